Context: an optimization exercise on an open-source flow, tuned for small area and a short achievable clock period. The choices shown serve that exercise and are no tape-out recipe.
The RTL was checked by simulation tests, not by an equivalence proof against the original design.
Runs are listed by start time; runs that overlapped did not see each other's results, and the first one shown may already differ from the original design.
Not every run is shown, and edits may drop behaviour that the tests do not exercise.

<file path="design/flow/run.sh">
#!/bin/bash
# synth_recipe.tcl (not shown) runs the flow's synth.tcl, then flattens the netlist and writes it again
# the make line also repeats each setting of config.mk as NAME=value (left out here)
make -C /OpenROAD-flow-scripts/flow DESIGN_CONFIG=/design/flow/config.mk WORK_HOME=/design/flow/orfs CLKGATE_MAP_FILE= SYNTH_SCRIPT=/design/flow/synth_recipe.tcl finish
</file>
<file path="design/flow/config.mk">
export PLATFORM = sky130hd
export DESIGN_NAME = hw8Pipelined
export DESIGN_NICKNAME = hw8Pipelined
export VERILOG_FILES = /design/flow/design.v
export SDC_FILE = /design/flow/constraint.sdc
export NUM_CORES = 4
export LEC_CHECK = 0
export CAP_MARGIN = 20
export CORE_MARGIN = 2
export CORE_UTILIZATION = 40
export SLEW_MARGIN = 20
</file>
<file path="design/flow/constraint.sdc">
create_clock -name core_clock -period 5.5 [get_ports {CLK}]
set_input_delay 1.1000 -clock core_clock [delete_from_list [all_inputs] [get_ports {CLK}]]
set_output_delay 1.1000 -clock core_clock [all_outputs]
set_load 0.01 [all_outputs]
</file>
<file path="design/flow/design.v">
module hw8Pipelined        #(parameter WL = 8)
                    (input signed [WL-1:0] in1,
                    input signed [WL-1:0] in2,
						  input signed [WL-1:0] in3,
						  input signed [WL-1:0] c1,
                    input signed [WL-1:0] c2,
						  input signed [WL-1:0] c3,
						  input CLK,
                    output reg [(WL*2)+1:0] q);
		reg signed [(WL*2)-1:0] o1, o2, o3;
		always @(posedge CLK) begin 
		o1 <= in1 * c1;
		o2 <= in2 * c2;
		o3 <= in3 * c3;
		q <= o1 + o2 + o3;
         end
endmodule
</file>
==> flow_metrics.env, run 1 <==
export IMPL_async_flop_share=0
export IMPL_die_w_um=161
export IMPL_grt_ovfl_total=0
export IMPL_rows=57
export IMPL_fin_crit_sh=0.940
export IMPL_min_path_cells=3
export IMPL_area_growth_pct=17.5
export IMPL_finalMaxSlewViolations=0
export IMPL_critical_path_arrival_ps=5370
export IMPL_grt_max_degree=13
export IMPL_clk_pin_slew_worst_paths_ps=50
export IMPL_dieHeight_um=161
export IMPL_yosysUniqueCellTypes=46
export IMPL_ios=67
export IMPL_antenna_found_initial=0
export IMPL_clk_insertion_delay_late_ps=320
export IMPL_fin_nets=1483
export IMPL_rsz0062_at_grt="no"
export IMPL_worstHoldEndpoint="q[0]"
export IMPL_min_path_type="register to register"
export IMPL_ys_seq_elements=66
export IMPL_fillCellCount=2324
export IMPL_hold_buffers=0
export IMPL_cts_buffers=9
export IMPL_max_freq_ghz=0.193
export IMPL_path_buf_inv=5
export IMPL_synth_simple_area_share=0.149
export IMPL_cts_max_level=3
export IMPL_grt_pass1_wl_um=32300
export IMPL_critPathMaxStageDelay_ps=540
export IMPL_routed_wl_um=18100
export IMPL_synthesis_area_um2=9900
export IMPL_crit_type="input pin to register"
export IMPL_hold_viol=0
export IMPL_clock_sinks=66
export IMPL_first_global_vias=6942
export IMPL_crit_fanout=8
export IMPL_cap_violations=0
export IMPL_end_kind="register"
export IMPL_via_per_inst=4.51
export IMPL_core_region_area_um2=24300
export IMPL_avgSynthCellArea_um2=9.66
export IMPL_synth_area_top_cells="fa_1 37%, dfxtp_1 13%, ha_1 13%, inv_1 9.5%, and2_1 8.2%"
export IMPL_timing_rr_end="q[17]"
export IMPL_status="complete, no violations"
export IMPL_regArea_um2=1320
export IMPL_drt_initial_drc_count=260
export IMPL_drive_gt1_frac=0.0659
export IMPL_clock_path_buffers=2
export IMPL_muxShareOfSynthArea=0.00442
export IMPL_dr_pass1_iters=5
export IMPL_start_util=0.407
export IMPL_slew_headroom=0.701
export IMPL_cts_root_buf="clkbuf_16"
export IMPL_cts_tree="yes"
export IMPL_cts_resized=0
export IMPL_dp_hpwl_um=16400
export IMPL_synth_top_area_share=0.368
export IMPL_cts_setup_buffers=0
export IMPL_cp_slowest_cell="fa_1"
export IMPL_synth_area_leader_cell="fa_1"
export IMPL_multi_input_area_um2=7630
export IMPL_min_period_ps=5170
export IMPL_synth_compound_area_frac=0.0657
export IMPL_grt_use_total=0.151
export IMPL_yosysSeqAreaShare=0.133
export IMPL_gp_congestion=0.826
export IMPL_rr_startpoint="o3[0]"
export IMPL_worst_pin_slew_ps=446
export IMPL_final_antenna_net_count=0
export IMPL_die_area_um2=26000
export IMPL_rr_worst_depth=12
export IMPL_yosys_most_used_dff="dfxtp_1"
export IMPL_vias=6669
export IMPL_ys_warn_count=1
export IMPL_setup_viol=0
export IMPL_diodes=0
export IMPL_hold_start="o1[0]"
export IMPL_setup_tns_ps=0
export IMPL_port_buffers=66
export IMPL_drc=0
export IMPL_synth_xor_area_frac=0.0531
export IMPL_synthAdderAreaFrac=0.498
export IMPL_startpoint_type="input pin"
export IMPL_netlist_instances=1025
export IMPL_synth_edf_count=0
export IMPL_finClkSkew_ps=3.83
export IMPL_synth_top_family_by_area="adder cells"
export IMPL_critPathTopFamily="adder cells"
export IMPL_r2r_slack_ps=2720
export IMPL_crit_chain="clkdlybuf4s50_1 -> and2_1 -> fa_1 -> inv_1 -> fa_1 -> inv_1 -> fa_1 -> inv_1 -> fa_1 -> inv_1 -> ha_1 -> a21o_1 -> a31oi_1 -> o21ai_0 -> a31oi_1 -> o21ai_0 -> xnor2_1"
export IMPL_worstPathRequired_ps=5700
export IMPL_wl_per_cell_um=12.2
[worst reg2reg max path, stage by stage (launching register included)]
cell and delay [ps]:
dfxtp_1 410, inv_1 80, fa_1 350, inv_1 70, ha_1 180, inv_1 70
fa_1 500, nor2b_4 140, o21a_4 140, o21ai_4 70, a31oi_4 280, a2111oi_2 110
a211o_1 280
[how the worst max path moves through the flow]
stage	end	start	slack, ps	depth (start not counted)
finish	o1[15]	in1[5]	330	17
CTS	o1[15]	in1[5]	360	17
detailed placement	o1[15]	in1[5]	30	17
floorplan	o3[14]	c3[4]	740	16
global route	o1[15]	in1[4]	30	17
global placement	o3[13]	in3[4]	30	17
[per-stage QoR]
step	area, µm²	worst slack, ps	utilization	std cells	hold WS, ps
after floorplan	9900	744	-	1025	549
after global placement	11300	29.9	0.465	1462	595
after detailed placement	11300	25.8	0.465	1462	593
after CTS	11600	359	0.478	1478	600
after global routing	11600	32.1	0.478	1478	673
final	11600	330	0.478	1478	592
[Yosys cell counts (2+ instances only)]
| library cell | count |
|---|---|
| fa_1 | 182 |
| ha_1 | 103 |
| nor3_1 | 8 |
| nand4_1 | 5 |
| nor4_1 | 5 |
| mux2_2 | 3 |
| nand3_1 | 3 |
| nor2_1 | 18 |
| a21o_1 | 8 |
| a211o_1 | 2 |
| o21ai_1 | 2 |
| o21a_1 | 8 |
| xor2_1 | 6 |
| nand2_1 | 54 |
| a31oi_1 | 8 |
| nand2b_1 | 10 |
| and2_1 | 129 |
| a21oi_1 | 32 |
| o221ai_1 | 2 |
| xnor2_1 | 54 |
| a211oi_1 | 3 |
| nor2b_1 | 25 |
| inv_1 | 250 |
| or4_1 | 2 |
| dfxtp_1 | 66 |
| and3_1 | 2 |
| o21ai_0 | 16 |
[flip-flops by register name (all words and copies together) (netlist names)]
name	flops
o1	16
o2	16
o3	16
q	18
[area by class of cell]
cell class | count | area share
multi-input combinational | 708 | 0.656
sequential | 66 | 0.114
timing repair buffer | 114 | 0.0878
inverter | 250 | 0.0807
tap | 324 | 0.0348
clock buffer | 9 | 0.0194
clock inverter | 7 | 0.00807
[metal layers]
layer,global-route usage,part of all wire
met3,0.0195,0.023
met1,0.218,0.51
met2,0.250,0.47
met4,0.0211,0.0040
met5,0,0
[logic make-up (layout without fill, tap and decap cells)]
group	Yosys count	in the layout
AOI/OAI and AO/OA	95	95
adders and majority gates	285	285
DFF	66	66
buffers and inverters	251	380
and+or+nand+nor	264	264
muxes	4	4
xor gates and xnor gates	60	60
[cells in the final DEF (no fill, tap or decap), types with 2 or more instances in the layout]
master           netlist  routed
a211o_1                2       2
a211oi_1               3       3
a21o_1                 8       8
a21oi_1               32      32
a31oi_1                8       8
and2_1               129     129
and3_1                 2       2
buf_4                  0      48
bufinv_16              0       2
clkbuf_16              0       9
clkdlybuf4s50_1        0      66
clkinv_2               0       2
clkinvlp_4             0       2
dfxtp_1               66      66
fa_1                 182     182
ha_1                 103     103
inv_1                250     250
mux2_2                 3       3
nand2_1               54      54
nand2b_1              10      10
nand3_1                3       3
nand4_1                5       5
nor2_1                18      18
nor2b_1               25      25
nor3_1                 8       8
nor4_1                 5       5
o21a_1                 8       8
o21ai_0               16      16
o21ai_1                2       2
o221ai_1               2       2
or4_1                  2       2
xnor2_1               54      54
xor2_1                 6       6
Power of run 1 is not shown: the default activity estimate is doubtful for this run.
==> inputs of run 2 (changes only) <==
==> design/flow/design.v (replaced) <==
module hw8Pipelined        #(parameter WL = 8)
  (input signed [WL-1:0] in1,
   input signed [WL-1:0] in2,
   input signed [WL-1:0] in3,
   input signed [WL-1:0] c1,
   input signed [WL-1:0] c2,
   input signed [WL-1:0] c3,
   input CLK,
   output reg [(WL*2)+1:0] q);
  reg [51:0] r;
  wire p1_0_0 = ~(in1[0] & c1[0]);
  wire p1_0_1 = ~(in1[0] & c1[1]);
  wire p1_0_2 = ~(in1[0] & c1[2]);
  wire p1_0_3 = ~(in1[0] & c1[3]);
  wire p1_0_4 = ~(in1[0] & c1[4]);
  wire p1_0_5 = ~(in1[0] & c1[5]);
  wire p1_0_6 = ~(in1[0] & c1[6]);
  wire p1_0_7 = in1[0] & c1[7];
  wire p1_1_0 = ~(in1[1] & c1[0]);
  wire p1_1_1 = ~(in1[1] & c1[1]);
  wire p1_1_2 = ~(in1[1] & c1[2]);
  wire p1_1_3 = ~(in1[1] & c1[3]);
  wire p1_1_4 = ~(in1[1] & c1[4]);
  wire p1_1_5 = ~(in1[1] & c1[5]);
  wire p1_1_6 = ~(in1[1] & c1[6]);
  wire p1_1_7 = in1[1] & c1[7];
  wire p1_2_0 = ~(in1[2] & c1[0]);
  wire p1_2_1 = ~(in1[2] & c1[1]);
  wire p1_2_2 = ~(in1[2] & c1[2]);
  wire p1_2_3 = ~(in1[2] & c1[3]);
  wire p1_2_4 = ~(in1[2] & c1[4]);
  wire p1_2_5 = ~(in1[2] & c1[5]);
  wire p1_2_6 = ~(in1[2] & c1[6]);
  wire p1_2_7 = in1[2] & c1[7];
  wire p1_3_0 = ~(in1[3] & c1[0]);
  wire p1_3_1 = ~(in1[3] & c1[1]);
  wire p1_3_2 = ~(in1[3] & c1[2]);
  wire p1_3_3 = ~(in1[3] & c1[3]);
  wire p1_3_4 = ~(in1[3] & c1[4]);
  wire p1_3_5 = ~(in1[3] & c1[5]);
  wire p1_3_6 = ~(in1[3] & c1[6]);
  wire p1_3_7 = in1[3] & c1[7];
  wire p1_4_0 = ~(in1[4] & c1[0]);
  wire p1_4_1 = ~(in1[4] & c1[1]);
  wire p1_4_2 = ~(in1[4] & c1[2]);
  wire p1_4_3 = ~(in1[4] & c1[3]);
  wire p1_4_4 = ~(in1[4] & c1[4]);
  wire p1_4_5 = ~(in1[4] & c1[5]);
  wire p1_4_6 = ~(in1[4] & c1[6]);
  wire p1_4_7 = in1[4] & c1[7];
  wire p1_5_0 = ~(in1[5] & c1[0]);
  wire p1_5_1 = ~(in1[5] & c1[1]);
  wire p1_5_2 = ~(in1[5] & c1[2]);
  wire p1_5_3 = ~(in1[5] & c1[3]);
  wire p1_5_4 = ~(in1[5] & c1[4]);
  wire p1_5_5 = ~(in1[5] & c1[5]);
  wire p1_5_6 = ~(in1[5] & c1[6]);
  wire p1_5_7 = in1[5] & c1[7];
  wire p1_6_0 = ~(in1[6] & c1[0]);
  wire p1_6_1 = ~(in1[6] & c1[1]);
  wire p1_6_2 = ~(in1[6] & c1[2]);
  wire p1_6_3 = ~(in1[6] & c1[3]);
  wire p1_6_4 = ~(in1[6] & c1[4]);
  wire p1_6_5 = ~(in1[6] & c1[5]);
  wire p1_6_6 = ~(in1[6] & c1[6]);
  wire p1_6_7 = in1[6] & c1[7];
  wire p1_7_0 = in1[7] & c1[0];
  wire p1_7_1 = in1[7] & c1[1];
  wire p1_7_2 = in1[7] & c1[2];
  wire p1_7_3 = in1[7] & c1[3];
  wire p1_7_4 = in1[7] & c1[4];
  wire p1_7_5 = in1[7] & c1[5];
  wire p1_7_6 = in1[7] & c1[6];
  wire p1_7_7 = ~(in1[7] & c1[7]);
  wire p2_0_0 = ~(in2[0] & c2[0]);
  wire p2_0_1 = ~(in2[0] & c2[1]);
  wire p2_0_2 = ~(in2[0] & c2[2]);
  wire p2_0_3 = ~(in2[0] & c2[3]);
  wire p2_0_4 = ~(in2[0] & c2[4]);
  wire p2_0_5 = ~(in2[0] & c2[5]);
  wire p2_0_6 = ~(in2[0] & c2[6]);
  wire p2_0_7 = in2[0] & c2[7];
  wire p2_1_0 = ~(in2[1] & c2[0]);
  wire p2_1_1 = ~(in2[1] & c2[1]);
  wire p2_1_2 = ~(in2[1] & c2[2]);
  wire p2_1_3 = ~(in2[1] & c2[3]);
  wire p2_1_4 = ~(in2[1] & c2[4]);
  wire p2_1_5 = ~(in2[1] & c2[5]);
  wire p2_1_6 = ~(in2[1] & c2[6]);
  wire p2_1_7 = in2[1] & c2[7];
  wire p2_2_0 = ~(in2[2] & c2[0]);
  wire p2_2_1 = ~(in2[2] & c2[1]);
  wire p2_2_2 = ~(in2[2] & c2[2]);
  wire p2_2_3 = ~(in2[2] & c2[3]);
  wire p2_2_4 = ~(in2[2] & c2[4]);
  wire p2_2_5 = ~(in2[2] & c2[5]);
  wire p2_2_6 = ~(in2[2] & c2[6]);
  wire p2_2_7 = in2[2] & c2[7];
  wire p2_3_0 = ~(in2[3] & c2[0]);
  wire p2_3_1 = ~(in2[3] & c2[1]);
  wire p2_3_2 = ~(in2[3] & c2[2]);
  wire p2_3_3 = ~(in2[3] & c2[3]);
  wire p2_3_4 = ~(in2[3] & c2[4]);
  wire p2_3_5 = ~(in2[3] & c2[5]);
  wire p2_3_6 = ~(in2[3] & c2[6]);
  wire p2_3_7 = in2[3] & c2[7];
  wire p2_4_0 = ~(in2[4] & c2[0]);
  wire p2_4_1 = ~(in2[4] & c2[1]);
  wire p2_4_2 = ~(in2[4] & c2[2]);
  wire p2_4_3 = ~(in2[4] & c2[3]);
  wire p2_4_4 = ~(in2[4] & c2[4]);
  wire p2_4_5 = ~(in2[4] & c2[5]);
  wire p2_4_6 = ~(in2[4] & c2[6]);
  wire p2_4_7 = in2[4] & c2[7];
  wire p2_5_0 = ~(in2[5] & c2[0]);
  wire p2_5_1 = ~(in2[5] & c2[1]);
  wire p2_5_2 = ~(in2[5] & c2[2]);
  wire p2_5_3 = ~(in2[5] & c2[3]);
  wire p2_5_4 = ~(in2[5] & c2[4]);
  wire p2_5_5 = ~(in2[5] & c2[5]);
  wire p2_5_6 = ~(in2[5] & c2[6]);
  wire p2_5_7 = in2[5] & c2[7];
  wire p2_6_0 = ~(in2[6] & c2[0]);
  wire p2_6_1 = ~(in2[6] & c2[1]);
  wire p2_6_2 = ~(in2[6] & c2[2]);
  wire p2_6_3 = ~(in2[6] & c2[3]);
  wire p2_6_4 = ~(in2[6] & c2[4]);
  wire p2_6_5 = ~(in2[6] & c2[5]);
  wire p2_6_6 = ~(in2[6] & c2[6]);
  wire p2_6_7 = in2[6] & c2[7];
  wire p2_7_0 = in2[7] & c2[0];
  wire p2_7_1 = in2[7] & c2[1];
  wire p2_7_2 = in2[7] & c2[2];
  wire p2_7_3 = in2[7] & c2[3];
  wire p2_7_4 = in2[7] & c2[4];
  wire p2_7_5 = in2[7] & c2[5];
  wire p2_7_6 = in2[7] & c2[6];
  wire p2_7_7 = ~(in2[7] & c2[7]);
  wire p3_0_0 = ~(in3[0] & c3[0]);
  wire p3_0_1 = ~(in3[0] & c3[1]);
  wire p3_0_2 = ~(in3[0] & c3[2]);
  wire p3_0_3 = ~(in3[0] & c3[3]);
  wire p3_0_4 = ~(in3[0] & c3[4]);
  wire p3_0_5 = ~(in3[0] & c3[5]);
  wire p3_0_6 = ~(in3[0] & c3[6]);
  wire p3_0_7 = in3[0] & c3[7];
  wire p3_1_0 = ~(in3[1] & c3[0]);
  wire p3_1_1 = ~(in3[1] & c3[1]);
  wire p3_1_2 = ~(in3[1] & c3[2]);
  wire p3_1_3 = ~(in3[1] & c3[3]);
  wire p3_1_4 = ~(in3[1] & c3[4]);
  wire p3_1_5 = ~(in3[1] & c3[5]);
  wire p3_1_6 = ~(in3[1] & c3[6]);
  wire p3_1_7 = in3[1] & c3[7];
  wire p3_2_0 = ~(in3[2] & c3[0]);
  wire p3_2_1 = ~(in3[2] & c3[1]);
  wire p3_2_2 = ~(in3[2] & c3[2]);
  wire p3_2_3 = ~(in3[2] & c3[3]);
  wire p3_2_4 = ~(in3[2] & c3[4]);
  wire p3_2_5 = ~(in3[2] & c3[5]);
  wire p3_2_6 = ~(in3[2] & c3[6]);
  wire p3_2_7 = in3[2] & c3[7];
  wire p3_3_0 = ~(in3[3] & c3[0]);
  wire p3_3_1 = ~(in3[3] & c3[1]);
  wire p3_3_2 = ~(in3[3] & c3[2]);
  wire p3_3_3 = ~(in3[3] & c3[3]);
  wire p3_3_4 = ~(in3[3] & c3[4]);
  wire p3_3_5 = ~(in3[3] & c3[5]);
  wire p3_3_6 = ~(in3[3] & c3[6]);
  wire p3_3_7 = in3[3] & c3[7];
  wire p3_4_0 = ~(in3[4] & c3[0]);
  wire p3_4_1 = ~(in3[4] & c3[1]);
  wire p3_4_2 = ~(in3[4] & c3[2]);
  wire p3_4_3 = ~(in3[4] & c3[3]);
  wire p3_4_4 = ~(in3[4] & c3[4]);
  wire p3_4_5 = ~(in3[4] & c3[5]);
  wire p3_4_6 = ~(in3[4] & c3[6]);
  wire p3_4_7 = in3[4] & c3[7];
  wire p3_5_0 = ~(in3[5] & c3[0]);
  wire p3_5_1 = ~(in3[5] & c3[1]);
  wire p3_5_2 = ~(in3[5] & c3[2]);
  wire p3_5_3 = ~(in3[5] & c3[3]);
  wire p3_5_4 = ~(in3[5] & c3[4]);
  wire p3_5_5 = ~(in3[5] & c3[5]);
  wire p3_5_6 = ~(in3[5] & c3[6]);
  wire p3_5_7 = in3[5] & c3[7];
  wire p3_6_0 = ~(in3[6] & c3[0]);
  wire p3_6_1 = ~(in3[6] & c3[1]);
  wire p3_6_2 = ~(in3[6] & c3[2]);
  wire p3_6_3 = ~(in3[6] & c3[3]);
  wire p3_6_4 = ~(in3[6] & c3[4]);
  wire p3_6_5 = ~(in3[6] & c3[5]);
  wire p3_6_6 = ~(in3[6] & c3[6]);
  wire p3_6_7 = in3[6] & c3[7];
  wire p3_7_0 = in3[7] & c3[0];
  wire p3_7_1 = in3[7] & c3[1];
  wire p3_7_2 = in3[7] & c3[2];
  wire p3_7_3 = in3[7] & c3[3];
  wire p3_7_4 = in3[7] & c3[4];
  wire p3_7_5 = in3[7] & c3[5];
  wire p3_7_6 = in3[7] & c3[6];
  wire p3_7_7 = ~(in3[7] & c3[7]);
  wire s1, k2;
  fa_cell u2 (.a(p1_0_0), .b(p2_0_0), .c(p3_0_0), .s(s1), .co(k2));
  wire s3, k4;
  fa_cell u4 (.a(p1_0_1), .b(p1_1_0), .c(p2_0_1), .s(s3), .co(k4));
  wire s5, k6;
  fa_cell u6 (.a(p2_1_0), .b(p3_0_1), .c(p3_1_0), .s(s5), .co(k6));
  wire s7, k8;
  fa_cell u8 (.a(k2), .b(s3), .c(s5), .s(s7), .co(k8));
  wire s9, k10;
  fa_cell u10 (.a(p1_0_2), .b(p1_1_1), .c(p1_2_0), .s(s9), .co(k10));
  wire s11, k12;
  fa_cell u12 (.a(p2_0_2), .b(p2_1_1), .c(p2_2_0), .s(s11), .co(k12));
  wire s13, k14;
  fa_cell u14 (.a(p3_0_2), .b(p3_1_1), .c(p3_2_0), .s(s13), .co(k14));
  wire s15, k16;
  fa_cell u16 (.a(k4), .b(k6), .c(s11), .s(s15), .co(k16));
  wire s17, k18;
  fa_cell u18 (.a(s13), .b(s9), .c(k8), .s(s17), .co(k18));
  wire s19, k20;
  fa_cell u20 (.a(p1_0_3), .b(p1_1_2), .c(p1_2_1), .s(s19), .co(k20));
  wire s21, k22;
  fa_cell u22 (.a(p1_3_0), .b(p2_0_3), .c(p2_1_2), .s(s21), .co(k22));
  wire s23, k24;
  fa_cell u24 (.a(p2_2_1), .b(p2_3_0), .c(p3_0_3), .s(s23), .co(k24));
  wire s25, k26;
  fa_cell u26 (.a(p3_1_2), .b(p3_2_1), .c(p3_3_0), .s(s25), .co(k26));
  wire s27, k28;
  fa_cell u28 (.a(k10), .b(k12), .c(k14), .s(s27), .co(k28));
  wire s29, k30;
  fa_cell u30 (.a(s19), .b(s21), .c(s23), .s(s29), .co(k30));
  wire s31, k32;
  fa_cell u32 (.a(s25), .b(k16), .c(s27), .s(s31), .co(k32));
  wire s33, k34;
  fa_cell u34 (.a(s29), .b(k18), .c(s31), .s(s33), .co(k34));
  wire s35, k36;
  fa_cell u36 (.a(p1_0_4), .b(p1_1_3), .c(p1_2_2), .s(s35), .co(k36));
  wire s37, k38;
  fa_cell u38 (.a(p1_3_1), .b(p1_4_0), .c(p2_0_4), .s(s37), .co(k38));
  wire s39, k40;
  fa_cell u40 (.a(p2_1_3), .b(p2_2_2), .c(p2_3_1), .s(s39), .co(k40));
  wire s41, k42;
  fa_cell u42 (.a(p2_4_0), .b(p3_0_4), .c(p3_1_3), .s(s41), .co(k42));
  wire s43, k44;
  fa_cell u44 (.a(p3_2_2), .b(p3_3_1), .c(p3_4_0), .s(s43), .co(k44));
  wire s45, k46;
  fa_cell u46 (.a(k20), .b(k22), .c(k24), .s(s45), .co(k46));
  wire s47, k48;
  fa_cell u48 (.a(k26), .b(s35), .c(s37), .s(s47), .co(k48));
  wire s49, k50;
  fa_cell u50 (.a(s39), .b(s41), .c(s43), .s(s49), .co(k50));
  wire s51, k52;
  fa_cell u52 (.a(k28), .b(k30), .c(s45), .s(s51), .co(k52));
  wire s53, k54;
  fa_cell u54 (.a(s47), .b(s49), .c(k32), .s(s53), .co(k54));
  wire s55, k56;
  fa_cell u56 (.a(p1_0_5), .b(p1_1_4), .c(p1_2_3), .s(s55), .co(k56));
  wire s57, k58;
  fa_cell u58 (.a(p1_3_2), .b(p1_4_1), .c(p1_5_0), .s(s57), .co(k58));
  wire s59, k60;
  fa_cell u60 (.a(p2_0_5), .b(p2_1_4), .c(p2_2_3), .s(s59), .co(k60));
  wire s61, k62;
  fa_cell u62 (.a(p2_3_2), .b(p2_4_1), .c(p2_5_0), .s(s61), .co(k62));
  wire s63, k64;
  fa_cell u64 (.a(p3_0_5), .b(p3_1_4), .c(p3_2_3), .s(s63), .co(k64));
  wire s65, k66;
  fa_cell u66 (.a(p3_3_2), .b(p3_4_1), .c(p3_5_0), .s(s65), .co(k66));
  wire s67, k68;
  fa_cell u68 (.a(k36), .b(k38), .c(k40), .s(s67), .co(k68));
  wire s69, k70;
  fa_cell u70 (.a(k42), .b(k44), .c(s55), .s(s69), .co(k70));
  wire s71, k72;
  fa_cell u72 (.a(s57), .b(s59), .c(s61), .s(s71), .co(k72));
  wire s73, k74;
  fa_cell u74 (.a(s63), .b(s65), .c(k46), .s(s73), .co(k74));
  wire s75, k76;
  fa_cell u76 (.a(k48), .b(k50), .c(s67), .s(s75), .co(k76));
  wire s77, k78;
  fa_cell u78 (.a(s69), .b(s71), .c(k52), .s(s77), .co(k78));
  wire s79, k80;
  fa_cell u80 (.a(p1_0_6), .b(p1_1_5), .c(p1_2_4), .s(s79), .co(k80));
  wire s81, k82;
  fa_cell u82 (.a(p1_3_3), .b(p1_4_2), .c(p1_5_1), .s(s81), .co(k82));
  wire s83, k84;
  fa_cell u84 (.a(p1_6_0), .b(p2_0_6), .c(p2_1_5), .s(s83), .co(k84));
  wire s85, k86;
  fa_cell u86 (.a(p2_2_4), .b(p2_3_3), .c(p2_4_2), .s(s85), .co(k86));
  wire s87, k88;
  fa_cell u88 (.a(p2_5_1), .b(p2_6_0), .c(p3_0_6), .s(s87), .co(k88));
  wire s89, k90;
  fa_cell u90 (.a(p3_1_5), .b(p3_2_4), .c(p3_3_3), .s(s89), .co(k90));
  wire s91, k92;
  fa_cell u92 (.a(p3_4_2), .b(p3_5_1), .c(p3_6_0), .s(s91), .co(k92));
  wire s93, k94;
  fa_cell u94 (.a(k56), .b(k58), .c(k60), .s(s93), .co(k94));
  wire s95, k96;
  fa_cell u96 (.a(k62), .b(k64), .c(k66), .s(s95), .co(k96));
  wire s97, k98;
  fa_cell u98 (.a(s79), .b(s81), .c(s83), .s(s97), .co(k98));
  wire s99, k100;
  fa_cell u100 (.a(s85), .b(s87), .c(s89), .s(s99), .co(k100));
  wire s101, k102;
  fa_cell u102 (.a(s91), .b(k68), .c(k70), .s(s101), .co(k102));
  wire s103, k104;
  fa_cell u104 (.a(k72), .b(s93), .c(s95), .s(s103), .co(k104));
  wire s105, k106;
  fa_cell u106 (.a(s97), .b(s99), .c(k74), .s(s105), .co(k106));
  wire s107, k108;
  fa_cell u108 (.a(k76), .b(s101), .c(s103), .s(s107), .co(k108));
  wire s109, k110;
  fa_cell u110 (.a(p1_0_7), .b(p1_1_6), .c(p1_2_5), .s(s109), .co(k110));
  wire s111, k112;
  fa_cell u112 (.a(p1_3_4), .b(p1_4_3), .c(p1_5_2), .s(s111), .co(k112));
  wire s113, k114;
  fa_cell u114 (.a(p1_6_1), .b(p1_7_0), .c(p2_0_7), .s(s113), .co(k114));
  wire s115, k116;
  fa_cell u116 (.a(p2_1_6), .b(p2_2_5), .c(p2_3_4), .s(s115), .co(k116));
  wire s117, k118;
  fa_cell u118 (.a(p2_4_3), .b(p2_5_2), .c(p2_6_1), .s(s117), .co(k118));
  wire s119, k120;
  fa_cell u120 (.a(p2_7_0), .b(p3_0_7), .c(p3_1_6), .s(s119), .co(k120));
  wire s121, k122;
  fa_cell u122 (.a(p3_2_5), .b(p3_3_4), .c(p3_4_3), .s(s121), .co(k122));
  wire s123, k124;
  fa_cell u124 (.a(p3_5_2), .b(p3_6_1), .c(p3_7_0), .s(s123), .co(k124));
  wire s125, k126;
  fa_cell u126 (.a(k80), .b(k82), .c(k84), .s(s125), .co(k126));
  wire s127, k128;
  fa_cell u128 (.a(k86), .b(k88), .c(k90), .s(s127), .co(k128));
  wire s129, k130;
  fa_cell u130 (.a(k92), .b(s109), .c(s111), .s(s129), .co(k130));
  wire s131, k132;
  fa_cell u132 (.a(s113), .b(s115), .c(s117), .s(s131), .co(k132));
  wire s133, k134;
  fa_cell u134 (.a(s119), .b(s121), .c(s123), .s(s133), .co(k134));
  wire s135, k136;
  fa_cell u136 (.a(k100), .b(k94), .c(k96), .s(s135), .co(k136));
  wire s137, k138;
  fa_cell u138 (.a(k98), .b(s125), .c(s127), .s(s137), .co(k138));
  wire s139, k140;
  fa_cell u140 (.a(s129), .b(s131), .c(s133), .s(s139), .co(k140));
  wire s141, k142;
  fa_cell u142 (.a(k102), .b(k104), .c(s135), .s(s141), .co(k142));
  wire s143, k144;
  fa_cell u144 (.a(1'b0), .b(p1_1_7), .c(p1_2_6), .s(s143), .co(k144));
  wire s145, k146;
  fa_cell u146 (.a(p1_3_5), .b(p1_4_4), .c(p1_5_3), .s(s145), .co(k146));
  wire s147, k148;
  fa_cell u148 (.a(p1_6_2), .b(p1_7_1), .c(p2_1_7), .s(s147), .co(k148));
  wire s149, k150;
  fa_cell u150 (.a(p2_2_6), .b(p2_3_5), .c(p2_4_4), .s(s149), .co(k150));
  wire s151, k152;
  fa_cell u152 (.a(p2_5_3), .b(p2_6_2), .c(p2_7_1), .s(s151), .co(k152));
  wire s153, k154;
  fa_cell u154 (.a(p3_1_7), .b(p3_2_6), .c(p3_3_5), .s(s153), .co(k154));
  wire s155, k156;
  fa_cell u156 (.a(p3_4_4), .b(p3_5_3), .c(p3_6_2), .s(s155), .co(k156));
  wire s157, k158;
  fa_cell u158 (.a(p3_7_1), .b(k110), .c(k112), .s(s157), .co(k158));
  wire s159, k160;
  fa_cell u160 (.a(k114), .b(k116), .c(k118), .s(s159), .co(k160));
  wire s161, k162;
  fa_cell u162 (.a(k120), .b(k122), .c(k124), .s(s161), .co(k162));
  wire s163, k164;
  fa_cell u164 (.a(s143), .b(s145), .c(s147), .s(s163), .co(k164));
  wire s165, k166;
  fa_cell u166 (.a(s149), .b(s151), .c(s153), .s(s165), .co(k166));
  wire s167, k168;
  fa_cell u168 (.a(s155), .b(k126), .c(k128), .s(s167), .co(k168));
  wire s169, k170;
  fa_cell u170 (.a(k130), .b(k132), .c(k134), .s(s169), .co(k170));
  wire s171, k172;
  fa_cell u172 (.a(s157), .b(s159), .c(s161), .s(s171), .co(k172));
  wire s173, k174;
  fa_cell u174 (.a(s163), .b(s165), .c(k136), .s(s173), .co(k174));
  wire s175, k176;
  fa_cell u176 (.a(k138), .b(k140), .c(s167), .s(s175), .co(k176));
  wire s177, k178;
  fa_cell u178 (.a(1'b0), .b(p1_2_7), .c(p1_3_6), .s(s177), .co(k178));
  wire s179, k180;
  fa_cell u180 (.a(p1_4_5), .b(p1_5_4), .c(p1_6_3), .s(s179), .co(k180));
  wire s181, k182;
  fa_cell u182 (.a(p1_7_2), .b(p2_2_7), .c(p2_3_6), .s(s181), .co(k182));
  wire s183, k184;
  fa_cell u184 (.a(p2_4_5), .b(p2_5_4), .c(p2_6_3), .s(s183), .co(k184));
  wire s185, k186;
  fa_cell u186 (.a(p2_7_2), .b(p3_2_7), .c(p3_3_6), .s(s185), .co(k186));
  wire s187, k188;
  fa_cell u188 (.a(p3_4_5), .b(p3_5_4), .c(p3_6_3), .s(s187), .co(k188));
  wire s189, k190;
  fa_cell u190 (.a(p3_7_2), .b(k144), .c(k146), .s(s189), .co(k190));
  wire s191, k192;
  fa_cell u192 (.a(k148), .b(k150), .c(k152), .s(s191), .co(k192));
  wire s193, k194;
  fa_cell u194 (.a(k154), .b(k156), .c(s177), .s(s193), .co(k194));
  wire s195, k196;
  fa_cell u196 (.a(s179), .b(s181), .c(s183), .s(s195), .co(k196));
  wire s197, k198;
  fa_cell u198 (.a(s185), .b(s187), .c(k158), .s(s197), .co(k198));
  wire s199, k200;
  fa_cell u200 (.a(k160), .b(k162), .c(k164), .s(s199), .co(k200));
  wire s201, k202;
  fa_cell u202 (.a(k166), .b(s189), .c(s191), .s(s201), .co(k202));
  wire s203, k204;
  fa_cell u204 (.a(s193), .b(s195), .c(k168), .s(s203), .co(k204));
  wire s205, k206;
  fa_cell u206 (.a(k170), .b(k172), .c(s197), .s(s205), .co(k206));
  wire s207, k208;
  fa_cell u208 (.a(p1_3_7), .b(p1_4_6), .c(p1_5_5), .s(s207), .co(k208));
  wire s209, k210;
  fa_cell u210 (.a(p1_6_4), .b(p1_7_3), .c(p2_3_7), .s(s209), .co(k210));
  wire s211, k212;
  fa_cell u212 (.a(p2_4_6), .b(p2_5_5), .c(p2_6_4), .s(s211), .co(k212));
  wire s213, k214;
  fa_cell u214 (.a(p2_7_3), .b(p3_3_7), .c(p3_4_6), .s(s213), .co(k214));
  wire s215, k216;
  fa_cell u216 (.a(p3_5_5), .b(p3_6_4), .c(p3_7_3), .s(s215), .co(k216));
  wire s217, k218;
  fa_cell u218 (.a(k178), .b(k180), .c(k182), .s(s217), .co(k218));
  wire s219, k220;
  fa_cell u220 (.a(k184), .b(k186), .c(k188), .s(s219), .co(k220));
  wire s221, k222;
  fa_cell u222 (.a(s207), .b(s209), .c(s211), .s(s221), .co(k222));
  wire s223, k224;
  fa_cell u224 (.a(s213), .b(s215), .c(k190), .s(s223), .co(k224));
  wire s225, k226;
  fa_cell u226 (.a(k192), .b(k194), .c(k196), .s(s225), .co(k226));
  wire s227, k228;
  fa_cell u228 (.a(s217), .b(s219), .c(s221), .s(s227), .co(k228));
  wire s229, k230;
  fa_cell u230 (.a(k198), .b(k200), .c(k202), .s(s229), .co(k230));
  wire s231, k232;
  fa_cell u232 (.a(s223), .b(s225), .c(s227), .s(s231), .co(k232));
  wire s233, k234;
  fa_cell u234 (.a(p1_4_7), .b(p1_5_6), .c(p1_6_5), .s(s233), .co(k234));
  wire s235, k236;
  fa_cell u236 (.a(p1_7_4), .b(p2_4_7), .c(p2_5_6), .s(s235), .co(k236));
  wire s237, k238;
  fa_cell u238 (.a(p2_6_5), .b(p2_7_4), .c(p3_4_7), .s(s237), .co(k238));
  wire s239, k240;
  fa_cell u240 (.a(p3_5_6), .b(p3_6_5), .c(p3_7_4), .s(s239), .co(k240));
  wire s241, k242;
  fa_cell u242 (.a(k208), .b(k210), .c(k212), .s(s241), .co(k242));
  wire s243, k244;
  fa_cell u244 (.a(k214), .b(k216), .c(s233), .s(s243), .co(k244));
  wire s245, k246;
  fa_cell u246 (.a(s235), .b(s237), .c(s239), .s(s245), .co(k246));
  wire s247, k248;
  fa_cell u248 (.a(k218), .b(k220), .c(k222), .s(s247), .co(k248));
  wire s249, k250;
  fa_cell u250 (.a(s241), .b(s243), .c(s245), .s(s249), .co(k250));
  wire s251, k252;
  fa_cell u252 (.a(k224), .b(k226), .c(k228), .s(s251), .co(k252));
  wire s253, k254;
  fa_cell u254 (.a(p1_5_7), .b(p1_6_6), .c(p1_7_5), .s(s253), .co(k254));
  wire s255, k256;
  fa_cell u256 (.a(p2_5_7), .b(p2_6_6), .c(p2_7_5), .s(s255), .co(k256));
  wire s257, k258;
  fa_cell u258 (.a(p3_5_7), .b(p3_6_6), .c(p3_7_5), .s(s257), .co(k258));
  wire s259, k260;
  fa_cell u260 (.a(k234), .b(k236), .c(k238), .s(s259), .co(k260));
  wire s261, k262;
  fa_cell u262 (.a(k240), .b(s253), .c(s255), .s(s261), .co(k262));
  wire s263, k264;
  fa_cell u264 (.a(s257), .b(k242), .c(k244), .s(s263), .co(k264));
  wire s265, k266;
  fa_cell u266 (.a(k246), .b(s259), .c(s261), .s(s265), .co(k266));
  wire s267, k268;
  fa_cell u268 (.a(k248), .b(k250), .c(s263), .s(s267), .co(k268));
  wire s269, k270;
  fa_cell u270 (.a(p1_6_7), .b(p1_7_6), .c(p2_6_7), .s(s269), .co(k270));
  wire s271, k272;
  fa_cell u272 (.a(p2_7_6), .b(p3_6_7), .c(p3_7_6), .s(s271), .co(k272));
  wire s273, k274;
  fa_cell u274 (.a(k254), .b(k256), .c(k258), .s(s273), .co(k274));
  wire s275, k276;
  fa_cell u276 (.a(s269), .b(s271), .c(k260), .s(s275), .co(k276));
  wire s277, k278;
  fa_cell u278 (.a(k262), .b(s273), .c(k264), .s(s277), .co(k278));
  wire s279, k280;
  fa_cell u280 (.a(p1_7_7), .b(p2_7_7), .c(p3_7_7), .s(s279), .co(k280));
  wire s281, k282;
  fa_cell u282 (.a(k270), .b(k272), .c(s279), .s(s281), .co(k282));
  wire s283, k284;
  fa_cell u284 (.a(k274), .b(s281), .c(k276), .s(s283), .co(k284));
  wire s285, k286;
  fa_cell u286 (.a(1'b0), .b(k280), .c(k282), .s(s285), .co(k286));
  wire s287, k288;
  xnor_cell xs287 (.a(s15), .b(s17), .y(s287));
  or_cell ok288 (.a(s15), .b(s17), .y(k288));
  wire s289, k290;
  xnor_cell xs289 (.a(r[15]), .b(r[16]), .y(s289));
  or_cell ok290 (.a(r[15]), .b(r[16]), .y(k290));
  wire s291, k292;
  fa_cell u292 (.a(r[20]), .b(r[21]), .c(r[22]), .s(s291), .co(k292));
  wire s293, k294;
  fa_cell u294 (.a(r[25]), .b(r[26]), .c(r[27]), .s(s293), .co(k294));
  wire s295, k296;
  xnor_cell xs295 (.a(r[28]), .b(r[29]), .y(s295));
  or_cell ok296 (.a(r[28]), .b(r[29]), .y(k296));
  wire s297, k298;
  fa_cell u298 (.a(r[31]), .b(r[32]), .c(r[33]), .s(s297), .co(k298));
  wire s299, k300;
  fa_cell u300 (.a(r[35]), .b(r[36]), .c(r[37]), .s(s299), .co(k300));
  wire s301, k302;
  xnor_cell xs301 (.a(r[10]), .b(r[11]), .y(s301));
  or_cell ok302 (.a(r[10]), .b(r[11]), .y(k302));
  wire s303, k304;
  xnor_cell xs303 (.a(r[12]), .b(r[13]), .y(s303));
  or_cell ok304 (.a(r[12]), .b(r[13]), .y(k304));
  wire s305, k306;
  fa_cell u306 (.a(r[17]), .b(r[18]), .c(r[19]), .s(s305), .co(k306));
  wire s307, k308;
  fa_cell u308 (.a(r[23]), .b(r[24]), .c(k290), .s(s307), .co(k308));
  wire s309, k310;
  fa_cell u310 (.a(r[30]), .b(s295), .c(k292), .s(s309), .co(k310));
  wire s311, k312;
  fa_cell u312 (.a(r[34]), .b(k296), .c(k294), .s(s311), .co(k312));
  wire s313, k314;
  fa_cell u314 (.a(r[38]), .b(r[39]), .c(k298), .s(s313), .co(k314));
  wire s315, k316;
  fa_cell u316 (.a(r[40]), .b(r[41]), .c(r[42]), .s(s315), .co(k316));
  wire s317, k318;
  fa_cell u318 (.a(r[43]), .b(r[44]), .c(r[45]), .s(s317), .co(k318));
  wire s319, k320;
  xnor_cell xs319 (.a(r[5]), .b(r[6]), .y(s319));
  or_cell ok320 (.a(r[5]), .b(r[6]), .y(k320));
  wire s321, k322;
  fa_cell u322 (.a(r[8]), .b(r[9]), .c(s301), .s(s321), .co(k322));
  wire s323, k324;
  fa_cell u324 (.a(r[14]), .b(k302), .c(s303), .s(s323), .co(k324));
  wire s325, k326;
  fa_cell u326 (.a(k304), .b(s289), .c(s305), .s(s325), .co(k326));
  wire s327, k328;
  fa_cell u328 (.a(k306), .b(s291), .c(s307), .s(s327), .co(k328));
  wire s329, k330;
  fa_cell u330 (.a(s293), .b(k308), .c(s309), .s(s329), .co(k330));
  wire s331, k332;
  fa_cell u332 (.a(s297), .b(k310), .c(s311), .s(s331), .co(k332));
  wire s333, k334;
  fa_cell u334 (.a(s299), .b(k312), .c(s313), .s(s333), .co(k334));
  wire s335, k336;
  fa_cell u336 (.a(k300), .b(s315), .c(k314), .s(s335), .co(k336));
  wire s337, k338;
  fa_cell u338 (.a(r[46]), .b(k316), .c(s317), .s(s337), .co(k338));
  wire s339, k340;
  fa_cell u340 (.a(r[47]), .b(r[48]), .c(k318), .s(s339), .co(k340));
  wire s341, k342;
  xnor_cell xs341 (.a(r[49]), .b(r[50]), .y(s341));
  or_cell ok342 (.a(r[49]), .b(r[50]), .y(k342));
  wire [51:0] r_d = {k286, s285, k284, s283, k278, s277, k268, s275, k266, s267, k252, s265, s251, k232, k230, s249, s247, s231, s229, k206, k204, s205, s203, k176, k174, s201, s199, s175, s173, k142, s171, s169, s141, k108, k106, s139, s137, s107, s105, k78, s77, k54, s75, s73, s53, k34, s51, k288, s33, s287, s7, s1};
  wire [17:0] sum_a = {1'b0, r[51], s341, k338, s337, k334, k332, k330, k328, k326, k324, k322, k320, r[7], r[3], r[2], r[1], r[0]};
  wire [17:0] sum_b = {1'b1, k342, k340, s339, k336, s335, s333, s331, s329, s327, s325, s323, s321, s319, r[4], 1'b1, 1'b1, 1'b1};
  always @(posedge CLK) begin
    r <= r_d;
    q <= ~(sum_a + sum_b + 18'd1);
  end
endmodule
module fa_cell (input a, input b, input c, output s, output co);
  assign s = a ^ b ^ c;
  assign co = (a & b) | (a & c) | (b & c);
endmodule
module xnor_cell (input a, input b, output y);
  assign y = ~(a ^ b);
endmodule
module or_cell (input a, input b, output y);
  assign y = a | b;
endmodule
--- a/design/flow/config.mk
+++ b/design/flow/config.mk
@@ -7,5 +7,9 @@
 export LEC_CHECK = 0
 export CAP_MARGIN = 20
 export CORE_MARGIN = 2
-export CORE_UTILIZATION = 40
+export CORE_UTILIZATION = 65
+export CTS_BUF_LIST = sky130_fd_sc_hd__clkbuf_4 sky130_fd_sc_hd__clkbuf_8
+export SETUP_SLACK_MARGIN = 2.4
 export SLEW_MARGIN = 20
+export SYNTH_HIERARCHICAL = 1
+export SYNTH_MINIMUM_KEEP_SIZE = 0
==> run 2 against run 1 <==
  * Die area decreased by 59%
  * Global-route usage increased by 16 points
  * Core utilization increased by 32 points
  * Non-clock buffer count decreased by 40
  * Worst hold slack got worse by 230 ps
  * Flip-flop and latch count increased by 4
  * Critical endpoint is now q[17]
  * Via count decreased by 35%
  * Wire length decreased by 15%
  * Sequential share of layout area increased by 6.9 points
  * Register-to-register slack got worse by 390 ps
  * Count of clock-buffer cells in the layout increased by 2
==> flow_metrics.env, run 2 <==
export IMPL_setup_viol=0
export IMPL_cap_violations=0
export IMPL_routed_wl_um=15400
export IMPL_worstPathRequired_ps=5740
export IMPL_wl_per_cell_um=20.2
export IMPL_synth_top_area_share=0.517
export IMPL_hold_start="r[2]"
export IMPL_first_global_vias=4739
export IMPL_max_freq_ghz=0.316
export IMPL_clk_insertion_delay_late_ps=350
export IMPL_crit_type="register to register"
export IMPL_cts_max_level=3
export IMPL_synth_area_leader_cell="fa_1"
export IMPL_final_common_cell="nand2_1"
export IMPL_yosysSeqAreaShare=0.219
export IMPL_gp_congestion=0.978
export IMPL_startpoint_type="register"
export IMPL_min_path_type="register to register"
export IMPL_dp_hpwl_um=12400
export IMPL_area_growth_pct=20.1
export IMPL_die_area_um2=10600
export IMPL_core_region_area_um2=9640
export IMPL_cts_root_buf="clkbuf_8"
export IMPL_rr_startpoint="r[20]"
export IMPL_synthesis_area_um2=6390
export IMPL_port_buffers=66
export IMPL_fin_nets=851
export IMPL_timing_rr_end="q[17]"
export IMPL_avgSynthCellArea_um2=11.5
export IMPL_grt_ovfl_total=0
export IMPL_final_antenna_net_count=0
export IMPL_ys_top_cells_by_count="165 x fa_1, 158 x nand2_1, 70 x dfxtp_1"
export IMPL_hold_viol=0
export IMPL_dieHeight_um=103
export IMPL_rsz0062_at_grt="yes"
export IMPL_crit_fanout=4
export IMPL_netlist_instances=554
export IMPL_ios=67
export IMPL_diodes=0
export IMPL_clock_path_buffers=2
export IMPL_reg_top3="r: 52 flops, q: 18 flops"
export IMPL_die_w_um=103
export IMPL_critPathLaunch="r[20]"
export IMPL_clk_pin_slew_worst_paths_ps=80
export IMPL_yosys_most_used_dff="dfxtp_1"
export IMPL_status="complete, no violations"
export IMPL_clock_sinks=70
export IMPL_drt_initial_drc_count=356
export IMPL_grt_max_degree=13
export IMPL_via_per_inst=5.70
export IMPL_fin_crit_sh=0.576
export IMPL_hold_buffers=0
export IMPL_setup_tns_ps=0
export IMPL_drive_gt1_frac=0.301
export IMPL_grt_pass1_wl_um=24000
export IMPL_critical_path_arrival_ps=3400
export IMPL_vias=4334
export IMPL_async_flop_share=0
export IMPL_rows=36
export IMPL_cp_endpoint="q[17]"
export IMPL_synthMostInstantiatedCell="fa_1"
export IMPL_synth_edf_count=0
export IMPL_start_util=0.663
export IMPL_r2r_slack_ps=2330
export IMPL_dr_pass1_iters=5
export IMPL_synth_area_top_cells="fa_1 52%, dfxtp_1 22%, nand2_1 9.3%, and2_1 4.1%, ha_1 2.7%"
export IMPL_rr_worst_depth=8
export IMPL_drc=0
export IMPL_fillCellCount=612
export IMPL_regMostFlops="r"
export IMPL_grt_use_total=0.313
export IMPL_finalMaxSlewViolations=0
export IMPL_yosysUniqueCellTypes=40
export IMPL_cts_buffers=9
export IMPL_ys_seq_elements=70
export IMPL_mostFrequentLayoutCells="146 x nand2_1, 89 x fa_1, 76 x fa_2, 68 x dfxtp_1, 31 x and2_1"
export IMPL_largest_register_ffs=52
export IMPL_cts_tree="yes"
export IMPL_finClkSkew_ps=9.45
export IMPL_antenna_found_initial=0
export IMPL_min_period_ps=3170
export IMPL_end_kind="register"
export IMPL_ys_warn_count=7
## run 2: kinds of logic after synthesis
family,Yosys count,share of synthesized area
flops,70,0.219
fa+ha+maj,179,0.545
other cells,1,0.000587
compound gates,32,0.0394
simple gates,223,0.154
buf+inv,34,0.0212
xor+xnor,15,0.0206
## run 2: area by class of cell
type / count / area (µm²) / share of cell area
clock buffer: 11 / 145 / 0.0189
clock inverter: 5 / 82.6 / 0.0108
inverter: 16 / 60.1 / 0.00783
multi-input combinational: 452 / 5210 / 0.679
sequential: 70 / 1400 / 0.183
tap: 133 / 166 / 0.0217
timing repair buffer: 74 / 602 / 0.0785
## run 2: repair_timing
item,CTS,global route
buffers inserted,4,4
gates resized for setup,254,87
pin swaps,21,22
setup endpoints to repair,48,13
## run 2: critical path, cell delays in order, from the launching register on
cell	delay, ps
dfxtp_1	330
fa_2	380
fa_1	450
fa_1	560
ha_4	230
and3_4	200
a311o_2	420
a221o_1	310
a21o_1	180
## run 2: modules after synthesis (local to each module, per instance)
module        cell area (µm²)  flip-flops and latches  copies in the design  cells inside
hw8Pipelined             3000                      70                     1           376
fa_cell                  20.0                       0                   164             1
xnor_cell                8.76                       0                     7             1
or_cell                  6.26                       0                     7             1
## run 2: metrics by stage
| stage | cells | utilization | hold WS, ps | cell area (µm²) | worst slack, ps |
|---|---|---|---|---|---|
| after floorplan | 556 | - | 338 | 6780 | 2160 |
| after global placement | 737 | 0.761 | 341 | 7340 | 1520 |
| after detailed placement | 737 | 0.761 | 342 | 7340 | 1450 |
| after CTS | 757 | 0.774 | 359 | 7460 | 2270 |
| after global routing | 761 | 0.796 | 376 | 7670 | 2270 |
| final | 761 | 0.796 | 357 | 7670 | 2330 |
## run 2: routing by layer
layer	vias up	global-route usage	wire, µm
li1	1853	-	-
met5	-	0	0
met4	0	0.0830	217
met2	228	0.495	7470
met1	2231	0.437	6310
met3	22	0.0881	1410
## run 2: how the worst min path moves through the flow
stage	slack (ps)	depth (start not counted)	to
after floorplan	340	1	q[0]
after global placement	340	1	q[2]
after detailed placement	340	1	q[2]
after CTS	360	1	q[2]
after global routing	380	1	q[0]
final	360	1	q[2]
Power of run 2 is left out: the tool's default activity adds up to more than one toggle a clock period on the data nets, which glitch-free logic cannot reach.
==> inputs of run 3 (changes only) <==
--- a/design/flow/design.v
+++ b/design/flow/design.v
@@ -550,11 +550,223 @@
   xnor_cell xs341 (.a(r[49]), .b(r[50]), .y(s341));
   or_cell ok342 (.a(r[49]), .b(r[50]), .y(k342));
   wire [51:0] r_d = {k286, s285, k284, s283, k278, s277, k268, s275, k266, s267, k252, s265, s251, k232, k230, s249, s247, s231, s229, k206, k204, s205, s203, k176, k174, s201, s199, s175, s173, k142, s171, s169, s141, k108, k106, s139, s137, s107, s105, k78, s77, k54, s75, s73, s53, k34, s51, k288, s33, s287, s7, s1};
-  wire [17:0] sum_a = {1'b0, r[51], s341, k338, s337, k334, k332, k330, k328, k326, k324, k322, k320, r[7], r[3], r[2], r[1], r[0]};
-  wire [17:0] sum_b = {1'b1, k342, k340, s339, k336, s335, s333, s331, s329, s327, s325, s323, s321, s319, r[4], 1'b1, 1'b1, 1'b1};
+  wire [17:0] sum_a = {~1'b0, ~r[51], ~s341, ~k338, ~s337, ~k334, ~k332, ~k330, ~k328, ~k326, ~k324, ~k322, ~k320, ~r[7], ~r[3], ~r[2], ~r[1], ~r[0]};
+  wire [17:0] sum_b = {1'b0, ~k342, ~k340, ~s339, ~k336, ~s335, ~s333, ~s331, ~s329, ~s327, ~s325, ~s323, ~s321, ~s319, ~r[4], 1'b0, 1'b0, 1'b0};
+  wire [17:0] q_d;
+  wire y343;
+  nor_cell uy343 (.a(r[3]), .b(r[4]), .y(y343));
+  wire y344;
+  xor_cell uy344 (.a(r[3]), .b(r[4]), .y(y344));
+  wire y345;
+  nor_cell uy345 (.a(r[7]), .b(s319), .y(y345));
+  wire y346;
+  xor_cell uy346 (.a(r[7]), .b(s319), .y(y346));
+  wire y347;
+  nor_cell uy347 (.a(k320), .b(s321), .y(y347));
+  wire y348;
+  xor_cell uy348 (.a(k320), .b(s321), .y(y348));
+  wire y349;
+  nor_cell uy349 (.a(k322), .b(s323), .y(y349));
+  wire y350;
+  xor_cell uy350 (.a(k322), .b(s323), .y(y350));
+  wire y351;
+  nor_cell uy351 (.a(k324), .b(s325), .y(y351));
+  wire y352;
+  xor_cell uy352 (.a(k324), .b(s325), .y(y352));
+  wire y353;
+  nor_cell uy353 (.a(k326), .b(s327), .y(y353));
+  wire y354;
+  xor_cell uy354 (.a(k326), .b(s327), .y(y354));
+  wire y355;
+  nor_cell uy355 (.a(k328), .b(s329), .y(y355));
+  wire y356;
+  xor_cell uy356 (.a(k328), .b(s329), .y(y356));
+  wire y357;
+  nor_cell uy357 (.a(k330), .b(s331), .y(y357));
+  wire y358;
+  xor_cell uy358 (.a(k330), .b(s331), .y(y358));
+  wire y359;
+  nor_cell uy359 (.a(k332), .b(s333), .y(y359));
+  wire y360;
+  xor_cell uy360 (.a(k332), .b(s333), .y(y360));
+  wire y361;
+  nor_cell uy361 (.a(k334), .b(s335), .y(y361));
+  wire y362;
+  xor_cell uy362 (.a(k334), .b(s335), .y(y362));
+  wire y363;
+  nor_cell uy363 (.a(s337), .b(k336), .y(y363));
+  wire y364;
+  xor_cell uy364 (.a(s337), .b(k336), .y(y364));
+  wire y365;
+  nor_cell uy365 (.a(k338), .b(s339), .y(y365));
+  wire y366;
+  xor_cell uy366 (.a(k338), .b(s339), .y(y366));
+  wire y367;
+  nor_cell uy367 (.a(s341), .b(k340), .y(y367));
+  wire y368;
+  xor_cell uy368 (.a(s341), .b(k340), .y(y368));
+  wire y369;
+  nor_cell uy369 (.a(r[51]), .b(k342), .y(y369));
+  wire y370;
+  xor_cell uy370 (.a(r[51]), .b(k342), .y(y370));
+  wire y371;
+  inv_cell uy371 (.a(r[2]), .y(y371));
+  wire y372;
+  nand_cell uy372 (.a(y344), .b(y371), .y(y372));
+  wire y373;
+  aoi21_cell uy373 (.a(y347), .b(y348), .c(y345), .y(y373));
+  wire y374;
+  nand_cell uy374 (.a(y348), .b(y346), .y(y374));
+  wire y375;
+  aoi21_cell uy375 (.a(y351), .b(y352), .c(y349), .y(y375));
+  wire y376;
+  nand_cell uy376 (.a(y352), .b(y350), .y(y376));
+  wire y377;
+  aoi21_cell uy377 (.a(y355), .b(y356), .c(y353), .y(y377));
+  wire y378;
+  nand_cell uy378 (.a(y356), .b(y354), .y(y378));
+  wire y379;
+  aoi21_cell uy379 (.a(y359), .b(y360), .c(y357), .y(y379));
+  wire y380;
+  nand_cell uy380 (.a(y360), .b(y358), .y(y380));
+  wire y381;
+  aoi21_cell uy381 (.a(y363), .b(y364), .c(y361), .y(y381));
+  wire y382;
+  nand_cell uy382 (.a(y364), .b(y362), .y(y382));
+  wire y383;
+  aoi21_cell uy383 (.a(y367), .b(y368), .c(y365), .y(y383));
+  wire y384;
+  nand_cell uy384 (.a(y368), .b(y366), .y(y384));
+  wire y385;
+  inv_cell uy385 (.a(y373), .y(y385));
+  wire y386;
+  aoi21_cell uy386 (.a(y349), .b(y350), .c(y385), .y(y386));
+  wire y387;
+  inv_cell uy387 (.a(y374), .y(y387));
+  wire y388;
+  nand_cell uy388 (.a(y350), .b(y387), .y(y388));
+  wire y389;
+  oai21_cell uy389 (.a(y375), .b(y376), .c(y373), .y(y389));
+  wire y390;
+  nor_cell uy390 (.a(y376), .b(y374), .y(y390));
+  wire y391;
+  inv_cell uy391 (.a(y377), .y(y391));
+  wire y392;
+  aoi21_cell uy392 (.a(y357), .b(y358), .c(y391), .y(y392));
+  wire y393;
+  inv_cell uy393 (.a(y378), .y(y393));
+  wire y394;
+  nand_cell uy394 (.a(y358), .b(y393), .y(y394));
+  wire y395;
+  oai21_cell uy395 (.a(y379), .b(y380), .c(y377), .y(y395));
+  wire y396;
+  nor_cell uy396 (.a(y380), .b(y378), .y(y396));
+  wire y397;
+  inv_cell uy397 (.a(y381), .y(y397));
+  wire y398;
+  aoi21_cell uy398 (.a(y365), .b(y366), .c(y397), .y(y398));
+  wire y399;
+  inv_cell uy399 (.a(y382), .y(y399));
+  wire y400;
+  nand_cell uy400 (.a(y366), .b(y399), .y(y400));
+  wire y401;
+  oai21_cell uy401 (.a(y383), .b(y384), .c(y381), .y(y401));
+  wire y402;
+  nor_cell uy402 (.a(y384), .b(y382), .y(y402));
+  wire y403;
+  aoi21_cell uy403 (.a(y345), .b(y346), .c(y343), .y(y403));
+  wire y404;
+  inv_cell uy404 (.a(y343), .y(y404));
+  wire y405;
+  oai21_cell uy405 (.a(y373), .b(y374), .c(y404), .y(y405));
+  wire y406;
+  inv_cell uy406 (.a(y343), .y(y406));
+  wire y407;
+  oai21_cell uy407 (.a(y386), .b(y388), .c(y406), .y(y407));
+  wire y408;
+  aoi21_cell uy408 (.a(y389), .b(y390), .c(y343), .y(y408));
+  wire y409;
+  aoi21_cell uy409 (.a(y361), .b(y362), .c(y395), .y(y409));
+  wire y410;
+  nand_cell uy410 (.a(y362), .b(y396), .y(y410));
+  wire y411;
+  inv_cell uy411 (.a(y395), .y(y411));
+  wire y412;
+  oai21_cell uy412 (.a(y381), .b(y382), .c(y411), .y(y412));
+  wire y413;
+  inv_cell uy413 (.a(y396), .y(y413));
+  wire y414;
+  nor_cell uy414 (.a(y382), .b(y413), .y(y414));
+  wire y415;
+  inv_cell uy415 (.a(y395), .y(y415));
+  wire y416;
+  oai21_cell uy416 (.a(y398), .b(y400), .c(y415), .y(y416));
+  wire y417;
+  inv_cell uy417 (.a(y396), .y(y417));
+  wire y418;
+  nor_cell uy418 (.a(y400), .b(y417), .y(y418));
+  wire y419;
+  aoi21_cell uy419 (.a(y401), .b(y402), .c(y395), .y(y419));
+  wire y420;
+  nand_cell uy420 (.a(y402), .b(y396), .y(y420));
+  wire y421;
+  inv_cell uy421 (.a(y408), .y(y421));
+  wire y422;
+  aoi21_cell uy422 (.a(y353), .b(y354), .c(y421), .y(y422));
+  wire y423;
+  oai21_cell uy423 (.a(y377), .b(y378), .c(y408), .y(y423));
+  wire y424;
+  oai21_cell uy424 (.a(y392), .b(y394), .c(y408), .y(y424));
+  wire y425;
+  inv_cell uy425 (.a(y408), .y(y425));
+  wire y426;
+  aoi21_cell uy426 (.a(y395), .b(y396), .c(y425), .y(y426));
+  wire y427;
+  oai21_cell uy427 (.a(y409), .b(y410), .c(y408), .y(y427));
+  wire y428;
+  inv_cell uy428 (.a(y408), .y(y428));
+  wire y429;
+  aoi21_cell uy429 (.a(y412), .b(y414), .c(y428), .y(y429));
+  wire y430;
+  inv_cell uy430 (.a(y408), .y(y430));
+  wire y431;
+  aoi21_cell uy431 (.a(y416), .b(y418), .c(y430), .y(y431));
+  wire y432;
+  oai21_cell uy432 (.a(y419), .b(y420), .c(y408), .y(y432));
+  wire y433;
+  aoi21_cell uy433 (.a(y369), .b(y370), .c(y432), .y(y433));
+  wire y434;
+  aoi21_cell uy434 (.a(y369), .b(y370), .c(y432), .y(y434));
+  wire y435;
+  xor_cell uy435 (.a(y346), .b(y343), .y(y435));
+  wire y436;
+  xor_cell uy436 (.a(y348), .b(y403), .y(y436));
+  wire y437;
+  xor_cell uy437 (.a(y350), .b(y405), .y(y437));
+  wire y438;
+  xor_cell uy438 (.a(y352), .b(y407), .y(y438));
+  wire y439;
+  xor_cell uy439 (.a(y354), .b(y408), .y(y439));
+  wire y440;
+  xor_cell uy440 (.a(y356), .b(y422), .y(y440));
+  wire y441;
+  xor_cell uy441 (.a(y358), .b(y423), .y(y441));
+  wire y442;
+  xor_cell uy442 (.a(y360), .b(y424), .y(y442));
+  wire y443;
+  xor_cell uy443 (.a(y362), .b(y426), .y(y443));
+  wire y444;
+  xor_cell uy444 (.a(y364), .b(y427), .y(y444));
+  wire y445;
+  xor_cell uy445 (.a(y366), .b(y429), .y(y445));
+  wire y446;
+  xor_cell uy446 (.a(y368), .b(y431), .y(y446));
+  wire y447;
+  xor_cell uy447 (.a(y370), .b(y432), .y(y447));
+  assign q_d = {y433, y447, ~y446, ~y445, y444, ~y443, y442, y441, ~y440, ~y439, y438, y437, ~y436, y435, y344, ~r[2], ~r[1], ~r[0]};
   always @(posedge CLK) begin
     r <= r_d;
-    q <= ~(sum_a + sum_b + 18'd1);
+    q <= q_d;
   end
 endmodule
 module fa_cell (input a, input b, input c, output s, output co);
@@ -567,3 +779,21 @@
 module or_cell (input a, input b, output y);
   assign y = a | b;
 endmodule
+module aoi21_cell (input a, input b, input c, output y);
+  assign y = ~(a | (b & c));
+endmodule
+module inv_cell (input a, output y);
+  assign y = ~a;
+endmodule
+module nand_cell (input a, input b, output y);
+  assign y = ~(a & b);
+endmodule
+module nor_cell (input a, input b, output y);
+  assign y = ~(a | b);
+endmodule
+module oai21_cell (input a, input b, input c, output y);
+  assign y = ~(a & (b | c));
+endmodule
+module xor_cell (input a, input b, output y);
+  assign y = a ^ b;
+endmodule
==> design/flow/flow/run.sh (new file) <==
#!/bin/bash
# Layout flow: the standard layout (standard.sh, unchanged synthesis) with two
# placement/CTS options changed:
#  - the port buffers start as the smallest buffer (buf_1); timing repair upsizes
#    the ones on critical paths as usual;
#  - clock tree synthesis inserts no dummy loads.
# make's full output goes to standard.log in this folder; each ORFS step also keeps
# its own log under orfs/logs/.
set -euo pipefail
export BUFFER_PORTS_ARGS="-buffer_cell sky130_fd_sc_hd__buf_1"
export CTS_ARGS="-sink_clustering_enable -repair_clock_nets -buf_list {sky130_fd_sc_hd__clkbuf_4 sky130_fd_sc_hd__clkbuf_8} -dont_use_dummy_load"
bash standard.sh > standard.log 2>&1
==> design/flow/standard.sh (new file) <==
#!/bin/bash
# synth_recipe.tcl (not shown) runs the flow's synth.tcl, then flattens the netlist and writes it again
# the make line also repeats each setting of config.mk as NAME=value (left out here)
make -C /OpenROAD-flow-scripts/flow DESIGN_CONFIG=/design/flow/config.mk WORK_HOME=/design/flow/orfs CLKGATE_MAP_FILE= SYNTH_SCRIPT=/design/flow/synth_recipe.tcl "${@:-finish}"
--- a/design/flow/config.mk
+++ b/design/flow/config.mk
@@ -9,7 +9,7 @@
 export CORE_MARGIN = 2
 export CORE_UTILIZATION = 65
 export CTS_BUF_LIST = sky130_fd_sc_hd__clkbuf_4 sky130_fd_sc_hd__clkbuf_8
-export SETUP_SLACK_MARGIN = 2.4
+export SETUP_SLACK_MARGIN = 2.35
 export SLEW_MARGIN = 20
 export SYNTH_HIERARCHICAL = 1
 export SYNTH_MINIMUM_KEEP_SIZE = 0
removed: design/flow/run.sh
==> run 3 against run 2 <==
  * Cell count is 0.13% higher
  * Flip-flop and latch count unchanged
  * Sequential share of layout area increased by 1.1 points
  * Wire length is 3.5% lower
  * Global-route usage decreased by 0.11 points
  * Synthesized cell count is 3.1% higher
  * Critical path depth shrank 2
  * Core utilization fell by 4.9 points
  * First-iteration DRC count fell by 53%
  * Worst setup slack improved by 37 ps
  * Clock skew up 16 ps
  * Register-to-register slack improved by 170 ps
==> flow_metrics.env, run 3 <==
export IMPL_post_dp_cell_area_um2=6850
export IMPL_cap_violations=0
export IMPL_synthMostInstantiatedCell="fa_1"
export IMPL_fin_nets=844
export IMPL_synth_area_leader_cell="fa_1"
export IMPL_rsz0062_at_grt="no"
export IMPL_ios=67
export IMPL_dp_hpwl_um=12600
export IMPL_hold_viol=0
export IMPL_min_period_ps=3130
export IMPL_setup_tns_ps=0
export IMPL_die_w_um=103
export IMPL_async_flop_share=0
export IMPL_end_kind="register"
export IMPL_cts_max_level=3
export IMPL_critical_path_arrival_ps=3360
export IMPL_setup_viol=0
export IMPL_largest_register_ffs=52
export IMPL_synthesis_area_um2=6420
export IMPL_worst_pin_slew_ps=500
export IMPL_die_area_um2=10700
export IMPL_yosysSeqAreaShare=0.218
export IMPL_synth_area_top_cells="fa_1 51%, dfxtp_1 22%, nand2_1 9.4%, and2_1 4.1%, xor2_1 3.7%"
export IMPL_cts_tree="yes"
export IMPL_port_buffers=66
export IMPL_cts_buffers=9
export IMPL_routed_wl_um=14900
export IMPL_final_antenna_net_count=0
export IMPL_start_util=0.663
export IMPL_area_growth_pct=12.6
export IMPL_rows=36
export IMPL_fin_crit_sh=0.569
export IMPL_grt_pass1_wl_um=23800
export IMPL_holdWs_ps=361
export IMPL_vias=4222
export IMPL_first_global_vias=4521
export IMPL_clock_sinks=70
export IMPL_slew_headroom=0.666
export IMPL_max_freq_ghz=0.320
export IMPL_ys_seq_elements=70
export IMPL_dr_pass1_iters=5
export IMPL_startpoint_type="input pin"
export IMPL_finalMaxSlewViolations=0
export IMPL_setup_ws_ps=2370
export IMPL_crit_fanout=8
export IMPL_wl_per_cell_um=19.5
export IMPL_regArea_um2=1400
export IMPL_grt_use_total=0.312
export IMPL_yosysUniqueCellTypes=13
export IMPL_via_per_inst=5.54
export IMPL_finClkSkew_ps=25.0
export IMPL_grt_ovfl_total=0
export IMPL_clk_insertion_delay_late_ps=350
export IMPL_fillCellCount=695
export IMPL_multi_input_area_um2=5020
export IMPL_cts_setup_buffers=0
export IMPL_dieHeight_um=103
export IMPL_synth_edf_count=0
export IMPL_avgSynthCellArea_um2=11.2
export IMPL_clock_path_buffers=2
export IMPL_pre_cts_ws_ps=1780
export IMPL_diodes=0
export IMPL_ys_warn_count=7
export IMPL_synth_top_area_share=0.512
export IMPL_crit_type="input pin to register"
export IMPL_gp_congestion=0.932
export IMPL_cts_root_buf="clkbuf_8"
export IMPL_mostFrequentLayoutCells="145 x nand2_1, 118 x fa_1, 70 x dfxtp_1, 46 x fa_2, 31 x and2_1"
export IMPL_yosys_most_used_dff="dfxtp_1"
export IMPL_worstPathRequired_ps=5730
export IMPL_core_region_area_um2=9680
export IMPL_drt_initial_drc_count=168
export IMPL_grt_max_degree=13
export IMPL_status="complete, no violations"
export IMPL_ys_top_cells_by_count="164 x fa_1, 161 x nand2_1, 70 x dfxtp_1"
export IMPL_min_path_type="register to register"
export IMPL_antenna_found_initial=0
export IMPL_final_common_cell="nand2_1"
export IMPL_reg_top3="r: 52 flops, q: 18 flops"
export IMPL_drive_gt1_frac=0.245
export IMPL_regMostFlops="r"
export IMPL_drc=0
export IMPL_stdcell_area_um2=7230
export IMPL_netlist_instances=571
export IMPL_clk_pin_slew_worst_paths_ps=70
==> run 3: cell count changes in the layout (fill, tap and decap cells not counted), moves of 9 or more <==
cell	change
a21oi_2	+17
buf_1	+18
clkdlybuf4s50_1	-18
fa_1	+29
fa_2	-30
ha_1	-9
inv_1	+9
nor2_1	+15
o21ai_1	+9
xor2_1	+22
==> run 3: critical path, cell delays in order <==
cell and delay (ps):
buf_4 140, and2_4 140, fa_1 540, fa_1 450, fa_1 500, fa_1 480
==> run 3: repair_timing <==
| item | CTS | global route |
|---|---|---|
| endpoints found under the hold margin | 0 | 0 |
| hold buffers | 0 | 0 |
| gates resized for setup | 51 | 79 |
| setup endpoints to repair | 31 | 11 |
| pin swaps | 3 | 16 |
==> run 3: layer usage <==
| metal | vias to the layer above | track usage | wire length, µm |
|---|---|---|---|
| li1 | 1818 | - | - |
| met1 | 2179 | 0.448 | 6280 |
| met2 | 198 | 0.493 | 7210 |
| met3 | 27 | 0.0746 | 1160 |
| met4 | 0 | 0.0739 | 235 |
| met5 | - | 0 | 0 |
==> run 3: cell families (layout without fill, tap and decap cells) <==
family / after synthesis / in the layout / share of synthesized area
flip-flops: 70 / 70 / 0.218
adder cells (fa/ha/maj): 164 / 164 / 0.512
AND/OR/NAND/NOR: 229 / 229 / 0.153
XOR/XNOR: 34 / 34 / 0.0464
AO/OA/AOI/OAI: 29 / 29 / 0.0331
buffers and inverters: 44 / 100 / 0.0368
other: 1 / 3 / 0.000584
==> run 3: path summary, 6_finish.rpt <==
kind               from  endpoint  slack (ps)  cells past startpoint
hold reg to reg    r[2]      q[2]         360                      1
hold / removal     r[2]      q[2]         360                      1
setup reg to reg  r[31]     q[15]        2500                     11
setup / recovery  c1[7]     r[34]        2370                      6
==> run 3: per-stage QoR <==
stage | std cells | utilization
after floorplan | 573 | -
after global placement | 753 | 0.707
after detailed placement | 753 | 0.707
after CTS | 762 | 0.728
after global routing | 762 | 0.746
final | 762 | 0.746
==> run 3: modules after synthesis (local to each module, per instance), a selection <==
module	times used	area, µm²
aoi21_cell	18	8.76
fa_cell	164	20.0
inv_cell	16	3.75
nor_cell	19	3.75
oai21_cell	11	5.00
or_cell	7	6.26
xnor_cell	7	8.76
xor_cell	27	8.76
==> run 3: cell type report <==
cell class	count	area share
Multi-Input combinational cell	459	0.695
Timing Repair Buffer	66	0.0580
Clock buffer	9	0.0171
Sequential cell	70	0.194
Tap cell	133	0.0230
Inverter	25	0.0130
Power of run 3 is not shown: the default activity estimate is doubtful for this run.
==> inputs of run 4 (changes only) <==
==> design/flow/design.v (replaced) <==
module hw8Pipelined        #(parameter WL = 8)
  (input signed [WL-1:0] in1,
   input signed [WL-1:0] in2,
   input signed [WL-1:0] in3,
   input signed [WL-1:0] c1,
   input signed [WL-1:0] c2,
   input signed [WL-1:0] c3,
   input CLK,
   output reg [(WL*2)+1:0] q);
  reg [53:0] r;
  wire p1_0_0 = ~(in1[0] & c1[0]);
  wire p1_0_1 = ~(in1[0] & c1[1]);
  wire p1_0_2 = ~(in1[0] & c1[2]);
  wire p1_0_3 = ~(in1[0] & c1[3]);
  wire p1_0_4 = ~(in1[0] & c1[4]);
  wire p1_0_5 = ~(in1[0] & c1[5]);
  wire p1_0_6 = ~(in1[0] & c1[6]);
  wire p1_0_7 = in1[0] & c1[7];
  wire p1_1_0 = ~(in1[1] & c1[0]);
  wire p1_1_1 = ~(in1[1] & c1[1]);
  wire p1_1_2 = ~(in1[1] & c1[2]);
  wire p1_1_3 = ~(in1[1] & c1[3]);
  wire p1_1_4 = ~(in1[1] & c1[4]);
  wire p1_1_5 = ~(in1[1] & c1[5]);
  wire p1_1_6 = ~(in1[1] & c1[6]);
  wire p1_1_7 = in1[1] & c1[7];
  wire p1_2_0 = ~(in1[2] & c1[0]);
  wire p1_2_1 = ~(in1[2] & c1[1]);
  wire p1_2_2 = ~(in1[2] & c1[2]);
  wire p1_2_3 = ~(in1[2] & c1[3]);
  wire p1_2_4 = ~(in1[2] & c1[4]);
  wire p1_2_5 = ~(in1[2] & c1[5]);
  wire p1_2_6 = ~(in1[2] & c1[6]);
  wire p1_2_7 = in1[2] & c1[7];
  wire p1_3_0 = ~(in1[3] & c1[0]);
  wire p1_3_1 = ~(in1[3] & c1[1]);
  wire p1_3_2 = ~(in1[3] & c1[2]);
  wire p1_3_3 = ~(in1[3] & c1[3]);
  wire p1_3_4 = ~(in1[3] & c1[4]);
  wire p1_3_5 = ~(in1[3] & c1[5]);
  wire p1_3_6 = ~(in1[3] & c1[6]);
  wire p1_3_7 = in1[3] & c1[7];
  wire p1_4_0 = ~(in1[4] & c1[0]);
  wire p1_4_1 = ~(in1[4] & c1[1]);
  wire p1_4_2 = ~(in1[4] & c1[2]);
  wire p1_4_3 = ~(in1[4] & c1[3]);
  wire p1_4_4 = ~(in1[4] & c1[4]);
  wire p1_4_5 = ~(in1[4] & c1[5]);
  wire p1_4_6 = ~(in1[4] & c1[6]);
  wire p1_4_7 = in1[4] & c1[7];
  wire p1_5_0 = ~(in1[5] & c1[0]);
  wire p1_5_1 = ~(in1[5] & c1[1]);
  wire p1_5_2 = ~(in1[5] & c1[2]);
  wire p1_5_3 = ~(in1[5] & c1[3]);
  wire p1_5_4 = ~(in1[5] & c1[4]);
  wire p1_5_5 = ~(in1[5] & c1[5]);
  wire p1_5_6 = ~(in1[5] & c1[6]);
  wire p1_5_7 = in1[5] & c1[7];
  wire p1_6_0 = ~(in1[6] & c1[0]);
  wire p1_6_1 = ~(in1[6] & c1[1]);
  wire p1_6_2 = ~(in1[6] & c1[2]);
  wire p1_6_3 = ~(in1[6] & c1[3]);
  wire p1_6_4 = ~(in1[6] & c1[4]);
  wire p1_6_5 = ~(in1[6] & c1[5]);
  wire p1_6_6 = ~(in1[6] & c1[6]);
  wire p1_6_7 = in1[6] & c1[7];
  wire p1_7_0 = in1[7] & c1[0];
  wire p1_7_1 = in1[7] & c1[1];
  wire p1_7_2 = in1[7] & c1[2];
  wire p1_7_3 = in1[7] & c1[3];
  wire p1_7_4 = in1[7] & c1[4];
  wire p1_7_5 = in1[7] & c1[5];
  wire p1_7_6 = in1[7] & c1[6];
  wire p1_7_7 = ~(in1[7] & c1[7]);
  wire p2_0_0 = ~(in2[0] & c2[0]);
  wire p2_0_1 = ~(in2[0] & c2[1]);
  wire p2_0_2 = ~(in2[0] & c2[2]);
  wire p2_0_3 = ~(in2[0] & c2[3]);
  wire p2_0_4 = ~(in2[0] & c2[4]);
  wire p2_0_5 = ~(in2[0] & c2[5]);
  wire p2_0_6 = ~(in2[0] & c2[6]);
  wire p2_0_7 = in2[0] & c2[7];
  wire p2_1_0 = ~(in2[1] & c2[0]);
  wire p2_1_1 = ~(in2[1] & c2[1]);
  wire p2_1_2 = ~(in2[1] & c2[2]);
  wire p2_1_3 = ~(in2[1] & c2[3]);
  wire p2_1_4 = ~(in2[1] & c2[4]);
  wire p2_1_5 = ~(in2[1] & c2[5]);
  wire p2_1_6 = ~(in2[1] & c2[6]);
  wire p2_1_7 = in2[1] & c2[7];
  wire p2_2_0 = ~(in2[2] & c2[0]);
  wire p2_2_1 = ~(in2[2] & c2[1]);
  wire p2_2_2 = ~(in2[2] & c2[2]);
  wire p2_2_3 = ~(in2[2] & c2[3]);
  wire p2_2_4 = ~(in2[2] & c2[4]);
  wire p2_2_5 = ~(in2[2] & c2[5]);
  wire p2_2_6 = ~(in2[2] & c2[6]);
  wire p2_2_7 = in2[2] & c2[7];
  wire p2_3_0 = ~(in2[3] & c2[0]);
  wire p2_3_1 = ~(in2[3] & c2[1]);
  wire p2_3_2 = ~(in2[3] & c2[2]);
  wire p2_3_3 = ~(in2[3] & c2[3]);
  wire p2_3_4 = ~(in2[3] & c2[4]);
  wire p2_3_5 = ~(in2[3] & c2[5]);
  wire p2_3_6 = ~(in2[3] & c2[6]);
  wire p2_3_7 = in2[3] & c2[7];
  wire p2_4_0 = ~(in2[4] & c2[0]);
  wire p2_4_1 = ~(in2[4] & c2[1]);
  wire p2_4_2 = ~(in2[4] & c2[2]);
  wire p2_4_3 = ~(in2[4] & c2[3]);
  wire p2_4_4 = ~(in2[4] & c2[4]);
  wire p2_4_5 = ~(in2[4] & c2[5]);
  wire p2_4_6 = ~(in2[4] & c2[6]);
  wire p2_4_7 = in2[4] & c2[7];
  wire p2_5_0 = ~(in2[5] & c2[0]);
  wire p2_5_1 = ~(in2[5] & c2[1]);
  wire p2_5_2 = ~(in2[5] & c2[2]);
  wire p2_5_3 = ~(in2[5] & c2[3]);
  wire p2_5_4 = ~(in2[5] & c2[4]);
  wire p2_5_5 = ~(in2[5] & c2[5]);
  wire p2_5_6 = ~(in2[5] & c2[6]);
  wire p2_5_7 = in2[5] & c2[7];
  wire p2_6_0 = ~(in2[6] & c2[0]);
  wire p2_6_1 = ~(in2[6] & c2[1]);
  wire p2_6_2 = ~(in2[6] & c2[2]);
  wire p2_6_3 = ~(in2[6] & c2[3]);
  wire p2_6_4 = ~(in2[6] & c2[4]);
  wire p2_6_5 = ~(in2[6] & c2[5]);
  wire p2_6_6 = ~(in2[6] & c2[6]);
  wire p2_6_7 = in2[6] & c2[7];
  wire p2_7_0 = in2[7] & c2[0];
  wire p2_7_1 = in2[7] & c2[1];
  wire p2_7_2 = in2[7] & c2[2];
  wire p2_7_3 = in2[7] & c2[3];
  wire p2_7_4 = in2[7] & c2[4];
  wire p2_7_5 = in2[7] & c2[5];
  wire p2_7_6 = in2[7] & c2[6];
  wire p2_7_7 = ~(in2[7] & c2[7]);
  wire p3_0_0 = ~(in3[0] & c3[0]);
  wire p3_0_1 = ~(in3[0] & c3[1]);
  wire p3_0_2 = ~(in3[0] & c3[2]);
  wire p3_0_3 = ~(in3[0] & c3[3]);
  wire p3_0_4 = ~(in3[0] & c3[4]);
  wire p3_0_5 = ~(in3[0] & c3[5]);
  wire p3_0_6 = ~(in3[0] & c3[6]);
  wire p3_0_7 = in3[0] & c3[7];
  wire p3_1_0 = ~(in3[1] & c3[0]);
  wire p3_1_1 = ~(in3[1] & c3[1]);
  wire p3_1_2 = ~(in3[1] & c3[2]);
  wire p3_1_3 = ~(in3[1] & c3[3]);
  wire p3_1_4 = ~(in3[1] & c3[4]);
  wire p3_1_5 = ~(in3[1] & c3[5]);
  wire p3_1_6 = ~(in3[1] & c3[6]);
  wire p3_1_7 = in3[1] & c3[7];
  wire p3_2_0 = ~(in3[2] & c3[0]);
  wire p3_2_1 = ~(in3[2] & c3[1]);
  wire p3_2_2 = ~(in3[2] & c3[2]);
  wire p3_2_3 = ~(in3[2] & c3[3]);
  wire p3_2_4 = ~(in3[2] & c3[4]);
  wire p3_2_5 = ~(in3[2] & c3[5]);
  wire p3_2_6 = ~(in3[2] & c3[6]);
  wire p3_2_7 = in3[2] & c3[7];
  wire p3_3_0 = ~(in3[3] & c3[0]);
  wire p3_3_1 = ~(in3[3] & c3[1]);
  wire p3_3_2 = ~(in3[3] & c3[2]);
  wire p3_3_3 = ~(in3[3] & c3[3]);
  wire p3_3_4 = ~(in3[3] & c3[4]);
  wire p3_3_5 = ~(in3[3] & c3[5]);
  wire p3_3_6 = ~(in3[3] & c3[6]);
  wire p3_3_7 = in3[3] & c3[7];
  wire p3_4_0 = ~(in3[4] & c3[0]);
  wire p3_4_1 = ~(in3[4] & c3[1]);
  wire p3_4_2 = ~(in3[4] & c3[2]);
  wire p3_4_3 = ~(in3[4] & c3[3]);
  wire p3_4_4 = ~(in3[4] & c3[4]);
  wire p3_4_5 = ~(in3[4] & c3[5]);
  wire p3_4_6 = ~(in3[4] & c3[6]);
  wire p3_4_7 = in3[4] & c3[7];
  wire p3_5_0 = ~(in3[5] & c3[0]);
  wire p3_5_1 = ~(in3[5] & c3[1]);
  wire p3_5_2 = ~(in3[5] & c3[2]);
  wire p3_5_3 = ~(in3[5] & c3[3]);
  wire p3_5_4 = ~(in3[5] & c3[4]);
  wire p3_5_5 = ~(in3[5] & c3[5]);
  wire p3_5_6 = ~(in3[5] & c3[6]);
  wire p3_5_7 = in3[5] & c3[7];
  wire p3_6_0 = ~(in3[6] & c3[0]);
  wire p3_6_1 = ~(in3[6] & c3[1]);
  wire p3_6_2 = ~(in3[6] & c3[2]);
  wire p3_6_3 = ~(in3[6] & c3[3]);
  wire p3_6_4 = ~(in3[6] & c3[4]);
  wire p3_6_5 = ~(in3[6] & c3[5]);
  wire p3_6_6 = ~(in3[6] & c3[6]);
  wire p3_6_7 = in3[6] & c3[7];
  wire p3_7_0 = in3[7] & c3[0];
  wire p3_7_1 = in3[7] & c3[1];
  wire p3_7_2 = in3[7] & c3[2];
  wire p3_7_3 = in3[7] & c3[3];
  wire p3_7_4 = in3[7] & c3[4];
  wire p3_7_5 = in3[7] & c3[5];
  wire p3_7_6 = in3[7] & c3[6];
  wire p3_7_7 = ~(in3[7] & c3[7]);
  wire s1, k2;
  fa_cell u2 (.a(p1_0_0), .b(p2_0_0), .c(p3_0_0), .s(s1), .co(k2));
  wire s3, k4;
  fa_cell u4 (.a(p1_0_1), .b(p1_1_0), .c(p2_0_1), .s(s3), .co(k4));
  wire s5, k6;
  fa_cell u6 (.a(p2_1_0), .b(p3_0_1), .c(p3_1_0), .s(s5), .co(k6));
  wire s7, k8;
  fa_cell u8 (.a(k2), .b(s3), .c(s5), .s(s7), .co(k8));
  wire s9, k10;
  fa_cell u10 (.a(p1_0_2), .b(p1_1_1), .c(p1_2_0), .s(s9), .co(k10));
  wire s11, k12;
  fa_cell u12 (.a(p2_0_2), .b(p2_1_1), .c(p2_2_0), .s(s11), .co(k12));
  wire s13, k14;
  fa_cell u14 (.a(p3_0_2), .b(p3_1_1), .c(p3_2_0), .s(s13), .co(k14));
  wire s15, k16;
  fa_cell u16 (.a(k4), .b(k6), .c(s11), .s(s15), .co(k16));
  wire s17, k18;
  fa_cell u18 (.a(s13), .b(s9), .c(k8), .s(s17), .co(k18));
  wire s19, k20;
  fa_cell u20 (.a(p1_0_3), .b(p1_1_2), .c(p1_2_1), .s(s19), .co(k20));
  wire s21, k22;
  fa_cell u22 (.a(p1_3_0), .b(p2_0_3), .c(p2_1_2), .s(s21), .co(k22));
  wire s23, k24;
  fa_cell u24 (.a(p2_2_1), .b(p2_3_0), .c(p3_0_3), .s(s23), .co(k24));
  wire s25, k26;
  fa_cell u26 (.a(p3_1_2), .b(p3_2_1), .c(p3_3_0), .s(s25), .co(k26));
  wire s27, k28;
  fa_cell u28 (.a(k10), .b(k12), .c(k14), .s(s27), .co(k28));
  wire s29, k30;
  fa_cell u30 (.a(s19), .b(s21), .c(s23), .s(s29), .co(k30));
  wire s31, k32;
  fa_cell u32 (.a(s25), .b(k16), .c(s27), .s(s31), .co(k32));
  wire s33, k34;
  fa_cell u34 (.a(s29), .b(k18), .c(s31), .s(s33), .co(k34));
  wire s35, k36;
  fa_cell u36 (.a(p1_0_4), .b(p1_1_3), .c(p1_2_2), .s(s35), .co(k36));
  wire s37, k38;
  fa_cell u38 (.a(p1_3_1), .b(p1_4_0), .c(p2_0_4), .s(s37), .co(k38));
  wire s39, k40;
  fa_cell u40 (.a(p2_1_3), .b(p2_2_2), .c(p2_3_1), .s(s39), .co(k40));
  wire s41, k42;
  fa_cell u42 (.a(p2_4_0), .b(p3_0_4), .c(p3_1_3), .s(s41), .co(k42));
  wire s43, k44;
  fa_cell u44 (.a(p3_2_2), .b(p3_3_1), .c(p3_4_0), .s(s43), .co(k44));
  wire s45, k46;
  fa_cell u46 (.a(k20), .b(k22), .c(k24), .s(s45), .co(k46));
  wire s47, k48;
  fa_cell u48 (.a(k26), .b(s35), .c(s37), .s(s47), .co(k48));
  wire s49, k50;
  fa_cell u50 (.a(s39), .b(s41), .c(s43), .s(s49), .co(k50));
  wire s51, k52;
  fa_cell u52 (.a(k28), .b(k30), .c(s45), .s(s51), .co(k52));
  wire s53, k54;
  fa_cell u54 (.a(s47), .b(s49), .c(k32), .s(s53), .co(k54));
  wire s55, k56;
  fa_cell u56 (.a(p1_0_5), .b(p1_1_4), .c(p1_2_3), .s(s55), .co(k56));
  wire s57, k58;
  fa_cell u58 (.a(p1_3_2), .b(p1_4_1), .c(p1_5_0), .s(s57), .co(k58));
  wire s59, k60;
  fa_cell u60 (.a(p2_0_5), .b(p2_1_4), .c(p2_2_3), .s(s59), .co(k60));
  wire s61, k62;
  fa_cell u62 (.a(p2_3_2), .b(p2_4_1), .c(p2_5_0), .s(s61), .co(k62));
  wire s63, k64;
  fa_cell u64 (.a(p3_0_5), .b(p3_1_4), .c(p3_2_3), .s(s63), .co(k64));
  wire s65, k66;
  fa_cell u66 (.a(p3_3_2), .b(p3_4_1), .c(p3_5_0), .s(s65), .co(k66));
  wire s67, k68;
  fa_cell u68 (.a(k36), .b(k38), .c(k40), .s(s67), .co(k68));
  wire s69, k70;
  fa_cell u70 (.a(k42), .b(k44), .c(s55), .s(s69), .co(k70));
  wire s71, k72;
  fa_cell u72 (.a(s57), .b(s59), .c(s61), .s(s71), .co(k72));
  wire s73, k74;
  fa_cell u74 (.a(s63), .b(s65), .c(k46), .s(s73), .co(k74));
  wire s75, k76;
  fa_cell u76 (.a(k48), .b(k50), .c(s67), .s(s75), .co(k76));
  wire s77, k78;
  fa_cell u78 (.a(s69), .b(s71), .c(k52), .s(s77), .co(k78));
  wire s79, k80;
  fa_cell u80 (.a(p1_0_6), .b(p1_1_5), .c(p1_2_4), .s(s79), .co(k80));
  wire s81, k82;
  fa_cell u82 (.a(p1_3_3), .b(p1_4_2), .c(p1_5_1), .s(s81), .co(k82));
  wire s83, k84;
  fa_cell u84 (.a(p1_6_0), .b(p2_0_6), .c(p2_1_5), .s(s83), .co(k84));
  wire s85, k86;
  fa_cell u86 (.a(p2_2_4), .b(p2_3_3), .c(p2_4_2), .s(s85), .co(k86));
  wire s87, k88;
  fa_cell u88 (.a(p2_5_1), .b(p2_6_0), .c(p3_0_6), .s(s87), .co(k88));
  wire s89, k90;
  fa_cell u90 (.a(p3_1_5), .b(p3_2_4), .c(p3_3_3), .s(s89), .co(k90));
  wire s91, k92;
  fa_cell u92 (.a(p3_4_2), .b(p3_5_1), .c(p3_6_0), .s(s91), .co(k92));
  wire s93, k94;
  fa_cell u94 (.a(k56), .b(k58), .c(k60), .s(s93), .co(k94));
  wire s95, k96;
  fa_cell u96 (.a(k62), .b(k64), .c(k66), .s(s95), .co(k96));
  wire s97, k98;
  fa_cell u98 (.a(s79), .b(s81), .c(s83), .s(s97), .co(k98));
  wire s99, k100;
  fa_cell u100 (.a(s85), .b(s87), .c(s89), .s(s99), .co(k100));
  wire s101, k102;
  fa_cell u102 (.a(s91), .b(k68), .c(k70), .s(s101), .co(k102));
  wire s103, k104;
  fa_cell u104 (.a(k72), .b(s93), .c(s95), .s(s103), .co(k104));
  wire s105, k106;
  fa_cell u106 (.a(s97), .b(s99), .c(k74), .s(s105), .co(k106));
  wire s107, k108;
  fa_cell u108 (.a(k76), .b(s101), .c(s103), .s(s107), .co(k108));
  wire s109, k110;
  fa_cell u110 (.a(p1_1_6), .b(p1_2_5), .c(p1_3_4), .s(s109), .co(k110));
  wire s111, k112;
  fa_cell u112 (.a(p1_4_3), .b(p1_5_2), .c(p1_6_1), .s(s111), .co(k112));
  wire s113, k114;
  fa_cell u114 (.a(p2_1_6), .b(p2_2_5), .c(p2_3_4), .s(s113), .co(k114));
  wire s115, k116;
  fa_cell u116 (.a(p2_4_3), .b(p2_5_2), .c(p2_6_1), .s(s115), .co(k116));
  wire s117, k118;
  fa_cell u118 (.a(p3_1_6), .b(p3_2_5), .c(p3_3_4), .s(s117), .co(k118));
  wire s119, k120;
  fa_cell u120 (.a(p3_4_3), .b(p3_5_2), .c(p3_6_1), .s(s119), .co(k120));
  wire s121, k122;
  fa_cell u122 (.a(p1_0_7), .b(p1_7_0), .c(p2_0_7), .s(s121), .co(k122));
  wire s123, k124;
  fa_cell u124 (.a(p2_7_0), .b(p3_0_7), .c(p3_7_0), .s(s123), .co(k124));
  wire s125, k126;
  fa_cell u126 (.a(k80), .b(k82), .c(k84), .s(s125), .co(k126));
  wire s127, k128;
  fa_cell u128 (.a(k86), .b(k88), .c(k90), .s(s127), .co(k128));
  wire s129, k130;
  fa_cell u130 (.a(k92), .b(s109), .c(s111), .s(s129), .co(k130));
  wire s131, k132;
  fa_cell u132 (.a(s113), .b(s115), .c(s117), .s(s131), .co(k132));
  wire s133, k134;
  fa_cell u134 (.a(s119), .b(s121), .c(s123), .s(s133), .co(k134));
  wire s135, k136;
  fa_cell u136 (.a(k100), .b(k94), .c(k96), .s(s135), .co(k136));
  wire s137, k138;
  fa_cell u138 (.a(k98), .b(s125), .c(s127), .s(s137), .co(k138));
  wire s139, k140;
  fa_cell u140 (.a(s129), .b(s131), .c(s133), .s(s139), .co(k140));
  wire s141, k142;
  fa_cell u142 (.a(k102), .b(k104), .c(s135), .s(s141), .co(k142));
  wire s143, k144;
  ha_cell u144 (.a(p1_2_6), .b(p1_3_5), .s(s143), .co(k144));
  wire s145, k146;
  fa_cell u146 (.a(p1_4_4), .b(p1_5_3), .c(p1_6_2), .s(s145), .co(k146));
  wire s147, k148;
  fa_cell u148 (.a(p2_2_6), .b(p2_3_5), .c(p2_4_4), .s(s147), .co(k148));
  wire s149, k150;
  fa_cell u150 (.a(p2_5_3), .b(p2_6_2), .c(p3_2_6), .s(s149), .co(k150));
  wire s151, k152;
  fa_cell u152 (.a(p3_3_5), .b(p3_4_4), .c(p3_5_3), .s(s151), .co(k152));
  wire s153, k154;
  fa_cell u154 (.a(p3_6_2), .b(p1_1_7), .c(p1_7_1), .s(s153), .co(k154));
  wire s155, k156;
  fa_cell u156 (.a(p2_1_7), .b(p2_7_1), .c(p3_1_7), .s(s155), .co(k156));
  wire s157, k158;
  fa_cell u158 (.a(p3_7_1), .b(s143), .c(k110), .s(s157), .co(k158));
  wire s159, k160;
  fa_cell u160 (.a(k112), .b(k114), .c(k116), .s(s159), .co(k160));
  wire s161, k162;
  fa_cell u162 (.a(k118), .b(k120), .c(s145), .s(s161), .co(k162));
  wire s163, k164;
  fa_cell u164 (.a(s147), .b(s149), .c(s151), .s(s163), .co(k164));
  wire s165, k166;
  fa_cell u166 (.a(k122), .b(k124), .c(s153), .s(s165), .co(k166));
  wire s167, k168;
  fa_cell u168 (.a(s155), .b(k126), .c(k128), .s(s167), .co(k168));
  wire s169, k170;
  fa_cell u170 (.a(k130), .b(k132), .c(s157), .s(s169), .co(k170));
  wire s171, k172;
  fa_cell u172 (.a(s159), .b(s161), .c(s163), .s(s171), .co(k172));
  wire s173, k174;
  fa_cell u174 (.a(k134), .b(s165), .c(k136), .s(s173), .co(k174));
  wire s175, k176;
  fa_cell u176 (.a(k138), .b(s167), .c(s169), .s(s175), .co(k176));
  wire s177, k178;
  ha_cell u178 (.a(p1_3_6), .b(p1_4_5), .s(s177), .co(k178));
  wire s179, k180;
  fa_cell u180 (.a(p1_5_4), .b(p1_6_3), .c(p2_3_6), .s(s179), .co(k180));
  wire s181, k182;
  fa_cell u182 (.a(p2_4_5), .b(p2_5_4), .c(p2_6_3), .s(s181), .co(k182));
  wire s183, k184;
  fa_cell u184 (.a(p3_3_6), .b(p3_4_5), .c(p3_5_4), .s(s183), .co(k184));
  wire s185, k186;
  fa_cell u186 (.a(p3_6_3), .b(p1_2_7), .c(p1_7_2), .s(s185), .co(k186));
  wire s187, k188;
  fa_cell u188 (.a(p2_2_7), .b(p2_7_2), .c(p3_2_7), .s(s187), .co(k188));
  wire s189, k190;
  fa_cell u190 (.a(p3_7_2), .b(k144), .c(s177), .s(s189), .co(k190));
  wire s191, k192;
  fa_cell u192 (.a(k146), .b(k148), .c(k150), .s(s191), .co(k192));
  wire s193, k194;
  fa_cell u194 (.a(k152), .b(s179), .c(s181), .s(s193), .co(k194));
  wire s195, k196;
  fa_cell u196 (.a(s183), .b(k154), .c(k156), .s(s195), .co(k196));
  wire s197, k198;
  fa_cell u198 (.a(s185), .b(s187), .c(s189), .s(s197), .co(k198));
  wire s199, k200;
  fa_cell u200 (.a(k158), .b(k160), .c(k162), .s(s199), .co(k200));
  wire s201, k202;
  fa_cell u202 (.a(k164), .b(s191), .c(s193), .s(s201), .co(k202));
  wire s203, k204;
  fa_cell u204 (.a(k166), .b(s195), .c(s197), .s(s203), .co(k204));
  wire s205, k206;
  fa_cell u206 (.a(k168), .b(k170), .c(k172), .s(s205), .co(k206));
  wire s207, k208;
  fa_cell u208 (.a(p1_4_6), .b(p1_5_5), .c(p1_6_4), .s(s207), .co(k208));
  wire s209, k210;
  fa_cell u210 (.a(p2_4_6), .b(p2_5_5), .c(p2_6_4), .s(s209), .co(k210));
  wire s211, k212;
  fa_cell u212 (.a(p3_4_6), .b(p3_5_5), .c(p3_6_4), .s(s211), .co(k212));
  wire s213, k214;
  fa_cell u214 (.a(p1_3_7), .b(p1_7_3), .c(p2_3_7), .s(s213), .co(k214));
  wire s215, k216;
  fa_cell u216 (.a(p2_7_3), .b(p3_3_7), .c(p3_7_3), .s(s215), .co(k216));
  wire s217, k218;
  fa_cell u218 (.a(k178), .b(k180), .c(k182), .s(s217), .co(k218));
  wire s219, k220;
  fa_cell u220 (.a(k184), .b(s207), .c(s209), .s(s219), .co(k220));
  wire s221, k222;
  fa_cell u222 (.a(s211), .b(k186), .c(k188), .s(s221), .co(k222));
  wire s223, k224;
  fa_cell u224 (.a(s213), .b(s215), .c(k190), .s(s223), .co(k224));
  wire s225, k226;
  fa_cell u226 (.a(k192), .b(k194), .c(s217), .s(s225), .co(k226));
  wire s227, k228;
  fa_cell u228 (.a(s219), .b(k196), .c(s221), .s(s227), .co(k228));
  wire s229, k230;
  fa_cell u230 (.a(k198), .b(s223), .c(k200), .s(s229), .co(k230));
  wire s231, k232;
  fa_cell u232 (.a(p1_5_6), .b(p1_6_5), .c(p2_5_6), .s(s231), .co(k232));
  wire s233, k234;
  fa_cell u234 (.a(p2_6_5), .b(p3_5_6), .c(p3_6_5), .s(s233), .co(k234));
  wire s235, k236;
  fa_cell u236 (.a(p1_4_7), .b(p1_7_4), .c(p2_4_7), .s(s235), .co(k236));
  wire s237, k238;
  fa_cell u238 (.a(p2_7_4), .b(p3_4_7), .c(p3_7_4), .s(s237), .co(k238));
  wire s239, k240;
  fa_cell u240 (.a(k208), .b(k210), .c(k212), .s(s239), .co(k240));
  wire s241, k242;
  fa_cell u242 (.a(s231), .b(s233), .c(k214), .s(s241), .co(k242));
  wire s243, k244;
  fa_cell u244 (.a(k216), .b(s235), .c(s237), .s(s243), .co(k244));
  wire s245, k246;
  fa_cell u246 (.a(k218), .b(k220), .c(s239), .s(s245), .co(k246));
  wire s247, k248;
  fa_cell u248 (.a(k222), .b(s241), .c(s243), .s(s247), .co(k248));
  wire s249, k250;
  fa_cell u250 (.a(k224), .b(k226), .c(s245), .s(s249), .co(k250));
  wire s251, k252;
  fa_cell u252 (.a(p1_6_6), .b(p2_6_6), .c(p3_6_6), .s(s251), .co(k252));
  wire s253, k254;
  fa_cell u254 (.a(p1_5_7), .b(p1_7_5), .c(p2_5_7), .s(s253), .co(k254));
  wire s255, k256;
  fa_cell u256 (.a(p2_7_5), .b(p3_5_7), .c(p3_7_5), .s(s255), .co(k256));
  wire s257, k258;
  fa_cell u258 (.a(k232), .b(k234), .c(s251), .s(s257), .co(k258));
  wire s259, k260;
  fa_cell u260 (.a(k236), .b(k238), .c(s253), .s(s259), .co(k260));
  wire s261, k262;
  fa_cell u262 (.a(s255), .b(k240), .c(s257), .s(s261), .co(k262));
  wire s263, k264;
  fa_cell u264 (.a(k242), .b(k244), .c(s259), .s(s263), .co(k264));
  wire s265, k266;
  fa_cell u266 (.a(p1_6_7), .b(p1_7_6), .c(p2_6_7), .s(s265), .co(k266));
  wire s267, k268;
  fa_cell u268 (.a(p2_7_6), .b(p3_6_7), .c(p3_7_6), .s(s267), .co(k268));
  wire s269, k270;
  fa_cell u270 (.a(k252), .b(k254), .c(k256), .s(s269), .co(k270));
  wire s271, k272;
  fa_cell u272 (.a(s265), .b(s267), .c(k258), .s(s271), .co(k272));
  wire s273, k274;
  fa_cell u274 (.a(k260), .b(s269), .c(k262), .s(s273), .co(k274));
  wire s275, k276;
  fa_cell u276 (.a(p1_7_7), .b(p2_7_7), .c(p3_7_7), .s(s275), .co(k276));
  wire s277, k278;
  fa_cell u278 (.a(s275), .b(k266), .c(k268), .s(s277), .co(k278));
  wire s279, k280;
  fa_cell u280 (.a(k270), .b(s277), .c(k272), .s(s279), .co(k280));
  wire s281, k282;
  ha_cell u282 (.a(k276), .b(k278), .s(s281), .co(k282));
  wire s283, k284;
  xnor_cell xs283 (.a(s15), .b(s17), .y(s283));
  or_cell ok284 (.a(s15), .b(s17), .y(k284));
  wire s285, k286;
  xnor_cell xs285 (.a(r[15]), .b(r[16]), .y(s285));
  or_cell ok286 (.a(r[15]), .b(r[16]), .y(k286));
  wire s287, k288;
  fa_cell u288 (.a(r[20]), .b(r[21]), .c(r[22]), .s(s287), .co(k288));
  wire s289, k290;
  fa_cell u290 (.a(r[25]), .b(r[26]), .c(r[27]), .s(s289), .co(k290));
  wire s291, k292;
  xnor_cell xs291 (.a(r[28]), .b(r[29]), .y(s291));
  or_cell ok292 (.a(r[28]), .b(r[29]), .y(k292));
  wire s293, k294;
  fa_cell u294 (.a(r[31]), .b(r[32]), .c(r[33]), .s(s293), .co(k294));
  wire s295, k296;
  fa_cell u296 (.a(r[34]), .b(r[35]), .c(r[36]), .s(s295), .co(k296));
  wire s297, k298;
  fa_cell u298 (.a(r[37]), .b(r[38]), .c(r[39]), .s(s297), .co(k298));
  wire s299, k300;
  fa_cell u300 (.a(r[41]), .b(r[42]), .c(r[43]), .s(s299), .co(k300));
  wire s301, k302;
  xnor_cell xs301 (.a(r[10]), .b(r[11]), .y(s301));
  or_cell ok302 (.a(r[10]), .b(r[11]), .y(k302));
  wire s303, k304;
  xnor_cell xs303 (.a(r[12]), .b(r[13]), .y(s303));
  or_cell ok304 (.a(r[12]), .b(r[13]), .y(k304));
  wire s305, k306;
  fa_cell u306 (.a(r[17]), .b(r[18]), .c(r[19]), .s(s305), .co(k306));
  wire s307, k308;
  fa_cell u308 (.a(r[23]), .b(r[24]), .c(k286), .s(s307), .co(k308));
  wire s309, k310;
  fa_cell u310 (.a(r[30]), .b(s291), .c(k288), .s(s309), .co(k310));
  wire s311, k312;
  fa_cell u312 (.a(k292), .b(k290), .c(s293), .s(s311), .co(k312));
  wire s313, k314;
  fa_cell u314 (.a(r[40]), .b(k294), .c(k296), .s(s313), .co(k314));
  wire s315, k316;
  fa_cell u316 (.a(r[44]), .b(r[45]), .c(k298), .s(s315), .co(k316));
  wire s317, k318;
  fa_cell u318 (.a(r[46]), .b(r[47]), .c(r[48]), .s(s317), .co(k318));
  wire s319, k320;
  xnor_cell xs319 (.a(r[5]), .b(r[6]), .y(s319));
  or_cell ok320 (.a(r[5]), .b(r[6]), .y(k320));
  wire s321, k322;
  fa_cell u322 (.a(r[8]), .b(r[9]), .c(s301), .s(s321), .co(k322));
  wire s323, k324;
  fa_cell u324 (.a(r[14]), .b(k302), .c(s303), .s(s323), .co(k324));
  wire s325, k326;
  fa_cell u326 (.a(k304), .b(s285), .c(s305), .s(s325), .co(k326));
  wire s327, k328;
  fa_cell u328 (.a(k306), .b(s287), .c(s307), .s(s327), .co(k328));
  wire s329, k330;
  fa_cell u330 (.a(s289), .b(k308), .c(s309), .s(s329), .co(k330));
  wire s331, k332;
  fa_cell u332 (.a(s295), .b(k310), .c(s311), .s(s331), .co(k332));
  wire s333, k334;
  fa_cell u334 (.a(s297), .b(k312), .c(s313), .s(s333), .co(k334));
  wire s335, k336;
  fa_cell u336 (.a(s299), .b(k314), .c(s315), .s(s335), .co(k336));
  wire s337, k338;
  fa_cell u338 (.a(k300), .b(s317), .c(k316), .s(s337), .co(k338));
  wire s339, k340;
  fa_cell u340 (.a(r[49]), .b(r[50]), .c(k318), .s(s339), .co(k340));
  wire s341, k342;
  xnor_cell xs341 (.a(r[51]), .b(r[52]), .y(s341));
  or_cell ok342 (.a(r[51]), .b(r[52]), .y(k342));
  wire [53:0] r_d = {k282, s281, k280, s279, k274, s273, k264, s271, k250, s263, k248, s261, k246, s249, k230, s247, k228, s229, k206, k204, s227, s225, k202, s205, k176, k174, s203, s201, s199, s175, s173, k142, k140, s171, s141, k108, k106, s139, s137, s107, s105, k78, s77, k54, s75, s73, s53, k34, s51, k284, s33, s283, s7, s1};
  wire [17:0] sum_a = {~1'b0, ~r[53], ~s341, ~s339, ~k336, ~k334, ~k332, ~k330, ~k328, ~k326, ~k324, ~k322, ~k320, ~r[7], ~r[3], ~r[2], ~r[1], ~r[0]};
  wire [17:0] sum_b = {1'b0, ~k342, ~k340, ~k338, ~s337, ~s335, ~s333, ~s331, ~s329, ~s327, ~s325, ~s323, ~s321, ~s319, ~r[4], 1'b0, 1'b0, 1'b0};
  wire [17:0] q_d;
  wire y343;
  and_11_0 uy343 (.a(r[3]), .b(r[4]), .y(y343));
  wire y344;
  xor_cell uy344 (.a(r[3]), .b(r[4]), .y(y344));
  wire y345;
  and_11_0 uy345 (.a(r[7]), .b(s319), .y(y345));
  wire y346;
  xor_cell uy346 (.a(r[7]), .b(s319), .y(y346));
  wire y347;
  and_11_0 uy347 (.a(k320), .b(s321), .y(y347));
  wire y348;
  xor_cell uy348 (.a(k320), .b(s321), .y(y348));
  wire y349;
  and_11_0 uy349 (.a(k322), .b(s323), .y(y349));
  wire y350;
  xor_cell uy350 (.a(k322), .b(s323), .y(y350));
  wire y351;
  and_11_0 uy351 (.a(k324), .b(s325), .y(y351));
  wire y352;
  xor_cell uy352 (.a(k324), .b(s325), .y(y352));
  wire y353;
  and_11_0 uy353 (.a(k326), .b(s327), .y(y353));
  wire y354;
  xor_cell uy354 (.a(k326), .b(s327), .y(y354));
  wire y355;
  and_11_0 uy355 (.a(k328), .b(s329), .y(y355));
  wire y356;
  xor_cell uy356 (.a(k328), .b(s329), .y(y356));
  wire y357;
  and_11_0 uy357 (.a(k330), .b(s331), .y(y357));
  wire y358;
  xor_cell uy358 (.a(k330), .b(s331), .y(y358));
  wire y359;
  and_11_0 uy359 (.a(k332), .b(s333), .y(y359));
  wire y360;
  xor_cell uy360 (.a(k332), .b(s333), .y(y360));
  wire y361;
  and_11_0 uy361 (.a(k334), .b(s335), .y(y361));
  wire y362;
  xor_cell uy362 (.a(k334), .b(s335), .y(y362));
  wire y363;
  and_11_0 uy363 (.a(k336), .b(s337), .y(y363));
  wire y364;
  xor_cell uy364 (.a(k336), .b(s337), .y(y364));
  wire y365;
  and_11_0 uy365 (.a(s339), .b(k338), .y(y365));
  wire y366;
  xor_cell uy366 (.a(s339), .b(k338), .y(y366));
  wire y367;
  and_11_0 uy367 (.a(s341), .b(k340), .y(y367));
  wire y368;
  xor_cell uy368 (.a(s341), .b(k340), .y(y368));
  wire y369;
  and_11_0 uy369 (.a(r[53]), .b(k342), .y(y369));
  wire y370;
  xor_cell uy370 (.a(r[53]), .b(k342), .y(y370));
  wire y371;
  and_01_1 uy371 (.a(y344), .b(r[2]), .y(y371));
  wire y372;
  ao21_000_1 uy372 (.a(y347), .b(y348), .c(y345), .y(y372));
  wire y373;
  and_00_1 uy373 (.a(y348), .b(y346), .y(y373));
  wire y374;
  ao21_000_1 uy374 (.a(y351), .b(y352), .c(y349), .y(y374));
  wire y375;
  and_00_1 uy375 (.a(y352), .b(y350), .y(y375));
  wire y376;
  ao21_000_1 uy376 (.a(y355), .b(y356), .c(y353), .y(y376));
  wire y377;
  and_00_1 uy377 (.a(y356), .b(y354), .y(y377));
  wire y378;
  ao21_000_1 uy378 (.a(y359), .b(y360), .c(y357), .y(y378));
  wire y379;
  and_00_1 uy379 (.a(y360), .b(y358), .y(y379));
  wire y380;
  ao21_000_1 uy380 (.a(y363), .b(y364), .c(y361), .y(y380));
  wire y381;
  and_00_1 uy381 (.a(y364), .b(y362), .y(y381));
  wire y382;
  ao21_000_1 uy382 (.a(y367), .b(y368), .c(y365), .y(y382));
  wire y383;
  and_00_1 uy383 (.a(y368), .b(y366), .y(y383));
  wire y384;
  ao21_111_0 uy384 (.a(y374), .b(y375), .c(y372), .y(y384));
  wire y385;
  and_11_0 uy385 (.a(y375), .b(y373), .y(y385));
  wire y386;
  ao21_111_0 uy386 (.a(y378), .b(y379), .c(y376), .y(y386));
  wire y387;
  and_11_0 uy387 (.a(y379), .b(y377), .y(y387));
  wire y388;
  ao21_111_0 uy388 (.a(y382), .b(y383), .c(y380), .y(y388));
  wire y389;
  and_11_0 uy389 (.a(y383), .b(y381), .y(y389));
  wire y390;
  ao21_000_1 uy390 (.a(y384), .b(y385), .c(y343), .y(y390));
  wire y391;
  ao21_000_1 uy391 (.a(y388), .b(y389), .c(y386), .y(y391));
  wire y392;
  and_00_1 uy392 (.a(y389), .b(y387), .y(y392));
  wire y393;
  ao21_111_0 uy393 (.a(y391), .b(y392), .c(y390), .y(y393));
  wire y394;
  ao21_001_1 uy394 (.a(y386), .b(y387), .c(y390), .y(y394));
  wire y395;
  ao21_110_0 uy395 (.a(y372), .b(y373), .c(y343), .y(y395));
  wire y396;
  ao21_111_0 uy396 (.a(y376), .b(y377), .c(y390), .y(y396));
  wire y397;
  ao21_111_0 uy397 (.a(y380), .b(y381), .c(y394), .y(y397));
  wire y398;
  ao21_000_1 uy398 (.a(y369), .b(y370), .c(y393), .y(y398));
  wire y399;
  ao21_000_1 uy399 (.a(y345), .b(y346), .c(y343), .y(y399));
  wire y400;
  ao21_000_1 uy400 (.a(y349), .b(y350), .c(y395), .y(y400));
  wire y401;
  ao21_001_1 uy401 (.a(y353), .b(y354), .c(y390), .y(y401));
  wire y402;
  ao21_000_1 uy402 (.a(y357), .b(y358), .c(y396), .y(y402));
  wire y403;
  ao21_001_1 uy403 (.a(y361), .b(y362), .c(y394), .y(y403));
  wire y404;
  ao21_000_1 uy404 (.a(y365), .b(y366), .c(y397), .y(y404));
  wire y405;
  ao21_000_1 uy405 (.a(y369), .b(y370), .c(y393), .y(y405));
  wire y406;
  xor_cell uy406 (.a(y346), .b(y343), .y(y406));
  wire y407;
  xnor_cell uy407 (.a(y348), .b(y399), .y(y407));
  wire y408;
  xor_cell uy408 (.a(y350), .b(y395), .y(y408));
  wire y409;
  xnor_cell uy409 (.a(y352), .b(y400), .y(y409));
  wire y410;
  xnor_cell uy410 (.a(y354), .b(y390), .y(y410));
  wire y411;
  xnor_cell uy411 (.a(y356), .b(y401), .y(y411));
  wire y412;
  xor_cell uy412 (.a(y358), .b(y396), .y(y412));
  wire y413;
  xnor_cell uy413 (.a(y360), .b(y402), .y(y413));
  wire y414;
  xnor_cell uy414 (.a(y362), .b(y394), .y(y414));
  wire y415;
  xnor_cell uy415 (.a(y364), .b(y403), .y(y415));
  wire y416;
  xor_cell uy416 (.a(y366), .b(y397), .y(y416));
  wire y417;
  xnor_cell uy417 (.a(y368), .b(y404), .y(y417));
  wire y418;
  xor_cell uy418 (.a(y370), .b(y393), .y(y418));
  assign q_d = {y405, y418, y417, y416, y415, y414, y413, y412, y411, y410, y409, y408, y407, y406, y344, ~r[2], ~r[1], ~r[0]};
  always @(posedge CLK) begin
    r <= r_d;
    q <= q_d;
  end
endmodule
module fa_cell (input a, input b, input c, output s, output co);
  assign s = a ^ b ^ c;
  assign co = (a & b) | (a & c) | (b & c);
endmodule
module ha_cell (input a, input b, output s, output co);
  assign s = a ^ b;
  assign co = a & b;
endmodule
module xnor_cell (input a, input b, output y);
  assign y = ~(a ^ b);
endmodule
module or_cell (input a, input b, output y);
  assign y = a | b;
endmodule
module and_00_1 (input a, input b, output y);
  assign y = ~(a & b);
endmodule
module and_01_1 (input a, input b, output y);
  assign y = ~(a & ~b);
endmodule
module and_11_0 (input a, input b, output y);
  assign y = ~a & ~b;
endmodule
module ao21_000_1 (input a, input b, input c, output y);
  assign y = ~(a | (b & c));
endmodule
module ao21_001_1 (input a, input b, input c, output y);
  assign y = ~(a | (b & ~c));
endmodule
module ao21_110_0 (input a, input b, input c, output y);
  assign y = ~a | (~b & c);
endmodule
module ao21_111_0 (input a, input b, input c, output y);
  assign y = ~a | (~b & ~c);
endmodule
module xor_cell (input a, input b, output y);
  assign y = a ^ b;
endmodule
--- a/design/flow/config.mk
+++ b/design/flow/config.mk
@@ -9,7 +9,8 @@
 export CORE_MARGIN = 2
 export CORE_UTILIZATION = 65
 export CTS_BUF_LIST = sky130_fd_sc_hd__clkbuf_4 sky130_fd_sc_hd__clkbuf_8
-export SETUP_SLACK_MARGIN = 2.35
+export SETUP_SLACK_MARGIN = 2.45
 export SLEW_MARGIN = 20
 export SYNTH_HIERARCHICAL = 1
 export SYNTH_MINIMUM_KEEP_SIZE = 0
+export TNS_END_PERCENT = 5
==> run 4 against run 3 <==
  * Still clean
  * Core utilization down 0.90 points
  * Register-to-register slack worse by 20 ps
  * Worst setup slack better by 13 ps
  * Worst hold slack worse by 1.8 ps
  * Clock skew down 7.7 ps
  * Via count down 2.7%
  * Highest routed layer unchanged
  * Fmax up 0.42%
  * Sequential share of layout area up 1.6 points
  * Flip-flop and latch count up 2
  * Die area down 1.6%
  * Synthesized cell count down 5.1%
  * Wire length down 1.4%
==> flow_metrics.env, run 4 <==
export IMPL_status="complete, no violations"
export IMPL_synth_area_leader_cell="fa_1"
export IMPL_min_path_cells=1
export IMPL_wl_per_cell_um=20.2
export IMPL_rr_worst_depth=10
export IMPL_path_buf_inv=1
export IMPL_ys_warn_count=7
export IMPL_mostFrequentLayoutCells="152 x nand2_1, 139 x fa_1, 72 x dfxtp_1, 42 x and2_1, 28 x buf_2"
export IMPL_cts_root_buf="clkbuf_8"
export IMPL_start_util=0.676
export IMPL_cp_slowest_cell="fa_1"
export IMPL_yosysUniqueCellTypes=14
export IMPL_worst_pin_slew_ps=496
export IMPL_routed_wl_um=14700
export IMPL_critical_path_arrival_ps=3330
export IMPL_worstPathRequired_ps=5710
export IMPL_max_freq_ghz=0.321
export IMPL_critPathLaunch="in2[4]"
export IMPL_first_global_vias=4438
export IMPL_synth_edf_count=0
export IMPL_synth_area_top_cells="fa_1 51%, dfxtp_1 23%, nand2_1 9.3%, and2_1 4.2%, xor2_1 2.6%"
export IMPL_ys_seq_elements=72
export IMPL_r2r_slack_ps=2480
export IMPL_area_growth_pct=9.05
export IMPL_via_per_inst=5.65
export IMPL_avgSynthCellArea_um2=11.6
export IMPL_clock_sinks=72
export IMPL_hold_viol=0
export IMPL_cts_tree="yes"
export IMPL_cts_max_level=3
export IMPL_netlist_instances=542
export IMPL_worstHoldEndpoint="q[2]"
export IMPL_fin_crit_sh=0.567
export IMPL_die_w_um=103
export IMPL_setup_viol=0
export IMPL_dieHeight_um=103
export IMPL_rows=35
export IMPL_yosys_most_used_dff="dfxtp_1"
export IMPL_hold_start="r[2]"
export IMPL_timing_rr_end="q[15]"
export IMPL_drc=0
export IMPL_drt_initial_drc_count=306
export IMPL_grt_use_total=0.312
export IMPL_gp_congestion=0.994
export IMPL_grt_max_degree=14
export IMPL_critPathMostFrequentCell="fa_1"
export IMPL_largest_register_ffs=54
export IMPL_cts_setup_buffers=0
export IMPL_final_antenna_net_count=0
export IMPL_slew_headroom=0.669
export IMPL_final_common_cell="nand2_1"
export IMPL_port_buffers=66
export IMPL_min_path_type="register to register"
export IMPL_yosysSeqAreaShare=0.229
export IMPL_async_flop_share=0
export IMPL_rsz0062_at_grt="yes"
export IMPL_antenna_found_initial=0
export IMPL_die_area_um2=10500
export IMPL_dr_pass1_iters=5
export IMPL_grt_ovfl_total=0
export IMPL_synthMostInstantiatedCell="fa_1"
export IMPL_min_period_ps=3120
export IMPL_grt_pass1_wl_um=23500
export IMPL_clock_path_buffers=2
export IMPL_reg_top3="r: 54 flops, q: 18 flops"
export IMPL_crit_chain="buf_2 -> nand2_1 -> fa_1 -> fa_1 -> fa_1 -> fa_1"
export IMPL_vias=4108
export IMPL_critPathMaxStageDelay_ps=520
export IMPL_end_kind="register"
export IMPL_finClkSkew_ps=17.3
export IMPL_drive_gt1_frac=0.167
export IMPL_ys_top_cells_by_count="161 x fa_1, 157 x nand2_1, 72 x dfxtp_1"
export IMPL_startpoint_type="input pin"
export IMPL_rr_startpoint="r[31]"
export IMPL_clk_pin_slew_worst_paths_ps=70
export IMPL_regMostFlops="r"
export IMPL_diodes=0
export IMPL_ios=67
export IMPL_crit_type="input pin to register"
export IMPL_dp_hpwl_um=12300
export IMPL_setup_tns_ps=0
export IMPL_fin_nets=813
export IMPL_synth_top_area_share=0.511
export IMPL_synthesis_area_um2=6310
export IMPL_cts_buffers=9
export IMPL_cap_violations=0
export IMPL_core_region_area_um2=9330
export IMPL_crit_fanout=8
export IMPL_clk_insertion_delay_late_ps=340
export IMPL_critPathTopFamily="adder cells"
export IMPL_finalMaxSlewViolations=0
## run 4: cell count changes after synthesis, sizes merged
cell / before / now
ha: 0 / 3
a21oi: 18 / 16
xor2: 27 / 19
xnor2: 7 / 15
nand2: 161 / 157
inv: 25 / 7
fa: 164 / 161
conb: 1 / 0
o21ai: 11 / 7
nor2: 19 / 17
dfxtp: 70 / 72
## run 4: final cells by class
class	count	area, µm²
fill	699	2450
tap	129	161
multi-input combinational	444	4790
timing repair buffer	66	335
inverter	7	26.3
clock buffer	9	124
sequential	72	1440
## run 4: kinds of logic after synthesis
| logic type | count (synthesis) | share of synthesized area |
|---|---|---|
| AOI/OAI and AO/OA | 23 | 0.0284 |
| buffers and inverters | 26 | 0.0268 |
| xor gates and xnor gates | 34 | 0.0472 |
| DFF | 72 | 0.229 |
| and+or+nand+nor | 223 | 0.152 |
| adders and majority gates | 164 | 0.517 |
## run 4: worst max-delay path by stage
stage | endpoint | slack (ps) | cells past startpoint
final | r[40] | 2380 | 6
after global routing | q[16] | 2330 | 9
after CTS | r[24] | 2410 | 6
after detailed placement | r[24] | 1820 | 6
after global placement | r[14] | 1850 | 6
after floorplan | r[24] | 2270 | 6
## run 4: through the flow
step / util / cell area (µm²) / setup slack (ps) / hold slack [ps] / cells
after floorplan: - / 6370 / 2270 / 338 / 542
after global placement: 0.711 / 6630 / 1850 / 338 / 718
after detailed placement: 0.711 / 6630 / 1820 / 345 / 718
after CTS: 0.732 / 6830 / 2410 / 360 / 727
after global routing: 0.737 / 6880 / 2330 / 373 / 727
final: 0.737 / 6880 / 2380 / 360 / 727
## run 4: modules after synthesis (local to each module, per instance), excerpt
module	area, µm²	flops+latches	cells	times used
ao21_110_0	12.5	0	2	1
and_11_0	3.75	0	1	17
ao21_000_1	8.76	0	1	13
hw8Pipelined	2420	72	286	1
or_cell	6.26	0	1	7
xnor_cell	8.76	0	1	15
xor_cell	8.76	0	1	19
## run 4: worst reg2reg max path, stage by stage (launching register included)
cell and delay, ps:
dfxtp_1 320, fa_1 550, fa_1 420, fa_1 560
xor2_2 230, nand2_1 140, o21ai_2 190, a21oi_2 70
o21ai_1 240, a21oi_2 90, xnor2_1 120
## run 4: repair_timing
item,in CTS,in global routing
cloned,0,0
setup endpoints to repair,30,22
resized for setup,48,17
pin swaps,0,2
endpoints found under the hold margin,0,0
hold buffers,0,0
## run 4: metal layers
layer	vias up	track usage	share of wire
met2	261	0.482	0.46
met1	2067	0.435	0.41
met5	-	0	0
li1	1744	-	-
met3	36	0.111	0.11
met4	0	0.0677	0.018
Power of run 4 is not shown: the default activity estimate is doubtful for this run.
==> inputs of run 5 (changes only) <==
--- a/design/flow/config.mk
+++ b/design/flow/config.mk
@@ -9,6 +9,7 @@
 export CORE_MARGIN = 2
 export CORE_UTILIZATION = 65
 export CTS_BUF_LIST = sky130_fd_sc_hd__clkbuf_4 sky130_fd_sc_hd__clkbuf_8
+export PLACE_DENSITY = 0.75
 export SETUP_SLACK_MARGIN = 2.45
 export SLEW_MARGIN = 20
 export SYNTH_HIERARCHICAL = 1
==> run 5 against run 4 <==
  * Count of clock-buffer cells in the layout unchanged
  * Die area unchanged
  * Flip-flop and latch count unchanged
  * Global-route usage down 0.53 points
  * Largest cell class unchanged
  * Register-to-register slack better by 30 ps
  * Worst setup slack better by 47 ps
  * Clock skew up 9.3 ps
  * Synthesized cell count unchanged
==> flow_metrics.env, run 5 <==
export IMPL_clk_insertion_delay_late_ps=350
export IMPL_grt_pass1_wl_um=23100
export IMPL_wl_per_cell_um=19.7
export IMPL_cts_tree="yes"
export IMPL_async_flop_share=0
export IMPL_status="complete, no violations"
export IMPL_diodes=0
export IMPL_setup_tns_ps=0
export IMPL_synth_area_top_cells="fa_1 51%, dfxtp_1 23%, nand2_1 9.3%, and2_1 4.2%, xor2_1 2.6%"
export IMPL_die_w_um=103
export IMPL_gp_congestion=1.01
export IMPL_rr_worst_depth=11
export IMPL_largest_register_ffs=54
export IMPL_synthAdderAreaFrac=0.517
export IMPL_ys_top_cells_by_count="161 x fa_1, 157 x nand2_1, 72 x dfxtp_1"
export IMPL_ios=67
export IMPL_final_antenna_net_count=0
export IMPL_avgSynthCellArea_um2=11.6
export IMPL_post_route_util=0.757
export IMPL_min_path_type="register to register"
export IMPL_fin_nets=819
export IMPL_fin_crit_sh=0.558
export IMPL_drive_gt1_frac=0.219
export IMPL_drt_initial_drc_count=263
export IMPL_start_util=0.676
export IMPL_drc=0
export IMPL_end_kind="register"
export IMPL_r2r_slack_ps=2510
export IMPL_synth_area_leader_cell="fa_1"
export IMPL_synthMostInstantiatedCell="fa_1"
export IMPL_yosysUniqueCellTypes=14
export IMPL_vias=4117
export IMPL_setup_viol=0
export IMPL_timing_rr_end="q[16]"
export IMPL_worstHoldEndpoint="q[1]"
export IMPL_hold_viol=0
export IMPL_mostFrequentLayoutCells="142 x nand2_1, 127 x fa_1, 72 x dfxtp_1, 42 x and2_1, 34 x fa_2"
export IMPL_clock_sinks=72
export IMPL_finClkSkew_ps=26.6
export IMPL_area_growth_pct=12.0
export IMPL_clk_pin_slew_worst_paths_ps=60
export IMPL_ys_seq_elements=72
export IMPL_regMostFlops="r"
export IMPL_min_period_ps=3070
export IMPL_grt_max_degree=14
export IMPL_rsz0062_at_grt="yes"
export IMPL_synth_compound_area_frac=0.0284
export IMPL_setup_ws_ps=2430
export IMPL_muxShareOfSynthArea=0
export IMPL_startpoint_type="input pin"
export IMPL_grt_use_total=0.306
export IMPL_synth_xor_area_frac=0.0472
export IMPL_worst_pin_slew_ps=437
export IMPL_dp_hpwl_um=12000
export IMPL_netlist_instances=542
export IMPL_max_freq_ghz=0.326
export IMPL_min_path_cells=1
export IMPL_grt_use_met2=0.465
export IMPL_dieHeight_um=103
export IMPL_crit_fanout=8
export IMPL_synth_simple_area_share=0.152
export IMPL_pre_cts_ws_ps=1830
export IMPL_finalMaxSlewViolations=0
export IMPL_cts_root_buf="clkbuf_8"
export IMPL_grt_ovfl_total=0
export IMPL_reg_top3="r: 54 flops, q: 18 flops"
export IMPL_gr_usage_met3=0.0997
export IMPL_synthesis_area_um2=6310
export IMPL_rows=35
export IMPL_synth_edf_count=0
export IMPL_fillCellCount=633
export IMPL_critical_path_arrival_ps=3270
export IMPL_die_area_um2=10500
export IMPL_grtUsageMet1=0.437
export IMPL_synth_top_area_share=0.511
export IMPL_final_common_cell="nand2_1"
export IMPL_yosysSeqAreaShare=0.229
export IMPL_slew_headroom=0.708
export IMPL_cts_buffers=9
export IMPL_cap_violations=0
export IMPL_antenna_found_initial=0
export IMPL_hold_start="r[1]"
export IMPL_worstPathRequired_ps=5700
export IMPL_routed_wl_um=14400
export IMPL_cts_max_level=3
export IMPL_port_buffers=66
export IMPL_dr_pass1_iters=5
export IMPL_grt_busiest_layer="met2"
export IMPL_yosys_most_used_dff="dfxtp_1"
export IMPL_clock_path_buffers=2
export IMPL_core_region_area_um2=9330
export IMPL_ys_warn_count=7
export IMPL_first_global_vias=4437
export IMPL_via_per_inst=5.62
export IMPL_synth_top_family_by_area="adder cells"
export IMPL_rr_startpoint="r[31]"
export IMPL_crit_type="input pin to register"
-- run 5: changes by cell type in the layout (fill, tap and decap cells not counted), sizes merged --
cell,previous run,this run
clkbuf,19,27
buf,56,54
-- run 5: repair_timing --
item / 4_1_cts / 5_1_grt
hold buffers: 0 / 0
pin swaps: 0 / 29
gates resized for setup: 46 / 79
setup endpoints to repair: 29 / 24
setup buffers: 0 / 6
-- run 5: per-stage QoR --
step	hold WS (ps)	instance area, µm²	cells
final	358	7060	733
after floorplan	338	6370	542
after global routing	369	7060	733
after CTS	360	6830	727
after global placement	339	6630	718
after detailed placement	345	6630	718
-- run 5: logic make-up (layout without fill, tap and decap cells) --
group,count (synthesis),after routing
AO/OA/AOI/OAI,23,23
flip-flops,72,72
buffers and inverters,26,88
adder cells (fa/ha/maj),164,164
AND/OR/NAND/NOR,223,223
XOR/XNOR,34,34
-- run 5: final cells by class --
| type | count | area (µm²) | share of cell area |
|---|---|---|---|
| clock buffers | 9 | 124 | 0.0175 |
| inverters | 7 | 26.3 | 0.00372 |
| multi-input cells | 444 | 4890 | 0.692 |
| flip-flops and latches | 72 | 1440 | 0.204 |
| well taps | 129 | 161 | 0.0228 |
| repair buffers | 72 | 425 | 0.0602 |
-- run 5: how the worst max path moves through the flow --
| stage | from | to | slack [ps] |
|---|---|---|---|
| 2_1_floorplan | c3[4] | r[24] | 2270 |
| 3_5_place_dp | c3[5] | r[30] | 1830 |
| 4_1_cts | in1[6] | r[30] | 2410 |
| 3_3_place_gp | c3[5] | r[14] | 1880 |
| 5_1_grt | in1[0] | r[19] | 2400 |
| 6_report | c2[1] | r[24] | 2430 |
-- run 5: routing by layer --
| layer | up-vias | wire length, µm |
|---|---|---|
| li1 | 1751 | - |
| met1 | 2106 | 5900 |
| met2 | 233 | 6660 |
| met3 | 27 | 1630 |
| met4 | 0 | 225 |
| met5 | - | 0 |
-- run 5: per-module statistics from Yosys (local to each module, per instance), excerpt --
module,cell area [µm²],copies in the design
and_00_1,3.75,7
ao21_001_1,12.5,3
ao21_110_0,12.5,1
ao21_111_0,5.00,6
ha_cell,12.5,3
hw8Pipelined,2420,1
xor_cell,8.76,19
-- run 5: critical path: stages --
cell	delay (ps)
buf_2	180
nand2_1	110
fa_1	510
fa_2	420
fa_1	530
fa_1	410
Power of run 5 is not shown: the default activity estimate is doubtful for this run.

==> what the ideal ports hide <==
In the flow no input, the clock included, has a driving cell. The finished layouts below were timed again as built, in two steps. Step 1: set_driving_cell puts a clkbuf_16 on CLK and a buf_2 on each other input, an assumption about the parent block. Step 2 also shifts input and output timing later by t, the mid clock arrival at the registers, as if the neighbouring blocks saw the same clock. a / b / c = ideal ports / drivers / drivers and shift; a / b = the first two.
| run | t (ns) | setup slack, ns | hold slack, ns |
|---|---|---|---|
| run 1 | 0.366 | 0.330 / 0.350 / -0.016 | 0.592 / 0.592 / 0.592 |
| run 2 | 0.373 | 2.333 / 2.333 / 1.985 | 0.357 / 0.357 / 0.357 |
| run 3 | 0.368 | 2.371 / 2.381 / 2.013 | 0.361 / 0.361 / 0.361 |
| run 4 | 0.371 | 2.384 / 2.394 / 2.023 | 0.360 / 0.360 / 0.360 |
| run 5 | 0.366 | 2.431 / 2.440 / 2.074 | 0.358 / 0.358 / 0.358 |
Met with ideal ports but missed after step 2: setup timing in run 1. The setup slack of run 4, which loses most, moves by +0.010 ns with the drivers and by -0.361 ns with both steps.
